What follows belongs to an exercise in optimizing a design on an open flow for small area; a production flow would make more cautious choices. The RTL was checked by simulation tests, not by an equivalence proof against the original design. Order is by start time. A run may have started before the one above it ended, and the first run may already hold edits. The series may have gaps, and a smaller design here may also do less where the tests do not look.

==> design/flow/design.v <==
module change_heat(	input clk, 
							input rst,  
							input button1,  
							input button2,  
							input toggle_oven,  
							input toggle_time_temp,  
							input toggle_set,  
							output reg [6:0] hex3,  
							output reg [6:0] hex2, 
							output reg [6:0] hex1, 
							output reg [6:0] hex0, 
							output reg temp_reached,  
							output reg timer_reached);  
	parameter MAX_COUNT_HEAT = 500;  
	reg [30:0] count;
	reg new_clk;
	parameter BUTTON_LIM = 100;  
	reg [30:0] button_count;
	reg button_clk;
	reg heat_val;  
	reg [9:0] updated_temp;  
	reg [9:0] goal_temp;  
	reg [3:0] hex3_num;
	reg [3:0] hex2_num;
	reg [3:0] hex1_num;
	reg [3:0] hex0_num;
	parameter max_count_timer = 250;  
	reg [28:0] count_timer;
	reg timer_clk;
	reg[3:0] number;
	reg[2:0] number2;
	reg[3:0] number3;
	reg[2:0] number4;
	reg[3:0] num;
	reg[2:0] num2;
	reg[3:0] num3;
	reg[2:0] num4;
	reg [5:0] set_sec;
	reg [5:0] set_min;
	reg [3:0] number1_clock;
	reg [2:0] number2_clock;
	reg [3:0] number3_clock;
	reg [2:0] number4_clock;
	wire button_tick = (button_count > BUTTON_LIM) && !button_clk;
	wire heat_tick   = (count > MAX_COUNT_HEAT) && !new_clk;
	wire timer_tick  = (count_timer > max_count_timer) && !timer_clk;
	always @ (posedge clk) begin
		if (rst) begin
			button_count <= 0;
			button_clk <= 0;
			count <= 0;
			new_clk <= 0;
			count_timer <= 0;
			timer_clk <= 0;
		end else begin
			if (button_count <= BUTTON_LIM) begin
				 button_count <= button_count + 1;
			end else begin 
				 button_count <= 0;
				 button_clk <= ~button_clk;
			end
			if (count <= MAX_COUNT_HEAT) begin
				 count <= count + 1;
			end else begin 
				 count <= 0;
				 new_clk <= ~new_clk;
			end
			if (count_timer <= max_count_timer) begin
				count_timer <= count_timer + 1;
			end else begin 
				count_timer <= 0;
				timer_clk <= ~timer_clk;
			end
		end
	end
	wire [5:0] set_min_up = set_min + 1;
	wire [5:0] set_min_dn = set_min - 1;
	wire [5:0] set_sec_up = set_sec + 5;
	wire [5:0] set_sec_dn = set_sec - 5;
	always @(posedge clk) begin
		if (rst) begin
			set_sec <= 0;
			set_min <= 0;
			num <= 0;
			num2 <= 0;
			num3 <= 0;
			num4 <= 0;
			goal_temp <= 300;
		end else if (button_tick) begin
			if (toggle_oven == 1) begin  
				if (toggle_time_temp == 0) begin  
					if(toggle_set == 0) begin  
						if (button1 == 0) begin
							if (set_sec >= 55) begin
								set_sec <= 0;
								set_min <= set_min_up;
								num3 <= set_min_up % 10;
								num4 <= set_min_up / 10;
							end else begin
								set_sec <= set_sec_up;
								num <= set_sec_up % 10;
								num2 <= set_sec_up / 10;
							end
						end else if (button2 == 0) begin
							if (set_sec == 0) begin
								set_min <= set_min_dn;
								num3 <= set_min_dn % 10;
								num4 <= set_min_dn / 10;
								set_sec <= 60;
							end else begin
								set_sec <= set_sec_dn;
								num <= set_sec_dn % 10;
								num2 <= set_sec_dn / 10;
							end
						end
					end
				end else begin  
					if (toggle_set == 0) begin  
						if (button1 == 0) begin  
							goal_temp <= goal_temp + 5;
						end else if (button2 == 0) begin
							goal_temp <= goal_temp - 5;
						end
					end
				end
			end
		end
	end
	always @(*) begin
		temp_reached = 0;  
		if (toggle_oven == 1) begin  
			if (toggle_time_temp == 1) begin 
				if (toggle_set == 0) begin  
					hex3_num = 11;
					hex2_num = goal_temp / 100; 
					hex1_num = (goal_temp / 10) % 10;
					hex0_num = goal_temp % 10;
				end else begin
					hex3_num = 11;
					hex2_num = updated_temp / 100; 
					hex1_num = (updated_temp / 10) % 10;
					hex0_num = updated_temp % 10;
				end
			end else begin
				if (toggle_set == 0) begin
					hex0_num = num;
					hex1_num = num2;
					hex2_num = num3;
					hex3_num = num4;
				end else begin
					hex0_num = number;
					hex1_num = number2;
					hex2_num = number3;
					hex3_num = number4;
				end
			end
			if (updated_temp > goal_temp - 2 && updated_temp < goal_temp + 2) begin
				temp_reached = 1;  
			end else begin
				temp_reached = 0;  
			end
		end else begin  
			hex3_num = number4_clock;
			hex2_num = number3_clock;
			hex1_num = number2_clock;
			hex0_num = number1_clock; 
		end
	end
	always @(*) begin
		if (updated_temp < goal_temp) begin
			heat_val = 1;
		end else begin
			heat_val = 0;
		end
	end
	always @(posedge clk) begin
		if (rst) begin
			updated_temp <= 60;
		end else if (heat_tick) begin
			if (heat_val == 1) begin
				updated_temp <= updated_temp + 4;
			end else begin
				updated_temp <= updated_temp - 1;
			end
		end
	end
	always @ (posedge clk) begin
		if (rst) begin
			timer_reached <= 0;
			number <= 0;
			number2 <= 0;
			number3 <= 0;
			number4 <= 0;
			number1_clock <= 0;
			number2_clock <= 0;
			number3_clock <= 0;
			number4_clock <= 0;
		end else if (timer_tick) begin
			if (toggle_oven == 1) begin  
				if (toggle_set == 0) begin
					number <= num;
					number2 <= num2;
					number3 <= num3;
					number4 <= num4;
				end else if (toggle_set == 1) begin  
					if (number == 0 && number2 == 0 && number3 == 0 && number4 == 0) begin
							timer_reached <= 1;
							number <= 0;
							number2 <= 0;
							number3 <= 0;
							number4 <= 0;
					end else begin
						timer_reached <= 0;
						if (number == 0) begin
							number <= 9;
							number2 <= number2 - 1;
							if (number2 == 0) begin
								number2 <= 5;
								number3 <= number3 - 1;
								if (number3 == 0) begin
									number3 <= 9;
									number4 <= number4 - 1;
									if (number4 == 0) begin
										number4 <= 5;
									end
								end else begin
									number3 <= number3 - 1;
								end
							end else begin
								number2 <= number2 - 1;
							end
						end else begin
							number <= number - 1;
						end
					end
				end
			end else begin  
				if (number1_clock >= 9) begin
					number1_clock <= 0;
					number2_clock <= number2_clock + 1;
					if (number2_clock >= 5) begin
						number2_clock <= 0;
						number3_clock <= number3_clock +1;
						if (number3_clock >= 9) begin
							number3_clock <= 0;
							number4_clock <= number4_clock + 1;
							if (number4_clock >= 5) begin
								number4_clock <= 0;
							end
						end else begin
							number3_clock <= number3_clock + 1;
						end
					end else begin
						number2_clock <= number2_clock + 1;
					end
				end else begin
					number1_clock <= number1_clock + 1;
				end
			end
		end
	end
	always @ (*) begin
		case (hex3_num) 
			 0: begin
				  hex3 = 7'b1000000;
			 end
			 1: begin
				  hex3 = 7'b1111001;
			 end
			 2: begin
				  hex3 = 7'b0100100;
			 end
			 3: begin
				  hex3 = 7'b0110000;
			 end
			 4: begin
				  hex3 = 7'b0011001;
			 end
			 5: begin
				  hex3 = 7'b0010010;
			 end
			 6: begin
				  hex3 = 7'b0000010;
			 end
			 7: begin
				  hex3 = 7'b1111000;
			 end
			 8: begin
				  hex3 = 7'b0000000;
			 end
			 9: begin
				  hex3 = 7'b0010000;
			 end
			 default: hex3 = 7'b1111111;
		endcase
		case (hex2_num) 
			 0: begin
				  hex2 = 7'b1000000;
			 end
			 1: begin
				  hex2 = 7'b1111001;
			 end
			 2: begin
				  hex2 = 7'b0100100;
			 end
			 3: begin
				  hex2 = 7'b0110000;
			 end
			 4: begin
				  hex2 = 7'b0011001;
			 end
			 5: begin
				  hex2 = 7'b0010010;
			 end
			 6: begin
				  hex2 = 7'b0000010;
			 end
			 7: begin
				  hex2 = 7'b1111000;
			 end
			 8: begin
				  hex2 = 7'b0000000;
			 end
			 9: begin
				  hex2 = 7'b0010000;
			 end
			 default: hex2 = 7'b1111111;
		endcase
		case (hex1_num) 
			 0: begin
				  hex1 = 7'b1000000;
			 end
			 1: begin
				  hex1 = 7'b1111001;
			 end
			 2: begin
				  hex1 = 7'b0100100;
			 end
			 3: begin
				  hex1 = 7'b0110000;
			 end
			 4: begin
				  hex1 = 7'b0011001;
			 end
			 5: begin
				  hex1 = 7'b0010010;
			 end
			 6: begin
				  hex1 = 7'b0000010;
			 end
			 7: begin
				  hex1 = 7'b1111000;
			 end
			 8: begin
				  hex1 = 7'b0000000;
			 end
			 9: begin
				  hex1 = 7'b0010000;
			 end
			 default: hex1 = 7'b1111111;
		endcase
		case (hex0_num) 
			 0: begin
				  hex0 = 7'b1000000;
			 end
			 1: begin
				  hex0 = 7'b1111001;
			 end
			 2: begin
				  hex0 = 7'b0100100;
			 end
			 3: begin
				  hex0 = 7'b0110000;
			 end
			 4: begin
				  hex0 = 7'b0011001;
			 end
			 5: begin
				  hex0 = 7'b0010010;
			 end
			 6: begin
				  hex0 = 7'b0000010;
			 end
			 7: begin
				  hex0 = 7'b1111000;
			 end
			 8: begin
				  hex0 = 7'b0000000;
			 end
			 9: begin
				  hex0 = 7'b0010000;
			 end
			 default: hex0 = 7'b1111111;
		endcase
	end
endmodule
==> design/flow/run.sh <==
#!/bin/bash
# synth_recipe.tcl (not shown) runs the flow's synth.tcl, then flattens the netlist and writes it again
# the make line also repeats each setting of config.mk as NAME=value (left out here)
make -C /OpenROAD-flow-scripts/flow DESIGN_CONFIG=/design/flow/config.mk WORK_HOME=/design/flow/orfs CLKGATE_MAP_FILE= SYNTH_SCRIPT=/design/flow/synth_recipe.tcl finish
==> design/flow/config.mk <==
export PLATFORM = sky130hd
export DESIGN_NAME = change_heat
export DESIGN_NICKNAME = change_heat
export VERILOG_FILES = /design/flow/design.v
export SDC_FILE = /design/flow/constraint.sdc
export NUM_CORES = 4
export LEC_CHECK = 0
export CAP_MARGIN = 20
export CORE_MARGIN = 2
export CORE_UTILIZATION = 40
export SLEW_MARGIN = 20
==> design/flow/constraint.sdc <==
create_clock -name core_clock -period 16.0 [get_ports {clk}]
set_input_delay 3.2000 -clock core_clock [delete_from_list [all_inputs] [get_ports {clk}]]
set_output_delay 3.2000 -clock core_clock [all_outputs]
set_load 0.01 [all_outputs]
==> results of run 1 <==
routing by layer:
| layer | vias to the layer above | wire length, um |
|---|---|---|
| li1 | 5917 | - |
| met5 | - | 0 |
| met3 | 49 | 1220 |
| met2 | 290 | 14300 |
| met1 | 5366 | 14300 |
| met4 | 0 | 683 |
synthesized netlist by cell type (19+ instances only):
cell	number
nand4_1	20
xor2_1	19
o21ai_0	87
nor4_1	27
nor3_1	44
a21oi_1	113
nor2b_1	24
dfxtp_1	169
nor2_1	201
nand3_1	49
nand2b_1	32
nand2_1	140
xnor2_1	64
ha_1	101
inv_1	76
a211oi_1	27
a31oi_1	29
clkbuf_1	34
mux2i_1	44
final cells by class:
type | instances | area share [%]
Multi-Input combinational cell | 1358 | 62.5
Sequential cell | 169 | 23.7
Timing Repair Buffer | 61 | 3.75
Tap cell | 402 | 3.52
Clock buffer | 17 | 2.98
Inverter | 83 | 2.18
Clock inverter | 15 | 1.42
logic make-up after synthesis:
family / after synthesis / synth area share [%]
flops: 169 / 26.8
compound gates: 436 / 23.2
buf+inv: 146 / 4.99
other cells: 1 / 0.0297
simple gates: 598 / 22.4
mux: 66 / 6.04
fa+ha+maj: 108 / 10.7
xor+xnor: 83 / 5.76
sequential cells by signal (all words and copies together) (netlist names), 6 cells and up:
signal        cells
count_timer      29
button_count     31
set_min           6
set_sec           6
goal_temp        10
updated_temp     10
count            31
stage by stage:
stage | util [%] | setup slack [ns]
after floorplan | - | 1.87
after global placement | 43.4 | 0.588
after detailed placement | 43.4 | 0.420
after CTS | 45.4 | 0.389
after global routing | 45.6 | -0.0117
final | 45.6 | 0.650
worst paths after layout:
check                                  endpoint  depth (start not counted)  slack [ns]
worst max-delay path                    hex1[5]                         39        0.65
worst min-delay path            button_count[0]                          1        0.47
worst max register to register          num3[2]                         16       12.02
worst min register to register  button_count[0]                          1        0.47
repair_timing:
item	in CTS	in global routing
endpoints found under the setup margin	0	7
setup buffers	0	0
endpoints found under the hold margin	0	0
gates resized for setup	0	10
hold buffers	0	0
==> results.py, run 1 <==
metrics = {
    "outcome": {
        "status": "no timing/DRC/antenna violations",
    },
    "sta": {
        "final_hold_viol_count": 0,
        "finClkSkew_ns": 0.0149,
        "fmax_ghz": 0.0651,
        "setup_viol": 0,
        "report.final.slew_viol_count": 0,
        "min_period_over_period_pct": 95.9,
        "worst_hold_slack_ns": 0.470,
        "fin_setup_tns_ns": 0,
        "relSlewSlack_pct": 31.5,
        "min_period_ns": 15.35,
        "worst_pin_slew_ns": 1.02,
    },
    "route": {
        "post_drt_wl_per_cell_um": 14.5,
        "dr.pass1.iters": 5,
        "wl_mm": 30.5,
        "drt_iter0_markers": 698,
        "antenna_left": 0,
        "num_vias": 11622,
        "remaining_drc_errors": 0,
        "viasPerCell": 5.52,
    },
    "floorplan": {
        "fp.dieW_um": 182,
        "rows": 65,
        "start_util_pct": 40.3,
        "coreArea_sq_um": 31300,
        "die_h_um": 182,
        "dieArea_sq_um": 33000,
        "num_io_pins": 37,
    },
    "global_route": {
        "grt_overflow": 0,
        "grt_pass1_wl_mm": 51.8,
        "antenna_found_initial": 0,
        "grt_most_used_layer": "met2",
        "grt_pass1_vias": 10712,
        "track_usage_pct": 18.6,
        "use_met3_pct": 2.11,
        "met2_usage_pct": 31.2,
        "grt_max_degree": 81,
        "grt_use_met1_pct": 24.8,
    },
    "clock_tree": {
        "htreeDepth": 4,
        "cts_made_buffers": 17,
        "cts_tree": "yes",
        "clkLatencyLatePin_ns": 0.43,
        "cts.sinks": 169,
        "clock_path_buffers": 2,
        "clkTransAtPathRegs_ns": 0.07,
        "clockRootBuffer": "clkbuf_16",
    },
    "critical_path": {
        "critPathKind": "in -> out",
        "critPathArrivalTime_ns": 12.15,
        "start_kind": "input port",
        "path_buf_inv": 4,
        "end_kind": "output pin",
        "critPathMaxFanout": 10,
        "critPathMaxStageDelay_ns": 0.52,
        "reg2reg_from": "set_min[0]",
        "required_ns": 12.80,
        "cp_slowest_cell": "clkdlybuf4s50_1",
        "cp-startpoint": "toggle_set",
        "path_delay_family": "compound AO/OA/AOI/OAI gates",
    },
    "layout": {
        "regArea_sq_um": 3380,
        "num-nets-final": 1800,
        "multi_input_area_sq_um": 8920,
        "drive_above_1_share_pct": 7.22,
        "diodes": 0,
        "final_cell_mix": "nor2_1, dfxtp_1, nand2_1",
        "stdcell_area_sq_um": 14300,
        "syn2layout_area_growth_pct": 13.2,
        "fin_cells": 2105,
        "final_common_cell": "nor2_1",
        "n_fill_cell": 3087,
    },
    "min_path": {
        "hp-class": "reg -> reg",
        "hold_start": "button_count[0]",
    },
    "place": {
        "dp_hpwl_mm": 22.7,
        "io_buffers": 36,
        "placedCellCount": 2072,
        "gp_congestion": 0.890,
        "dpl-instance-area_sq_um": 13600,
    },
    "synthesis": {
        "yosysTopAreaCellShare_pct": 26.8,
        "syn_area_sq_um": 12600,
        "yosys_warnings": 1,
        "synth-edff-count": 0,
        "avgSynthCellArea_sq_um": 7.86,
        "synthCells": 1607,
        "ys_async_sr_fraction_pct": 0,
        "synth_flop_cell": "dfxtp_1",
        "ys_ff_latch": 169,
        "post-synth-top-area-cell": "dfxtp_1",
        "yosysUniqueCellTypes": 106,
        "ys_seq_area_share_pct": 26.8,
        "synth_area_leaders": "dfxtp_1, ha_1, nor2_1",
    },
    "job": {
        "drv_cap": 0,
    },
}
Power of run 1 is not shown: the default activity estimate is doubtful for this run.
==> run 2, diff against run 1 <==
==> design/flow/design.v (replaced) <==
module change_heat(
	input clk,
	input rst,  
	input button1,  
	input button2,  
	input toggle_oven,
	input toggle_time_temp,
	input toggle_set,
	output reg [6:0] hex3,
	output reg [6:0] hex2,
	output reg [6:0] hex1,
	output reg [6:0] hex0,
	output reg temp_reached,
	output reg timer_reached);
	reg [7:0] lb; reg [8:0] lt; reg [9:0] lh;
	wire button_tick = (lb == 8'd205);
	wire timer_tick  = (lt == 9'd398);
	wire heat_tick   = (lh == 10'd278);
	always @(posedge clk) begin
		if (rst) begin
			lb <= 8'd50; lt <= 9'd72; lh <= 10'd780;
		end else begin
			lb <= button_tick ? 8'd18 : {lb[6:0], ~(lb[7]^lb[5]^lb[4]^lb[3])};
			lt <= timer_tick ? 9'd74 : {lt[7:0], ~(lt[8]^lt[4])};
			lh <= heat_tick ? 10'd844 : {lh[8:0], ~(lh[9]^lh[6])};
		end
	end
	reg [3:0] s;
	reg [3:0] d;
	reg [2:0] mt;
	reg [3:0] mo;
	wire set_time = button_tick && toggle_oven && !toggle_time_temp && !toggle_set;
	wire set_temp = button_tick && toggle_oven && toggle_time_temp && !toggle_set;
	always @(posedge clk) begin
		if (rst) begin
			s <= 0; d <= 0; mt <= 0; mo <= 0;
		end else if (set_time) begin
			if (!button1) begin
				if (s >= 4'd11) begin
					s <= 0;
					if (mt == 3'd6 && mo == 4'd3) begin mt <= 0; mo <= 0; end
					else if (mo == 4'd9) begin mo <= 0; mt <= mt + 1'b1; end
					else mo <= mo + 1'b1;
				end else begin
					s <= s + 1'b1;
					d <= s + 1'b1;
				end
			end else if (!button2) begin
				if (s == 4'd0) begin
					s <= 4'd12;
					if (mt == 3'd0 && mo == 4'd0) begin mt <= 3'd6; mo <= 4'd3; end
					else if (mo == 4'd0) begin mo <= 4'd9; mt <= mt - 1'b1; end
					else mo <= mo - 1'b1;
				end else begin
					s <= s - 1'b1;
					d <= s - 1'b1;
				end
			end
		end
	end
	reg [3:0] gh, gt, go;  
	reg [3:0] uh, ut, uo;  
	always @(posedge clk) begin
		if (rst) begin
			gh <= 4'd3; gt <= 4'd0; go <= 4'd0;
		end else if (set_temp) begin
			if (!button1) begin  
				if (gh == 4'd10 && (gt == 4'd2 || (gt == 4'd1 && go == 4'd9))) begin
					gh <= 0; gt <= 0; go <= (go == 4'd9) ? 4'd0 : go + 1'b1;
				end else if (go >= 4'd5) begin
					go <= go - 4'd5;
					if (gt == 4'd9) begin gt <= 0; gh <= gh + 1'b1; end
					else gt <= gt + 1'b1;
				end else go <= go + 4'd5;
			end else if (!button2) begin  
				if (gh == 4'd0 && gt == 4'd0 && go < 4'd5) begin
					gh <= 4'd10;
					if (go == 4'd0) begin gt <= 4'd1; go <= 4'd9; end
					else begin gt <= 4'd2; go <= go - 1'b1; end
				end else if (go >= 4'd5) go <= go - 4'd5;
				else begin
					go <= go + 4'd5;
					if (gt == 4'd0) begin gt <= 4'd9; gh <= gh - 1'b1; end
					else gt <= gt - 1'b1;
				end
			end
		end
	end
	wire heat_val = {uh, ut, uo} < {gh, gt, go};
	always @(posedge clk) begin
		if (rst) begin
			uh <= 4'd0; ut <= 4'd6; uo <= 4'd0;
		end else if (heat_tick) begin
			if (heat_val) begin  
				if (uh == 4'd10 && ut == 4'd2) begin uh <= 0; ut <= 0; end
				else if (uo >= 4'd6) begin
					uo <= uo - 4'd6;
					if (ut == 4'd9) begin ut <= 0; uh <= uh + 1'b1; end
					else ut <= ut + 1'b1;
				end else uo <= uo + 4'd4;
			end else begin  
				if (uh == 4'd0 && ut == 4'd0 && uo == 4'd0) begin
					uh <= 4'd10; ut <= 4'd2; uo <= 4'd3;
				end else if (uo == 4'd0) begin
					uo <= 4'd9;
					if (ut == 4'd0) begin ut <= 4'd9; uh <= uh - 1'b1; end
					else ut <= ut - 1'b1;
				end else uo <= uo - 1'b1;
			end
		end
	end
	wire eh = uh == gh, et = ut == gt;
	wire near_o = (uo == go) || (uo == go + 4'd1) || (go == uo + 4'd1);
	wire near = (eh && et && near_o) ||
		(eh && ut == gt + 4'd1 && uo == 4'd0 && go == 4'd9) ||
		(eh && gt == ut + 4'd1 && go == 4'd0 && uo == 4'd9) ||
		(uh == gh + 4'd1 && ut == 4'd0 && uo == 4'd0 && gt == 4'd9 && go == 4'd9) ||
		(gh == uh + 4'd1 && gt == 4'd0 && go == 4'd0 && ut == 4'd9 && uo == 4'd9);
	wire goal_ge2 = (gh != 0) || (gt != 0) || (go >= 4'd2);
	reg [3:0] n0; reg [2:0] n1; reg [3:0] n2; reg [2:0] n3;
	reg [3:0] c0; reg [2:0] c1; reg [3:0] c2; reg [2:0] c3;
	wire [3:0] num0 = {1'b0, d[0], 1'b0, d[0]};
	wire [2:0] num1 = d[3:1];
	wire n_zero = (n0 == 0) && (n1 == 0) && (n2 == 0) && (n3 == 0);
	always @(posedge clk) begin
		if (rst) begin
			timer_reached <= 0;
			n0 <= 0; n1 <= 0; n2 <= 0; n3 <= 0;
			c0 <= 0; c1 <= 0; c2 <= 0; c3 <= 0;
		end else if (timer_tick) begin
			if (toggle_oven) begin
				if (!toggle_set) begin
					n0 <= num0; n1 <= num1; n2 <= mo; n3 <= mt;
				end else if (n_zero) begin
					timer_reached <= 1;
				end else begin
					timer_reached <= 0;
					if (n0 != 0) n0 <= n0 - 1'b1;
					else begin
						n0 <= 4'd9;
						if (n1 != 0) n1 <= n1 - 1'b1;
						else begin
							n1 <= 3'd5;
							if (n2 != 0) n2 <= n2 - 1'b1;
							else begin
								n2 <= 4'd9;
								n3 <= n3 - 1'b1;
							end
						end
					end
				end
			end else begin
				if (c0 >= 4'd9) begin
					c0 <= 0;
					if (c1 >= 3'd5) begin
						c1 <= 0;
						if (c2 >= 4'd9) begin
							c2 <= 0;
							c3 <= (c3 >= 3'd5) ? 3'd0 : c3 + 1'b1;
						end else c2 <= c2 + 1'b1;
					end else c1 <= c1 + 1'b1;
				end else c0 <= c0 + 1'b1;
			end
		end
	end
	reg [3:0] h3, h2, h1, h0;
	always @(*) begin
		if (!toggle_oven) begin
			h3 = {1'b0, c3}; h2 = c2; h1 = {1'b0, c1}; h0 = c0;
		end else if (toggle_time_temp) begin
			h3 = 4'd11;
			if (toggle_set) begin h2 = uh; h1 = ut; h0 = uo; end
			else begin h2 = gh; h1 = gt; h0 = go; end
		end else if (!toggle_set) begin
			h3 = {1'b0, mt}; h2 = mo; h1 = {1'b0, num1}; h0 = num0;
		end else begin
			h3 = {1'b0, n3}; h2 = n2; h1 = {1'b0, n1}; h0 = n0;
		end
		temp_reached = toggle_oven && goal_ge2 && near;
	end
	function [6:0] seg(input [3:0] v);
		case (v)
			4'd0: seg = 7'b1000000;
			4'd1: seg = 7'b1111001;
			4'd2: seg = 7'b0100100;
			4'd3: seg = 7'b0110000;
			4'd4: seg = 7'b0011001;
			4'd5: seg = 7'b0010010;
			4'd6: seg = 7'b0000010;
			4'd7: seg = 7'b1111000;
			4'd8: seg = 7'b0000000;
			4'd9: seg = 7'b0010000;
			default: seg = 7'b1111111;
		endcase
	endfunction
	always @(*) begin
		hex3 = seg(h3); hex2 = seg(h2); hex1 = seg(h1); hex0 = seg(h0);
	end
endmodule
==> results.py, run 2 <==
metrics = {
    "clock_tree": {
        "clkTransAtPathRegs_ns": 0.08,
        "cts_tree": "yes",
        "cts_made_buffers": 9,
        "ctsHoldBuffers": 0,
        "htreeDepth": 3,
        "cts.sinks": 95,
        "post_cts_resized": 0,
        "clkLatencyLatePin_ns": 0.36,
        "post_cts_buffers": 0,
        "clockRootBuffer": "clkbuf_16",
        "clock_path_buffers": 2,
    },
    "route": {
        "drt_iter0_markers": 729,
        "wl_mm": 20.6,
        "post_drt_wl_per_cell_um": 16.4,
        "antenna_left": 0,
        "dr.pass1.iters": 5,
        "num_vias": 7056,
        "remaining_drc_errors": 0,
        "viasPerCell": 5.62,
    },
    "critical_path": {
        "reg2reg_from": "go[2]",
        "end_kind": "output pin",
        "r2r_cells": 8,
        "reg2reg_slack_ns": 12.85,
        "cp-startpoint": "toggle_time_temp",
        "critPathKind": "in -> out",
        "start_kind": "input port",
        "critPathMaxFanout": 15,
        "critPathArrivalTime_ns": 6.36,
        "reg2reg_to": "uh[2]",
        "required_ns": 12.80,
    },
    "floorplan": {
        "coreArea_sq_um": 18900,
        "rows": 50,
        "start_util_pct": 41.1,
        "fp.dieW_um": 143,
        "dieArea_sq_um": 20600,
        "num_io_pins": 37,
        "die_h_um": 143,
    },
    "layout": {
        "drive_above_1_share_pct": 5.83,
        "fin_cells": 1255,
        "regMostFlops": "lh",
        "stdcell_area_sq_um": 8590,
        "diodes": 0,
        "syn2layout_area_growth_pct": 10.5,
        "final_cell_mix": "a21oi_1, dfxtp_1, ha_1",
        "largest_register_ffs": 10,
        "reg_top3": "lh (10), lt (9), lb (8)",
        "num-nets-final": 1085,
    },
    "min_path": {
        "hp-class": "reg -> reg",
        "min_to": "lh[2]",
        "hold_path_depth": 1,
        "hold_start": "lh[1]",
    },
    "synthesis": {
        "post-synth-top-area-cell": "dfxtp_1",
        "synth_flop_cell": "dfxtp_1",
        "ys_async_sr_fraction_pct": 0,
        "yosysTopAreaCellShare_pct": 24.5,
        "yosys_warnings": 1,
        "ys_ff_latch": 95,
        "synth-edff-count": 0,
        "yosysUniqueCellTypes": 81,
        "synth_area_leaders": "dfxtp_1, ha_1, a21oi_1",
        "synth_commonest_cells": "a21oi_1, dfxtp_1, ha_1",
        "ys_seq_area_share_pct": 24.5,
        "avgSynthCellArea_sq_um": 7.88,
        "synthCells": 986,
        "syn_area_sq_um": 7770,
    },
    "sta": {
        "report.final.slew_viol_count": 0,
        "finClkSkew_ns": 0.0138,
        "worst_pin_slew_ns": 0.859,
        "relSlewSlack_pct": 42.7,
        "final_hold_viol_count": 0,
        "min_period_over_period_pct": 59.7,
        "rsz0062_at_grt": "no",
        "setup_viol": 0,
        "fin_setup_tns_ns": 0,
        "min_period_ns": 9.56,
        "fmax_ghz": 0.105,
    },
    "global_route": {
        "antenna_found_initial": 0,
        "grt_max_degree": 75,
        "grt_pass1_vias": 6599,
        "grt_overflow": 0,
        "grt_pass1_wl_mm": 34.1,
        "track_usage_pct": 20.6,
    },
    "job": {
        "drv_cap": 0,
    },
    "place": {
        "placedCellCount": 1239,
        "dpl-instance-area_sq_um": 8280,
        "dp_hpwl_mm": 15.0,
        "gp_congestion": 0.859,
        "io_buffers": 36,
    },
    "outcome": {
        "status": "no timing/DRC/antenna violations",
    },
}
[run 2: changes by cell type after synthesis, sizes merged, moves of 18 or more]
cell    previous run  this run
a211oi            32        12
a21oi            115        97
nand2b            33        13
nand2            141        85
o21ai            101        62
mux2i             50        24
xnor2             64        25
dfxtp            169        95
nor2             202        71
[run 2: final cells by class]
| type | count | area, sq um |
|---|---|---|
| clock inverter | 7 | 80.1 |
| tap | 260 | 325 |
| clock buffer | 9 | 225 |
| sequential | 95 | 1900 |
| timing repair buffer | 40 | 380 |
| inverter | 67 | 251 |
| fill | 1925 | 10300 |
| multi-input combinational | 777 | 5430 |
[run 2: cells by family (layout without fill, tap and decap cells)]
family	count (synthesis)	in the layout	share of synthesized area, %
buffers and inverters	114	123	5.72
multiplexers	35	35	6.04
flip-flops	95	95	24.5
AND/OR/NAND/NOR	338	338	22.3
adder cells (fa/ha/maj)	88	88	14.2
AO/OA/AOI/OAI	274	274	22.6
XOR/XNOR	42	42	4.73
[run 2: worst max path at each step]
stage	endpoint	slack, ns	cells after the start
3_5_place_dp	hex0[3]	6.47	6
4_1_cts	hex0[3]	6.47	6
2_1_floorplan	hex3[1]	7.50	9
5_1_grt	hex0[5]	6.21	6
3_3_place_gp	hex0[6]	6.54	6
6_report	hex0[3]	6.44	6
[run 2: per-stage QoR]
step	worst slack (ns)	util [%]	hold WS, ns
finish	6.44	45.5	0.443
global route	6.21	45.5	0.465
CTS	6.47	45.5	0.438
detailed placement	6.47	43.8	0.426
global placement	6.54	43.8	0.422
floorplan	7.50	-	0.407
[run 2: per-layer routing]
metal | part of all wire (%) | vias to the layer above | track usage, %
met3 | 4.1 | 24 | 2.23
met4 | 1.5 | 0 | 6.14
met5 | 0 | - | 0
met1 | 50 | 3279 | 29.3
met2 | 45 | 154 | 32.9
li1 | - | 3599 | -
[run 2: critical path, stage by stage]
cell and delay [ns]:
clkdlybuf4s50_1 0.91, mux4_2 0.42, mux2i_1 0.66, nor3b_1 0.54, a21oi_1 0.09, clkdlybuf4s50_1 0.52
Power of run 2 is not shown: the default activity estimate is doubtful for this run.
==> run 3, diff against run 2 <==
==> design/flow/flow/run.sh (new file) <==
#!/bin/bash
# Own flow: the standard synthesis, then the combinational logic re-mapped
# for area (flip-flops untouched), then the standard layout steps.
set -euo pipefail
R=$PWD/orfs/results/$FLOW_PLATFORM/change_heat/base
LIB=$FLOW_HOME/platforms/$FLOW_PLATFORM/lib/sky130_fd_sc_hd__tt_025C_1v80.lib
bash standard.sh $R/1_2_yosys.v > synth.log 2>&1
cp $R/1_2_yosys.v $PWD/standard_synth.v
sed -e "s|LIBFILE|$LIB|g" -e "s|IN_NETLIST|$PWD/standard_synth.v|" \
    -e "s|OUT_NETLIST|$R/1_2_yosys.v|" -e "s|ABCSCRIPT|$PWD/flow/area.abc|" \
    flow/reopt.ys > reopt_run.ys
yosys -s reopt_run.ys > reopt.log 2>&1
bash standard.sh "BUFFER_PORTS_ARGS=-buffer_cell sky130_fd_sc_hd__buf_1" finish > layout.log 2>&1
==> design/flow/flow/area.abc (new file) <==
strash
dch -f
amap
topo
==> design/flow/flow/reopt.ys (new file) <==
# Re-map the combinational logic of the standard synthesis netlist for area.
# The flip-flops (and their instance names) are kept as they are.
read_liberty -ignore_miss_func LIBFILE
read_verilog IN_NETLIST
hierarchy -top change_heat
setattr -mod -set keep_hierarchy 1 sky130_fd_sc_hd__df* sky130_fd_sc_hd__edf* sky130_fd_sc_hd__sdf* sky130_fd_sc_hd__dl*
flatten
delete t:$scopeinfo
select change_heat
opt_clean
opt -fast
abc -liberty LIBFILE -dont_use *lpflow* -dont_use *probe* -script ABCSCRIPT
opt_clean -purge
hilomap -singleton -hicell sky130_fd_sc_hd__conb_1 HI -locell sky130_fd_sc_hd__conb_1 LO
insbuf -buf sky130_fd_sc_hd__buf_4 A X
splitnets
opt_clean -purge
select -clear
blackbox sky130_fd_sc_hd__*
write_verilog -noattr -nohex -nodec -selected OUT_NETLIST
==> design/flow/standard.sh (new file) <==
#!/bin/bash
# synth_recipe.tcl (not shown) runs the flow's synth.tcl, then flattens the netlist and writes it again
# the make line also repeats each setting of config.mk as NAME=value (left out here)
make -C /OpenROAD-flow-scripts/flow DESIGN_CONFIG=/design/flow/config.mk WORK_HOME=/design/flow/orfs CLKGATE_MAP_FILE= SYNTH_SCRIPT=/design/flow/synth_recipe.tcl "${@:-finish}"
removed: design/flow/run.sh
==> results.py, run 3 <==
metrics = {
    "floorplan": {
        "rows": 44,
        "dieArea_sq_um": 16100,
        "start_util_pct": 41.2,
        "die_h_um": 127,
        "fp.dieW_um": 127,
        "coreArea_sq_um": 14600,
        "num_io_pins": 37,
    },
    "job": {
        "drv_cap": 0,
    },
    "synthesis": {
        "avgSynthCellArea_sq_um": 6.60,
        "syn_area_sq_um": 6030,
        "synthCells": 913,
        "yosys_warnings": 1,
    },
    "clock_tree": {
        "clock_path_buffers": 2,
        "ctsHoldBuffers": 0,
        "post_cts_buffers": 0,
        "clockRootBuffer": "clkbuf_16",
        "clkLatencyLatePin_ns": 0.36,
        "htreeDepth": 3,
        "cts_made_buffers": 9,
        "clkTransAtPathRegs_ns": 0.06,
        "post_cts_resized": 0,
        "cts_tree": "yes",
        "cts.sinks": 95,
    },
    "critical_path": {
        "required_ns": 12.80,
        "critPathMaxFanout": 14,
        "start_kind": "input port",
        "end_kind": "output pin",
        "critPathKind": "in -> out",
        "critPathArrivalTime_ns": 6.68,
    },
    "route": {
        "post_drt_wl_per_cell_um": 15.4,
        "remaining_drc_errors": 0,
        "num_vias": 6729,
        "antenna_left": 0,
        "dr.pass1.iters": 5,
        "viasPerCell": 5.83,
        "wl_mm": 17.8,
        "drt_iter0_markers": 630,
    },
    "sta": {
        "relSlewSlack_pct": 40.1,
        "min_period_over_period_pct": 61.8,
        "fmax_ghz": 0.101,
        "final_hold_viol_count": 0,
        "setup_viol": 0,
        "min_period_ns": 9.88,
        "fin_setup_tns_ns": 0,
        "finClkSkew_ns": 0.00978,
        "worst_pin_slew_ns": 0.898,
        "rsz0062_at_grt": "no",
        "report.final.slew_viol_count": 0,
    },
    "place": {
        "gp_congestion": 0.918,
        "io_buffers": 36,
        "dp_hpwl_mm": 13.1,
        "dpl-instance-area_sq_um": 6440,
    },
    "layout": {
        "drive_above_1_share_pct": 2.27,
        "final_common_cell": "nor2_1",
        "diodes": 0,
        "largest_register_ffs": 10,
        "num-nets-final": 972,
        "stdcell_area_sq_um": 6740,
        "reg_top3": "lh (10), lt (9), lb (8)",
        "regMostFlops": "lh",
        "final_cell_mix": "nor2_1, clkinv_1, dfxtp_1",
        "syn2layout_area_growth_pct": 11.8,
    },
    "outcome": {
        "status": "no timing/DRC/antenna violations",
    },
    "global_route": {
        "grt_overflow": 0,
        "grt_pass1_vias": 6034,
        "antenna_found_initial": 0,
        "grt_pass1_wl_mm": 29.9,
        "grt_max_degree": 62,
        "track_usage_pct": 22.6,
    },
    "min_path": {
        "hp-class": "reg -> reg",
    },
}
run 3: layout make-up:
type | count | area [sq um]
Timing Repair Buffer | 41 | 174
Sequential cell | 95 | 1900
Clock buffer | 10 | 229
Fill cell | 1534 | 7910
Clock inverter | 6 | 70.1
Inverter | 125 | 469
Tap cell | 184 | 230
Multi-Input combinational cell | 693 | 3660
run 3: path summary, 6_finish.rpt:
kind | slack [ns] | to | depth (start not counted) | start
setup / recovery | 6.12 | hex2[1] | 10 | toggle_oven
hold / removal | 0.42 | lb[2] | 2 | lb[1]
setup reg to reg | 12.41 | uh[1] | 15 | uh[2]
hold reg to reg | 0.42 | lb[2] | 2 | lb[1]
run 3: per-stage QoR:
| stage | util, % | cells | hold WS, ns | setup slack (ns) |
|---|---|---|---|---|
| CTS | 46.0 | 1154 | 0.421 | 6.22 |
| finish | 46.0 | 1154 | 0.415 | 6.12 |
| floorplan | - | 913 | 0.398 | 7.54 |
| detailed placement | 44.0 | 1138 | 0.412 | 6.23 |
| global placement | 44.0 | 1138 | 0.404 | 6.41 |
| global route | 46.0 | 1154 | 0.451 | 5.80 |
run 3: worst max-delay path, cell delays in order:
cell and delay (ns):
buf_1 0.51, clkinv_1 0.56, nor2_1 0.58, clkinv_1 0.24, o311ai_0 0.64, clkinv_1 0.24
nor2_1 0.27, nor3_1 0.09, or2_0 0.22, buf_1 0.13
run 3: per-layer routing:
metal | share of wire [%] | global-route usage, % | vias up | wire, um
met3 | 6.3 | 4.51 | 24 | 1120
met1 | 49 | 32.6 | 3057 | 8780
met2 | 43 | 33.4 | 221 | 7570
met5 | 0 | 0 | - | 0
li1 | - | - | 3427 | -
met4 | 1.7 | 7.69 | 0 | 297
Power of run 3 is not shown: the default activity estimate is doubtful for this run.
==> run 4, diff against run 3 <==
==> design/flow/flow/run.sh (replaced) <==
#!/bin/bash
# Own flow: the standard synthesis, then the combinational logic re-mapped
# for area (flip-flops untouched), then the standard layout steps.
set -euo pipefail
R=$PWD/orfs/results/$FLOW_PLATFORM/change_heat/base
LIB=$FLOW_HOME/platforms/$FLOW_PLATFORM/lib/sky130_fd_sc_hd__tt_025C_1v80.lib
ABC=${ABC:-area.abc}
bash standard.sh $R/1_2_yosys.v > synth.log 2>&1
cp $R/1_2_yosys.v $PWD/standard_synth.v
sed -e "s|LIBFILE|$LIB|g" -e "s|IN_NETLIST|$PWD/standard_synth.v|" \
    -e "s|OUT_NETLIST|$R/1_2_yosys.v|" -e "s|ABCSCRIPT|$PWD/flow/$ABC|" \
    flow/reopt.ys > reopt_run.ys
yosys -s reopt_run.ys > reopt.log 2>&1
CTS="${CTS:--sink_clustering_enable -repair_clock_nets -dont_use_dummy_load -buf_list sky130_fd_sc_hd__clkbuf_8}"
bash standard.sh "BUFFER_PORTS_ARGS=-buffer_cell sky130_fd_sc_hd__buf_1" "CTS_ARGS=$CTS" finish > layout.log 2>&1
==> design/flow/flow/area.abc (replaced) <==
strash
&get -n
&deepsyn -T 60
&put
dch -f
amap
topo
==> results.py, run 4 <==
metrics = {
    "sta": {
        "setup_viol": 0,
        "finClkSkew_ns": 0.0288,
        "rsz0062_at_grt": "no",
        "final_hold_viol_count": 0,
        "fin_setup_tns_ns": 0,
        "min_period_ns": 10.75,
        "relSlewSlack_pct": 30.5,
        "worst_pin_slew_ns": 1.03,
        "min_period_over_period_pct": 67.2,
        "fmax_ghz": 0.0930,
        "report.final.slew_viol_count": 0,
    },
    "layout": {
        "regArea_sq_um": 1900,
        "final_common_cell": "nor2_1",
        "multi_input_area_sq_um": 2930,
        "final_cell_mix": "nor2_1, clkinv_1, dfxtp_1",
        "diodes": 0,
        "num-nets-final": 822,
        "regMostFlops": "lh",
        "stdcell_area_sq_um": 5740,
        "reg_top3": "lh (10), lt (9), lb (8)",
        "n_fill_cell": 1350,
        "largest_register_ffs": 10,
        "drive_above_1_share_pct": 1.48,
        "syn2layout_area_growth_pct": 9.34,
    },
    "route": {
        "num_vias": 5644,
        "drt_iter0_markers": 467,
        "viasPerCell": 5.73,
        "antenna_left": 0,
        "remaining_drc_errors": 0,
        "wl_mm": 15.8,
        "dr.pass1.iters": 8,
        "post_drt_wl_per_cell_um": 16.0,
    },
    "synthesis": {
        "avgSynthCellArea_sq_um": 6.85,
        "synthCells": 766,
        "yosys_warnings": 1,
        "syn_area_sq_um": 5250,
    },
    "floorplan": {
        "die_h_um": 119,
        "fp.dieW_um": 119,
        "num_io_pins": 37,
        "rows": 41,
        "start_util_pct": 41.3,
        "dieArea_sq_um": 14100,
        "coreArea_sq_um": 12700,
    },
    "global_route": {
        "grt_overflow": 0,
        "grt_max_degree": 46,
        "antenna_found_initial": 0,
        "grt_pass1_vias": 5212,
        "track_usage_pct": 22.5,
        "grt_pass1_wl_mm": 25.6,
    },
    "clock_tree": {
        "ctsHoldBuffers": 0,
        "post_cts_resized": 0,
        "cts_made_buffers": 9,
        "clockRootBuffer": "clkbuf_8",
        "clkLatencyLatePin_ns": 0.40,
        "clock_path_buffers": 2,
        "htreeDepth": 3,
        "cts.sinks": 95,
        "post_cts_buffers": 0,
        "clkTransAtPathRegs_ns": 0.09,
        "cts_tree": "yes",
    },
    "place": {
        "dp_hpwl_mm": 11.9,
        "dpl-instance-area_sq_um": 5620,
        "io_buffers": 36,
        "gp_congestion": 0.929,
    },
    "job": {
        "drv_cap": 0,
    },
    "critical_path": {
        "cp-startpoint": "toggle_oven",
        "critPathArrivalTime_ns": 7.55,
        "reg2reg_to": "gh[2]",
        "critPathKind": "in -> out",
        "required_ns": 12.80,
        "start_kind": "input port",
        "reg2reg_slack_ns": 11.76,
        "r2r_cells": 14,
        "critPathMaxFanout": 16,
        "end_kind": "output pin",
        "reg2reg_from": "go[3]",
    },
    "min_path": {
        "hold_path_depth": 2,
        "hold_start": "lb[5]",
        "hp-class": "reg -> reg",
        "min_to": "lb[6]",
    },
    "outcome": {
        "status": "no timing/DRC/antenna violations",
    },
}
==> run 4: changes by cell type in the layout (fill, tap and decap cells not counted), moves of 4 or more <==
cell and delta:
o32ai_1 -4, nand2_1 -15, clkinv_1 -13, nor2_1 -46, clkbuf_16 -9, or3_1 +5, a221oi_1 -10, a21oi_1 -19
o21ai_0 -11, o22ai_1 -8, o221a_1 -5, or4_1 -7, clkbuf_8 +9
==> run 4: cell type report <==
cell class	instances	area share, %
multi-input cells	559	51.0
repair buffers	38	2.64
well taps	172	3.75
inverters	112	7.32
flip-flops and latches	95	33.1
clock buffers	9	2.16
==> run 4: how the worst max path moves through the flow <==
stage / endpoint / slack [ns] / cells past startpoint
floorplan: hex2[1] / 6.97 / 12
global placement: hex2[5] / 5.78 / 15
detailed placement: hex2[5] / 5.46 / 15
CTS: hex2[5] / 5.44 / 15
global route: hex2[5] / 4.84 / 15
finish: hex2[5] / 5.25 / 15
==> run 4: routing by layer <==
metal | global-route usage (%) | up-vias | wire [um] | part of all wire (%)
met1 | 30.2 | 2612 | 7270 | 46
met4 | 8.48 | 0 | 381 | 2.4
li1 | - | 2833 | - | -
met5 | 0 | - | 0 | 0
met2 | 35.0 | 167 | 7100 | 45
met3 | 5.41 | 32 | 1010 | 6.4
==> run 4: metrics by stage <==
step,utilization (%),hold slack [ns],setup WS (ns),std cells
after floorplan,-,0.398,6.97,766
after global placement,44.1,0.404,5.78,976
after detailed placement,44.1,0.411,5.46,976
after CTS,45.1,0.414,5.44,985
after global routing,45.1,0.431,4.84,985
final,45.1,0.412,5.25,985
==> run 4: worst max-delay path, cell delays in order <==
cell,delay [ns]
buf_1,0.57
clkinv_1,0.60
nor3_1,0.69
clkinv_1,0.42
o221ai_1,0.44
clkinv_1,0.17
nor2b_1,0.28
nor2_1,0.12
a21oi_1,0.18
o31ai_1,0.12
o21ai_0,0.31
a21oi_1,0.12
nor2_1,0.14
nand2_1,0.06
buf_1,0.13
Power of run 4 is not shown: the default activity estimate is doubtful for this run.
==> run 5, diff against run 4 <==
--- a/design/flow/design.v
+++ b/design/flow/design.v
@@ -60,34 +60,38 @@
 	end
-	reg [3:0] gh, gt, go;  
-	reg [3:0] uh, ut, uo;  
-	always @(posedge clk) begin
-		if (rst) begin
-			gh <= 4'd3; gt <= 4'd0; go <= 4'd0;
+	reg [3:0] gh, gt; reg gb; reg [2:0] gr;  
+	reg [3:0] uh, ut; reg ub; reg [2:0] ur;  
+	always @(posedge clk) begin
+		if (rst) begin
+			gh <= 4'd3; gt <= 4'd0; gb <= 0; gr <= 0;
 		end else if (set_temp) begin
 			if (!button1) begin  
-				if (gh == 4'd10 && (gt == 4'd2 || (gt == 4'd1 && go == 4'd9))) begin
-					gh <= 0; gt <= 0; go <= (go == 4'd9) ? 4'd0 : go + 1'b1;
-				end else if (go >= 4'd5) begin
-					go <= go - 4'd5;
-					if (gt == 4'd9) begin gt <= 0; gh <= gh + 1'b1; end
-					else gt <= gt + 1'b1;
-				end else go <= go + 4'd5;
+				if (gh == 4'd10 && (gt == 4'd2 || (gt == 4'd1 && gb && gr == 3'd4))) begin
+					gh <= 0; gt <= 0; gb <= 0; gr <= gb ? 3'd0 : gr + 1'b1;
+				end else begin
+					gb <= !gb;
+					if (gb) begin
+						if (gt == 4'd9) begin gt <= 0; gh <= gh + 1'b1; end
+						else gt <= gt + 1'b1;
+					end
+				end
 			end else if (!button2) begin  
-				if (gh == 4'd0 && gt == 4'd0 && go < 4'd5) begin
+				if (gh == 4'd0 && gt == 4'd0 && !gb) begin
 					gh <= 4'd10;
-					if (go == 4'd0) begin gt <= 4'd1; go <= 4'd9; end
-					else begin gt <= 4'd2; go <= go - 1'b1; end
-				end else if (go >= 4'd5) go <= go - 4'd5;
-				else begin
-					go <= go + 4'd5;
-					if (gt == 4'd0) begin gt <= 4'd9; gh <= gh - 1'b1; end
-					else gt <= gt - 1'b1;
-				end
-			end
-		end
-	end
-	wire heat_val = {uh, ut, uo} < {gh, gt, go};
-	always @(posedge clk) begin
-		if (rst) begin
-			uh <= 4'd0; ut <= 4'd6; uo <= 4'd0;
+					if (gr == 3'd0) begin gt <= 4'd1; gb <= 1; gr <= 3'd4; end
+					else begin gt <= 4'd2; gr <= gr - 1'b1; end
+				end else begin
+					gb <= !gb;
+					if (!gb) begin
+						if (gt == 4'd0) begin gt <= 4'd9; gh <= gh - 1'b1; end
+						else gt <= gt - 1'b1;
+					end
+				end
+			end
+		end
+	end
+	wire heat_val = {uh, ut, ub, ur} < {gh, gt, gb, gr};
+	wire ur0 = ur == 3'd0;
+	always @(posedge clk) begin
+		if (rst) begin
+			uh <= 4'd0; ut <= 4'd6; ub <= 0; ur <= 0;
 		end else if (heat_tick) begin
@@ -95,26 +99,39 @@
 				if (uh == 4'd10 && ut == 4'd2) begin uh <= 0; ut <= 0; end
-				else if (uo >= 4'd6) begin
-					uo <= uo - 4'd6;
-					if (ut == 4'd9) begin ut <= 0; uh <= uh + 1'b1; end
-					else ut <= ut + 1'b1;
-				end else uo <= uo + 4'd4;
+				else begin
+					ur <= ur0 ? 3'd4 : ur - 1'b1;
+					ub <= ub ^ !ur0;
+					if (!ur0 && ub) begin
+						if (ut == 4'd9) begin ut <= 0; uh <= uh + 1'b1; end
+						else ut <= ut + 1'b1;
+					end
+				end
 			end else begin  
-				if (uh == 4'd0 && ut == 4'd0 && uo == 4'd0) begin
-					uh <= 4'd10; ut <= 4'd2; uo <= 4'd3;
-				end else if (uo == 4'd0) begin
-					uo <= 4'd9;
-					if (ut == 4'd0) begin ut <= 4'd9; uh <= uh - 1'b1; end
-					else ut <= ut - 1'b1;
-				end else uo <= uo - 1'b1;
-			end
-		end
-	end
+				if (uh == 4'd0 && ut == 4'd0 && !ub && ur0) begin
+					uh <= 4'd10; ut <= 4'd2; ub <= 0; ur <= 3'd3;
+				end else begin
+					ur <= ur0 ? 3'd4 : ur - 1'b1;
+					ub <= ub ^ ur0;
+					if (ur0 && !ub) begin
+						if (ut == 4'd0) begin ut <= 4'd9; uh <= uh - 1'b1; end
+						else ut <= ut - 1'b1;
+					end
+				end
+			end
+		end
+	end
+	wire uo0 = !ub && ur == 3'd0, uo9 = ub && ur == 3'd4;
+	wire go0 = !gb && gr == 3'd0, go9 = gb && gr == 3'd4;
+	wire o_eq = ub == gb && ur == gr;
+	wire o_up = (ub == gb && ur == gr + 3'd1) || (!gb && gr == 3'd4 && ub && ur == 3'd0);
+	wire o_gp = (ub == gb && gr == ur + 3'd1) || (!ub && ur == 3'd4 && gb && gr == 3'd0);
 	wire eh = uh == gh, et = ut == gt;
-	wire near_o = (uo == go) || (uo == go + 4'd1) || (go == uo + 4'd1);
-	wire near = (eh && et && near_o) ||
-		(eh && ut == gt + 4'd1 && uo == 4'd0 && go == 4'd9) ||
-		(eh && gt == ut + 4'd1 && go == 4'd0 && uo == 4'd9) ||
-		(uh == gh + 4'd1 && ut == 4'd0 && uo == 4'd0 && gt == 4'd9 && go == 4'd9) ||
-		(gh == uh + 4'd1 && gt == 4'd0 && go == 4'd0 && ut == 4'd9 && uo == 4'd9);
-	wire goal_ge2 = (gh != 0) || (gt != 0) || (go >= 4'd2);
+	wire near = (eh && et && (o_eq || o_up || o_gp)) ||
+		(eh && ut == gt + 4'd1 && uo0 && go9) ||
+		(eh && gt == ut + 4'd1 && go0 && uo9) ||
+		(uh == gh + 4'd1 && ut == 4'd0 && uo0 && gt == 4'd9 && go9) ||
+		(gh == uh + 4'd1 && gt == 4'd0 && go0 && ut == 4'd9 && uo9);
+	wire goal_ge2 = (gh != 0) || (gt != 0) || gb || (gr >= 3'd2);
+	wire sb = toggle_set ? ub : gb;
+	wire [2:0] sr = toggle_set ? ur : gr;
+	wire [3:0] so = sb ? {1'b0, sr} + 4'd5 : {1'b0, sr};
 	reg [3:0] n0; reg [2:0] n1; reg [3:0] n2; reg [2:0] n3;
@@ -171,4 +188,5 @@
 			h3 = 4'd11;
-			if (toggle_set) begin h2 = uh; h1 = ut; h0 = uo; end
-			else begin h2 = gh; h1 = gt; h0 = go; end
+			if (toggle_set) begin h2 = uh; h1 = ut; end
+			else begin h2 = gh; h1 = gt; end
+			h0 = so;
 		end else if (!toggle_set) begin
==> results.py, run 5 <==
metrics = {
    "sta": {
        "worst_pin_slew_ns": 0.962,
        "min_period_ns": 9.86,
        "fmax_ghz": 0.101,
        "final_hold_viol_count": 0,
        "rsz0062_at_grt": "no",
        "min_period_over_period_pct": 61.6,
        "relSlewSlack_pct": 35.7,
        "finClkSkew_ns": 0.0194,
        "setup_viol": 0,
        "report.final.slew_viol_count": 0,
        "fin_setup_tns_ns": 0,
    },
    "global_route": {
        "track_usage_pct": 22.3,
        "antenna_found_initial": 0,
        "grt_pass1_vias": 5075,
        "grt_overflow": 0,
        "grt_max_degree": 50,
        "grt_pass1_wl_mm": 25.2,
    },
    "layout": {
        "num-nets-final": 805,
        "fin_cells": 968,
        "syn2layout_area_growth_pct": 9.29,
        "final_common_cell": "nor2_1",
        "diodes": 0,
        "reg_top3": "lh (10), lt (9), lb (8)",
        "final_cell_mix": "nor2_1, clkinv_1, dfxtp_1",
        "largest_register_ffs": 10,
        "drive_above_1_share_pct": 1.38,
        "regMostFlops": "lh",
    },
    "route": {
        "post_drt_wl_per_cell_um": 16.0,
        "drt_iter0_markers": 492,
        "num_vias": 5574,
        "route.met2.wl_mm": 6.74,
        "remaining_drc_errors": 0,
        "met3_wirelength_mm": 1.12,
        "wl_mm": 15.5,
        "antenna_left": 0,
        "viasPerCell": 5.76,
        "dr.max_layer_used": "met4",
        "m1WireLength_mm": 7.11,
        "dr.pass1.iters": 5,
    },
    "critical_path": {
        "path_buf_inv": 5,
        "critPathMaxStageDelay_ns": 0.58,
        "critPathKind": "in -> out",
        "reg2reg_to": "n1[0]",
        "reg2reg_slack_ns": 11.38,
        "path_delay_family": "compound AO/OA/AOI/OAI gates",
        "r2r_cells": 21,
        "critPathArrivalTime_ns": 6.66,
        "cp-startpoint": "toggle_oven",
        "end_kind": "output pin",
        "required_ns": 12.80,
        "critPathMaxFanout": 16,
        "crit_chain": "buf_1 -> nand2_1 -> nor2_1 -> clkinv_1 -> o22ai_1 -> nor2_1 -> o21a_1 -> a21oi_1 -> o21ai_0 -> clkinv_1 -> o22ai_1 -> o21ai_0 -> clkinv_1 -> o21ai_0 -> buf_1",
        "critical_path_depth": 15,
        "start_kind": "input port",
        "cp_slowest_cell": "buf_1",
        "reg2reg_from": "lt[2]",
        "crit_path_end": "hex1[1]",
    },
    "floorplan": {
        "start_util_pct": 41.2,
        "die_h_um": 118,
        "rows": 41,
        "coreArea_sq_um": 12700,
        "fp.dieW_um": 118,
        "dieArea_sq_um": 14000,
        "num_io_pins": 37,
    },
    "synthesis": {
        "avgSynthCellArea_sq_um": 6.95,
        "yosys_warnings": 1,
        "synthCells": 750,
        "syn_area_sq_um": 5220,
    },
    "clock_tree": {
        "clock_path_buffers": 2,
        "post_cts_resized": 0,
        "htreeDepth": 3,
        "ctsHoldBuffers": 0,
        "cts_tree": "yes",
        "cts.sinks": 95,
        "cts_made_buffers": 9,
        "clockRootBuffer": "clkbuf_8",
        "post_cts_buffers": 0,
        "clkTransAtPathRegs_ns": 0.07,
        "clkLatencyLatePin_ns": 0.38,
    },
    "place": {
        "io_buffers": 36,
        "gp_congestion": 0.940,
        "placedCellCount": 959,
        "dp_hpwl_mm": 11.8,
    },
    "job": {
        "drv_cap": 0,
    },
    "outcome": {
        "status": "no timing/DRC/antenna violations",
    },
    "min_path": {
        "hp-class": "reg -> reg",
    },
}
run 5: area by class of cell:
cell class | count | area (sq um)
flip-flops and latches | 95 | 1900
fillers | 1347 | 6970
well taps | 172 | 215
inverters | 118 | 443
clock buffers | 9 | 124
multi-input cells | 537 | 2870
repair buffers | 37 | 144
run 5: worst min path at each step:
stage / cells past startpoint / slack, ns / endpoint / start
after detailed placement: 2 / 0.41 / lh[4] / lh[3]
after floorplan: 2 / 0.40 / lh[4] / lh[3]
after global placement: 1 / 0.41 / lh[8] / lh[7]
after global routing: 2 / 0.44 / lh[4] / lh[3]
after CTS: 2 / 0.42 / lh[4] / lh[3]
final: 2 / 0.41 / lh[4] / lh[3]
run 5: worst min-delay path: cells and delay by family (launching register included):
family        cells  cell delay, ns
flops             1            0.30
simple gates      1            0.03
buf+inv           1            0.04
run 5: routing by layer:
layer	track usage, %	vias to the layer above
met2	34.0	209
met5	0	-
met4	10.8	0
li1	-	2774
met1	30.4	2556
met3	4.10	35
run 5: through the flow:
step	setup slack (ns)	instance area, sq um	hold slack, ns	utilization [%]
after CTS	6.18	5700	0.418	45.0
after global placement	6.43	5570	0.407	44.0
after floorplan	7.21	5220	0.397	-
after detailed placement	6.19	5570	0.406	44.0
final	6.14	5700	0.415	45.0
after global routing	5.72	5700	0.439	45.0
Power of run 5 is not shown: the default activity estimate is doubtful for this run.
==> run 6, diff against run 5 <==
--- a/design/flow/design.v
+++ b/design/flow/design.v
@@ -14,17 +14,22 @@
 	output reg timer_reached);
-	reg [7:0] lb; reg [8:0] lt; reg [9:0] lh;
-	wire button_tick = (lb == 8'd205);
-	wire timer_tick  = (lt == 9'd398);
-	wire heat_tick   = (lh == 10'd278);
-	always @(posedge clk) begin
-		if (rst) begin
-			lb <= 8'd50; lt <= 9'd72; lh <= 10'd780;
+	reg [2:0] c8;
+	reg [5:0] c63, c51;
+	reg [7:0] c251;
+	wire p1 = c8[1:0] == 2'd1;
+	wire w51 = c51 == 6'd19;
+	wire w251 = c251 == 8'd216;
+	wire button_tick = p1 && w51;
+	wire heat_tick   = p1 && w251;
+	wire timer_tick  = c8 == 3'd3 && c63 == 6'd32;
+	always @(posedge clk) begin
+		if (rst) begin
+			c8 <= 0; c63 <= 0; c51 <= 0; c251 <= 0;
 		end else begin
-			lb <= button_tick ? 8'd18 : {lb[6:0], ~(lb[7]^lb[5]^lb[4]^lb[3])};
-			lt <= timer_tick ? 9'd74 : {lt[7:0], ~(lt[8]^lt[4])};
-			lh <= heat_tick ? 10'd844 : {lh[8:0], ~(lh[9]^lh[6])};
-		end
-	end
-	reg [3:0] s;
-	reg [3:0] d;
+			c8 <= c8 + 1'b1;
+			c63 <= {c63[4:0], ~(c63[5] ^ c63[4])};
+			c51 <= w51 ? 6'd0 : {c51[4:0], ~(c51[5] ^ c51[4])};
+			c251 <= w251 ? 8'd0 : {c251[6:0], ~(c251[7] ^ c251[5] ^ c251[4] ^ c251[3])};
+		end
+	end
+	reg [3:0] e;
 	reg [2:0] mt;
@@ -33,26 +38,41 @@
 	wire set_temp = button_tick && toggle_oven && toggle_time_temp && !toggle_set;
-	always @(posedge clk) begin
-		if (rst) begin
-			s <= 0; d <= 0; mt <= 0; mo <= 0;
-		end else if (set_time) begin
-			if (!button1) begin
-				if (s >= 4'd11) begin
-					s <= 0;
-					if (mt == 3'd6 && mo == 4'd3) begin mt <= 0; mo <= 0; end
-					else if (mo == 4'd9) begin mo <= 0; mt <= mt + 1'b1; end
-					else mo <= mo + 1'b1;
-				end else begin
-					s <= s + 1'b1;
-					d <= s + 1'b1;
-				end
-			end else if (!button2) begin
-				if (s == 4'd0) begin
-					s <= 4'd12;
-					if (mt == 3'd0 && mo == 4'd0) begin mt <= 3'd6; mo <= 4'd3; end
-					else if (mo == 4'd0) begin mo <= 4'd9; mt <= mt - 1'b1; end
-					else mo <= mo - 1'b1;
-				end else begin
-					s <= s - 1'b1;
-					d <= s - 1'b1;
-				end
+	wire s_up = set_time && !button1;
+	wire s_dn = set_time && button1 && !button2;
+	reg [3:0] e_up, e_dn;
+	reg m_up, m_dn;
+	always @(*) begin
+		m_up = 0; m_dn = 0;
+		case (e)
+			4'd11: begin e_up = 4'd13; m_up = 1; end
+			4'd12: begin e_up = 4'd0; m_up = 1; end
+			4'd13: e_up = 4'd1;
+			4'd14: begin e_up = 4'd0; m_up = 1; end
+			4'd15: begin e_up = 4'd13; m_up = 1; end
+			default: e_up = e + 1'b1;
+		endcase
+		case (e)
+			4'd0: begin e_dn = 4'd12; m_dn = 1; end
+			4'd12: e_dn = 4'd11;
+			4'd13: begin e_dn = 4'd15; m_dn = 1; end
+			4'd14: e_dn = 4'd11;
+			4'd15: e_dn = 4'd11;
+			default: e_dn = e - 1'b1;
+		endcase
+	end
+	wire sp = e[3] && e[2];
+	wire [3:0] d = sp ? {e[0], 1'b0, e[0], e[0]} : e;
+	always @(posedge clk) begin
+		if (rst) begin
+			e <= 0; mt <= 0; mo <= 0;
+		end else begin
+			if (s_up) e <= e_up;
+			else if (s_dn) e <= e_dn;
+			if (s_up && m_up) begin
+				if (mt == 3'd6 && mo == 4'd3) begin mt <= 0; mo <= 0; end
+				else if (mo == 4'd9) begin mo <= 0; mt <= mt + 1'b1; end
+				else mo <= mo + 1'b1;
+			end else if (s_dn && m_dn) begin
+				if (mt == 3'd0 && mo == 4'd0) begin mt <= 3'd6; mo <= 4'd3; end
+				else if (mo == 4'd0) begin mo <= 4'd9; mt <= mt - 1'b1; end
+				else mo <= mo - 1'b1;
 			end
@@ -133,10 +153,8 @@
 	wire goal_ge2 = (gh != 0) || (gt != 0) || gb || (gr >= 3'd2);
-	wire sb = toggle_set ? ub : gb;
-	wire [2:0] sr = toggle_set ? ur : gr;
-	wire [3:0] so = sb ? {1'b0, sr} + 4'd5 : {1'b0, sr};
-	reg [3:0] n0; reg [2:0] n1; reg [3:0] n2; reg [2:0] n3;
-	reg [3:0] c0; reg [2:0] c1; reg [3:0] c2; reg [2:0] c3;
-	wire [3:0] num0 = {1'b0, d[0], 1'b0, d[0]};
+	reg n0b; reg [2:0] n0r; reg [2:0] n1; reg [3:0] n2; reg [2:0] n3;
+	reg c0b; reg [2:0] c0r; reg [2:0] c1; reg [3:0] c2; reg [2:0] c3;
 	wire [2:0] num1 = d[3:1];
-	wire n_zero = (n0 == 0) && (n1 == 0) && (n2 == 0) && (n3 == 0);
+	wire n0z = !n0b && n0r == 3'd0;
+	wire n_zero = n0z && (n1 == 0) && (n2 == 0) && (n3 == 0);
+	wire c09 = c0b && c0r == 3'd4;
 	always @(posedge clk) begin
@@ -144,4 +162,4 @@
 			timer_reached <= 0;
-			n0 <= 0; n1 <= 0; n2 <= 0; n3 <= 0;
-			c0 <= 0; c1 <= 0; c2 <= 0; c3 <= 0;
+			n0b <= 0; n0r <= 0; n1 <= 0; n2 <= 0; n3 <= 0;
+			c0b <= 0; c0r <= 0; c1 <= 0; c2 <= 0; c3 <= 0;
 		end else if (timer_tick) begin
@@ -149,3 +167,3 @@
 				if (!toggle_set) begin
-					n0 <= num0; n1 <= num1; n2 <= mo; n3 <= mt;
+					n0b <= d[0]; n0r <= 0; n1 <= num1; n2 <= mo; n3 <= mt;
 				end else if (n_zero) begin
@@ -154,5 +172,5 @@
 					timer_reached <= 0;
-					if (n0 != 0) n0 <= n0 - 1'b1;
-					else begin
-						n0 <= 4'd9;
+					n0r <= (n0r == 3'd0) ? 3'd4 : n0r - 1'b1;
+					if (n0r == 3'd0) n0b <= !n0b;
+					if (n0z) begin
 						if (n1 != 0) n1 <= n1 - 1'b1;
@@ -169,4 +187,5 @@
 			end else begin
-				if (c0 >= 4'd9) begin
-					c0 <= 0;
+				c0r <= (c0r == 3'd4) ? 3'd0 : c0r + 1'b1;
+				if (c0r == 3'd4) c0b <= !c0b;
+				if (c09) begin
 					if (c1 >= 3'd5) begin
@@ -178,19 +197,19 @@
 					end else c1 <= c1 + 1'b1;
-				end else c0 <= c0 + 1'b1;
-			end
-		end
-	end
-	reg [3:0] h3, h2, h1, h0;
+				end
+			end
+		end
+	end
+	reg [3:0] h3, h2, h1;
+	reg h0b; reg [2:0] h0r;
 	always @(*) begin
 		if (!toggle_oven) begin
-			h3 = {1'b0, c3}; h2 = c2; h1 = {1'b0, c1}; h0 = c0;
+			h3 = {1'b0, c3}; h2 = c2; h1 = {1'b0, c1}; h0b = c0b; h0r = c0r;
 		end else if (toggle_time_temp) begin
 			h3 = 4'd11;
-			if (toggle_set) begin h2 = uh; h1 = ut; end
-			else begin h2 = gh; h1 = gt; end
-			h0 = so;
+			if (toggle_set) begin h2 = uh; h1 = ut; h0b = ub; h0r = ur; end
+			else begin h2 = gh; h1 = gt; h0b = gb; h0r = gr; end
 		end else if (!toggle_set) begin
-			h3 = {1'b0, mt}; h2 = mo; h1 = {1'b0, num1}; h0 = num0;
+			h3 = {1'b0, mt}; h2 = mo; h1 = {1'b0, num1}; h0b = d[0]; h0r = 3'd0;
 		end else begin
-			h3 = {1'b0, n3}; h2 = n2; h1 = {1'b0, n1}; h0 = n0;
+			h3 = {1'b0, n3}; h2 = n2; h1 = {1'b0, n1}; h0b = n0b; h0r = n0r;
 		end
@@ -213,4 +232,19 @@
 	endfunction
+	function [6:0] seg5(input b, input [2:0] r);
+		case ({b, r})
+			4'd0: seg5 = 7'b1000000;
+			4'd1: seg5 = 7'b1111001;
+			4'd2: seg5 = 7'b0100100;
+			4'd3: seg5 = 7'b0110000;
+			4'd4: seg5 = 7'b0011001;
+			4'd8: seg5 = 7'b0010010;
+			4'd9: seg5 = 7'b0000010;
+			4'd10: seg5 = 7'b1111000;
+			4'd11: seg5 = 7'b0000000;
+			4'd12: seg5 = 7'b0010000;
+			default: seg5 = 7'b1111111;
+		endcase
+	endfunction
 	always @(*) begin
-		hex3 = seg(h3); hex2 = seg(h2); hex1 = seg(h1); hex0 = seg(h0);
+		hex3 = seg(h3); hex2 = seg(h2); hex1 = seg(h1); hex0 = seg5(h0b, h0r);
 	end
==> design/flow/flow/run.sh (replaced) <==
#!/bin/bash
# Own flow: the standard synthesis, then the combinational logic re-mapped
# for area by ABC (flip-flops and their names untouched; several seeds, the
# smallest kept), then the standard layout steps with small port buffers
# and a clock tree of clkbuf_8 without dummy loads.
set -euo pipefail
R=$PWD/orfs/results/$FLOW_PLATFORM/change_heat/base
LIB=$FLOW_HOME/platforms/$FLOW_PLATFORM/lib/sky130_fd_sc_hd__tt_025C_1v80.lib
SEEDS=${SEEDS:-1 2 3 4}
DEEP_T=${DEEP_T:-90}
bash standard.sh $R/1_2_yosys.v > synth.log 2>&1
cp $R/1_2_yosys.v $PWD/standard_synth.v
for s in $SEEDS; do
  printf 'strash\n&get -n\n&deepsyn -T %s -S %s\n&put\namap\ntopo\n' $DEEP_T $s > area_$s.abc
  sed -e "s|LIBFILE|$LIB|g" -e "s|IN_NETLIST|$PWD/standard_synth.v|" \
      -e "s|OUT_NETLIST|$PWD/reopt_$s.v|" -e "s|ABCSCRIPT|$PWD/area_$s.abc|" \
      flow/reopt.ys > reopt_$s.ys
  ( yosys -s reopt_$s.ys > reopt_$s.log 2>&1
    yosys -p "read_liberty -lib $LIB; read_verilog $PWD/reopt_$s.v; hierarchy -top $FLOW_TOP; tee -o $PWD/stat_$s.txt stat -liberty $LIB" > stat_$s.log 2>&1 ) &
done
wait
best=""; besta=""
for s in $SEEDS; do
  a=$(grep "Chip area" stat_$s.txt | head -1 | awk '{print $NF}')
  echo "seed $s area $a" >> reopt_choice.txt
  if [[ -n "$a" ]] && { [[ -z "$besta" ]] || python3 -c "import sys; sys.exit(0 if $a < $besta else 1)"; }; then best=$s; besta=$a; fi
done
echo "chosen seed $best area $besta" >> reopt_choice.txt
cp reopt_$best.v $R/1_2_yosys.v
CTS="${CTS:--sink_clustering_enable -repair_clock_nets -dont_use_dummy_load -buf_list sky130_fd_sc_hd__clkbuf_8}"
bash standard.sh "BUFFER_PORTS_ARGS=-buffer_cell sky130_fd_sc_hd__buf_1" "CTS_ARGS=$CTS" finish > layout.log 2>&1
removed: design/flow/flow/area.abc
==> results.py, run 6 <==
metrics = {
    "critical_path": {
        "crit_chain": "buf_1 -> clkinv_1 -> or2_0 -> nor2_1 -> a222oi_1 -> o221ai_1 -> and2_0 -> or2_0 -> o21ai_0 -> nor2_1 -> a22oi_1 -> o21ai_0 -> clkinv_1 -> o21ai_0 -> buf_1",
        "start_kind": "input port",
        "critPathMaxStageDelay_ns": 0.57,
        "critPathMaxFanout": 14,
        "reg2reg_from": "ut[0]",
        "end_kind": "output pin",
        "cp-startpoint": "toggle_oven",
        "cp_slowest_cell": "nor2_1",
        "critPathKind": "in -> out",
        "path_delay_family": "simple AND/OR/NAND/NOR gates",
        "critPathArrivalTime_ns": 6.82,
        "critical_path_depth": 15,
        "reg2reg_slack_ns": 11.83,
        "cpMostUsedCell": "o21ai_0",
        "required_ns": 12.80,
        "r2r_cells": 19,
        "path_buf_inv": 4,
    },
    "layout": {
        "syn2layout_area_growth_pct": 9.70,
        "n_fill_cell": 1292,
        "reg_top3": "c251 (8), c51 (6), c63 (6)",
        "regMostFlops": "c251",
        "final_cell_mix": "nor2_1, clkinv_1, dfxtp_1",
        "stdcell_area_sq_um": 5430,
        "final_common_cell": "nor2_1",
        "drive_above_1_share_pct": 1.42,
        "num-nets-final": 781,
        "diodes": 0,
        "largest_register_ffs": 8,
        "final_util_pct": 45.0,
    },
    "route": {
        "dr.pass1.iters": 6,
        "wl_mm": 14.9,
        "num_vias": 5409,
        "drt_iter0_markers": 588,
        "remaining_drc_errors": 0,
        "viasPerCell": 5.75,
        "post_drt_wl_per_cell_um": 15.8,
        "antenna_left": 0,
    },
    "clock_tree": {
        "clockRootBuffer": "clkbuf_8",
        "cts_tree": "yes",
        "cts_made_buffers": 9,
        "ctsHoldBuffers": 0,
        "post_cts_buffers": 0,
        "clkTransAtPathRegs_ns": 0.08,
        "clock_path_buffers": 2,
        "clkLatencyLatePin_ns": 0.38,
        "htreeDepth": 3,
        "cts.sinks": 87,
        "post_cts_resized": 0,
    },
    "sta": {
        "fin_setup_tns_ns": 0,
        "setup_viol": 0,
        "finClkSkew_ns": 0.0282,
        "rsz0062_at_grt": "no",
        "report.final.slew_viol_count": 0,
        "final_hold_viol_count": 0,
        "min_period_ns": 10.02,
        "relSlewSlack_pct": 28.8,
        "fmax_ghz": 0.0998,
        "worst_pin_slew_ns": 1.05,
        "min_period_over_period_pct": 62.6,
    },
    "global_route": {
        "antenna_found_initial": 0,
        "grt_pass1_vias": 5064,
        "grt_overflow": 0,
        "grt_pass1_wl_mm": 24.6,
        "grt_max_degree": 45,
        "track_usage_pct": 23.6,
    },
    "place": {
        "gp_congestion": 0.933,
        "dpl-instance-area_sq_um": 5310,
        "dp_hpwl_mm": 11.5,
        "io_buffers": 36,
    },
    "outcome": {
        "status": "no timing/DRC/antenna violations",
    },
    "synthesis": {
        "avgSynthCellArea_sq_um": 6.82,
        "syn_area_sq_um": 4950,
        "yosys_warnings": 1,
        "synthCells": 726,
    },
    "floorplan": {
        "start_util_pct": 41.0,
        "coreArea_sq_um": 12100,
        "dieArea_sq_um": 13300,
        "fp.dieW_um": 115,
        "num_io_pins": 37,
        "rows": 40,
        "die_h_um": 115,
    },
    "job": {
        "drv_cap": 0,
    },
    "min_path": {
        "hold_path_depth": 2,
        "hold_start": "c63[2]",
        "hp-class": "reg -> reg",
    },
}
[run 6: layer usage]
| layer | vias to the layer above | GRT usage (%) | wire [um] | share of wire (%) |
|---|---|---|---|---|
| li1 | 2684 | - | - | - |
| met1 | 2491 | 29.2 | 6330 | 43 |
| met2 | 198 | 39.5 | 7130 | 48 |
| met3 | 36 | 5.06 | 1000 | 6.7 |
| met4 | 0 | 10.4 | 411 | 2.8 |
| met5 | - | 0 | 0 | 0 |
[run 6: path summary, 6_finish.rpt]
kind | endpoint
max | hex2[1]
min | c63[3]
max reg2reg | uh[2]
min reg2reg | c63[3]
[run 6: cell type report]
type                       instances  area, sq um  area share [%]
sequential                        87         1740            32.1
inverter                         123          462            8.50
multi-input combinational        516         2750            50.6
tap                              168          210            3.87
timing repair buffer              37          144            2.65
clock buffer                       9          124            2.28
[run 6: stage by stage]
step,hold WS (ns),instances,setup WS [ns]
global placement,0.406,931,6.44
finish,0.417,940,5.98
global route,0.432,940,5.53
floorplan,0.397,726,7.03
CTS,0.419,940,6.12
detailed placement,0.407,931,6.15
[run 6: worst reg2reg max path: stages, from the launching register on]
cell and delay [ns]:
dfxtp_1 0.61, clkinv_1 0.46, nor2_1 0.26, nor2_1 0.07, a21oi_1 0.18, nor4_1 0.08, o21ai_0 0.25, o21ai_0 0.19
nor2_1 0.21, a22oi_1 0.13, nor2_1 0.16, clkinv_1 0.12, nor4_1 0.32, nor2_1 0.08, nor2_1 0.23, clkinv_1 0.13
nor2_1 0.20, o221ai_1 0.17, o21ai_0 0.18, a21oi_1 0.06
Power of run 6 is not shown: the default activity estimate is doubtful for this run.
==> run 7, diff against run 6 <==
==> design/flow/design.v (replaced) <==
module change_heat(
	input clk,
	input rst,  
	input button1,  
	input button2,  
	input toggle_oven,
	input toggle_time_temp,
	input toggle_set,
	output reg [6:0] hex3,
	output reg [6:0] hex2,
	output reg [6:0] hex1,
	output reg [6:0] hex0,
	output reg temp_reached,
	output reg timer_reached);
	reg [2:0] c8;
	reg [5:0] c63, c51;
	reg [7:0] c251;
	wire p1 = c8[1:0] == 2'd1;
	wire w51 = c51 == 6'd19;
	wire w251 = c251 == 8'd216;
	wire button_tick = p1 && w51;
	wire heat_tick   = p1 && w251;
	wire timer_tick  = c8 == 3'd3 && c63 == 6'd32;
	always @(posedge clk) begin
		if (rst) begin
			c8 <= 0; c63 <= 0; c51 <= 0; c251 <= 0;
		end else begin
			c8 <= c8 + 1'b1;
			c63 <= {c63[4:0], ~(c63[5] ^ c63[4])};
			c51 <= w51 ? 6'd0 : {c51[4:0], ~(c51[5] ^ c51[4])};
			c251 <= w251 ? 8'd0 : {c251[6:0], ~(c251[7] ^ c251[5] ^ c251[4] ^ c251[3])};
		end
	end
	reg [3:0] e;
	reg [5:0] sm;
	wire set_time = button_tick && toggle_oven && !toggle_time_temp && !toggle_set;
	wire set_temp = button_tick && toggle_oven && toggle_time_temp && !toggle_set;
	wire s_up = set_time && !button1;
	wire s_dn = set_time && button1 && !button2;
	reg [3:0] e_up, e_dn;
	reg m_up, m_dn;
	always @(*) begin
		m_up = 0; m_dn = 0;
		case (e)
			4'd11: begin e_up = 4'd13; m_up = 1; end
			4'd12: begin e_up = 4'd0; m_up = 1; end
			4'd13: e_up = 4'd1;
			4'd14: begin e_up = 4'd0; m_up = 1; end
			4'd15: begin e_up = 4'd13; m_up = 1; end
			default: e_up = e + 1'b1;
		endcase
		case (e)
			4'd0: begin e_dn = 4'd12; m_dn = 1; end
			4'd12: e_dn = 4'd11;
			4'd13: begin e_dn = 4'd15; m_dn = 1; end
			4'd14: e_dn = 4'd11;
			4'd15: e_dn = 4'd11;
			default: e_dn = e - 1'b1;
		endcase
	end
	wire sp = e[3] && e[2];
	wire [3:0] d = sp ? {e[0], 1'b0, e[0], e[0]} : e;
	always @(posedge clk) begin
		if (rst) begin
			e <= 0; sm <= 0;
		end else begin
			if (s_up) e <= e_up;
			else if (s_dn) e <= e_dn;
			if (s_up && m_up) sm <= sm + 1'b1;
			else if (s_dn && m_dn) sm <= sm - 1'b1;
		end
	end
	reg [6:0] gq; reg gb; reg [2:0] gr;  
	reg [6:0] uq; reg ub; reg [2:0] ur;  
	always @(posedge clk) begin
		if (rst) begin
			gq <= 7'd30; gb <= 0; gr <= 0;
		end else if (set_temp) begin
			if (!button1) begin  
				if (gq == 7'd102 || (gq == 7'd101 && gb && gr == 3'd4)) begin
					gq <= 0; gb <= 0; gr <= gb ? 3'd0 : gr + 1'b1;
				end else begin
					gb <= !gb;
					if (gb) gq <= gq + 1'b1;
				end
			end else if (!button2) begin  
				if (gq == 7'd0 && !gb) begin
					if (gr == 3'd0) begin gq <= 7'd101; gb <= 1; gr <= 3'd4; end
					else begin gq <= 7'd102; gr <= gr - 1'b1; end
				end else begin
					gb <= !gb;
					if (!gb) gq <= gq - 1'b1;
				end
			end
		end
	end
	wire ur0 = ur == 3'd0;
	wire [7:0] dq = {1'b0, uq} - {1'b0, gq};
	wire q_eq = dq == 8'd0, q_up = dq == 8'd1, q_dn = dq == 8'hff;
	wire o_lt = {ub, ur} < {gb, gr};
	wire heat_val = dq[7] || (q_eq && o_lt);
	always @(posedge clk) begin
		if (rst) begin
			uq <= 7'd6; ub <= 0; ur <= 0;
		end else if (heat_tick) begin
			if (heat_val) begin  
				if (uq == 7'd102) uq <= 0;
				else begin
					ur <= ur0 ? 3'd4 : ur - 1'b1;
					ub <= ub ^ !ur0;
					if (!ur0 && ub) uq <= uq + 1'b1;
				end
			end else begin  
				if (uq == 7'd0 && !ub && ur0) begin
					uq <= 7'd102; ub <= 0; ur <= 3'd3;
				end else begin
					ur <= ur0 ? 3'd4 : ur - 1'b1;
					ub <= ub ^ ur0;
					if (ur0 && !ub) uq <= uq - 1'b1;
				end
			end
		end
	end
	wire uo0 = !ub && ur == 3'd0, uo9 = ub && ur == 3'd4;
	wire go0 = !gb && gr == 3'd0, go9 = gb && gr == 3'd4;
	wire o_eq = ub == gb && ur == gr;
	wire o_up = (ub == gb && ur == gr + 3'd1) || (!gb && gr == 3'd4 && ub && ur == 3'd0);
	wire o_gp = (ub == gb && gr == ur + 3'd1) || (!ub && ur == 3'd4 && gb && gr == 3'd0);
	wire near = (q_eq && (o_eq || o_up || o_gp)) || (q_up && uo0 && go9) || (q_dn && go0 && uo9);
	wire goal_ge2 = (gq != 0) || gb || (gr >= 3'd2);
	reg [5:0] nm; reg [2:0] n1; reg n0b; reg [2:0] n0r;
	reg [5:0] cm; reg [2:0] c1; reg c0b; reg [2:0] c0r;
	wire [2:0] num1 = d[3:1];
	wire n0z = !n0b && n0r == 3'd0;
	wire ns_zero = n0z && n1 == 3'd0;
	wire n_zero = ns_zero && nm == 6'd0;
	wire c09 = c0b && c0r == 3'd4;
	always @(posedge clk) begin
		if (rst) begin
			timer_reached <= 0;
			nm <= 0; n1 <= 0; n0b <= 0; n0r <= 0;
			cm <= 0; c1 <= 0; c0b <= 0; c0r <= 0;
		end else if (timer_tick) begin
			if (toggle_oven) begin
				if (!toggle_set) begin
					nm <= sm; n1 <= num1; n0b <= d[0]; n0r <= 0;
				end else if (n_zero) begin
					timer_reached <= 1;
				end else begin
					timer_reached <= 0;
					n0r <= (n0r == 3'd0) ? 3'd4 : n0r - 1'b1;
					if (n0r == 3'd0) n0b <= !n0b;
					if (n0z) n1 <= (n1 == 3'd0) ? 3'd5 : n1 - 1'b1;
					if (ns_zero) nm <= nm - 1'b1;
				end
			end else begin
				c0r <= (c0r == 3'd4) ? 3'd0 : c0r + 1'b1;
				if (c0r == 3'd4) c0b <= !c0b;
				if (c09) begin
					if (c1 >= 3'd5) begin
						c1 <= 0;
						cm <= (cm == 6'd59) ? 6'd0 : cm + 1'b1;
					end else c1 <= c1 + 1'b1;
				end
			end
		end
	end
	wire temp_mode = toggle_oven && toggle_time_temp;
	wire [5:0] mins = !toggle_oven ? cm : (!toggle_set ? sm : nm);
	wire [6:0] cv = !temp_mode ? {1'b0, mins} : (toggle_set ? uq : gq);
	wire [3:0] cv_hi = cv / 7'd10;
	wire [3:0] cv_lo = cv % 7'd10;
	reg [2:0] h1t; reg h0b; reg [2:0] h0r;
	always @(*) begin
		if (!toggle_oven) begin
			h1t = c1; h0b = c0b; h0r = c0r;
		end else if (toggle_time_temp) begin
			h1t = 3'd0;
			if (toggle_set) begin h0b = ub; h0r = ur; end
			else begin h0b = gb; h0r = gr; end
		end else if (!toggle_set) begin
			h1t = num1; h0b = d[0]; h0r = 3'd0;
		end else begin
			h1t = n1; h0b = n0b; h0r = n0r;
		end
		temp_reached = toggle_oven && goal_ge2 && near;
	end
	wire [2:0] h3 = temp_mode ? 3'd7 : cv_hi[2:0];
	wire [3:0] h2 = temp_mode ? cv_hi : cv_lo;
	wire [3:0] h1 = temp_mode ? cv_lo : {1'b0, h1t};
	function [6:0] seg3(input [2:0] v);
		case (v)
			3'd0: seg3 = 7'b1000000;
			3'd1: seg3 = 7'b1111001;
			3'd2: seg3 = 7'b0100100;
			3'd3: seg3 = 7'b0110000;
			3'd4: seg3 = 7'b0011001;
			3'd5: seg3 = 7'b0010010;
			3'd6: seg3 = 7'b0000010;
			default: seg3 = 7'b1111111;
		endcase
	endfunction
	function [6:0] seg(input [3:0] v);
		case (v)
			4'd0: seg = 7'b1000000;
			4'd1: seg = 7'b1111001;
			4'd2: seg = 7'b0100100;
			4'd3: seg = 7'b0110000;
			4'd4: seg = 7'b0011001;
			4'd5: seg = 7'b0010010;
			4'd6: seg = 7'b0000010;
			4'd7: seg = 7'b1111000;
			4'd8: seg = 7'b0000000;
			4'd9: seg = 7'b0010000;
			default: seg = 7'b1111111;
		endcase
	endfunction
	function [6:0] seg5(input b, input [2:0] r);
		case ({b, r})
			4'd0: seg5 = 7'b1000000;
			4'd1: seg5 = 7'b1111001;
			4'd2: seg5 = 7'b0100100;
			4'd3: seg5 = 7'b0110000;
			4'd4: seg5 = 7'b0011001;
			4'd8: seg5 = 7'b0010010;
			4'd9: seg5 = 7'b0000010;
			4'd10: seg5 = 7'b1111000;
			4'd11: seg5 = 7'b0000000;
			4'd12: seg5 = 7'b0010000;
			default: seg5 = 7'b1111111;
		endcase
	endfunction
	always @(*) begin
		hex3 = seg3(h3); hex2 = seg(h2); hex1 = seg(h1); hex0 = seg5(h0b, h0r);
	end
endmodule
==> results.py, run 7 <==
metrics = {
    "layout": {
        "final_common_cell": "nor2_1",
        "diodes": 0,
        "regMostFlops": "c251",
        "largest_register_ffs": 8,
        "num-nets-final": 736,
        "final_cell_mix": "nor2_1, clkinv_1, dfxtp_1",
        "syn2layout_area_growth_pct": 9.52,
        "drive_above_1_share_pct": 1.65,
        "reg_top3": "c251 (8), gq (7), uq (7)",
    },
    "critical_path": {
        "critPathMaxFanout": 13,
        "critPathMaxStageDelay_ns": 0.50,
        "path_delay_family": "simple AND/OR/NAND/NOR gates",
        "critPathArrivalTime_ns": 8.98,
        "critPathKind": "in -> out",
        "path_buf_inv": 6,
        "cpMostUsedCell": "nor2_1",
        "end_kind": "output pin",
        "required_ns": 12.80,
        "cp_slowest_cell": "nor2_1",
        "start_kind": "input port",
    },
    "global_route": {
        "grt_pass1_wl_mm": 22.8,
        "antenna_found_initial": 0,
        "grt_pass1_vias": 4791,
        "track_usage_pct": 22.4,
        "grt_max_degree": 51,
        "grt_overflow": 0,
    },
    "synthesis": {
        "synthCells": 681,
        "yosys_warnings": 1,
        "avgSynthCellArea_sq_um": 6.92,
        "syn_area_sq_um": 4720,
    },
    "sta": {
        "finClkSkew_ns": 0.0193,
        "final_hold_viol_count": 0,
        "setup_viol": 0,
        "fmax_ghz": 0.0821,
        "report.final.slew_viol_count": 0,
        "setup_slack_ns": 3.82,
        "min_period_ns": 12.18,
        "worst_pin_slew_ns": 0.892,
        "fin_setup_tns_ns": 0,
        "rsz0062_at_grt": "no",
        "worst_hold_slack_ns": 0.417,
        "relSlewSlack_pct": 40.4,
        "min_period_over_period_pct": 76.1,
    },
    "clock_tree": {
        "cts.sinks": 82,
        "htreeDepth": 3,
        "clockRootBuffer": "clkbuf_8",
        "cts_tree": "yes",
        "post_cts_buffers": 0,
        "clkLatencyLatePin_ns": 0.37,
        "post_cts_resized": 0,
        "clock_path_buffers": 2,
        "clkTransAtPathRegs_ns": 0.07,
        "cts_made_buffers": 9,
        "ctsHoldBuffers": 0,
    },
    "place": {
        "post-place-ws_ns": 3.98,
        "io_buffers": 36,
        "dp_hpwl_mm": 10.5,
        "gp_congestion": 0.970,
    },
    "min_path": {
        "hp-class": "reg -> reg",
    },
    "floorplan": {
        "start_util_pct": 41.1,
        "fp.dieW_um": 113,
        "rows": 39,
        "coreArea_sq_um": 11500,
        "num_io_pins": 37,
        "die_h_um": 113,
        "dieArea_sq_um": 12700,
    },
    "route": {
        "num_vias": 5140,
        "dr.pass1.iters": 6,
        "wl_mm": 13.8,
        "remaining_drc_errors": 0,
        "viasPerCell": 5.91,
        "drt_iter0_markers": 449,
        "post_drt_wl_per_cell_um": 15.8,
        "antenna_left": 0,
    },
    "job": {
        "drv_cap": 0,
    },
    "outcome": {
        "status": "no timing/DRC/antenna violations",
    },
}
[run 7: metal layers]
layer	global-route usage [%]	vias to the layer above	wire length (um)
li1	-	2553	-
met1	28.5	2352	6000
met2	35.5	189	6300
met3	4.21	46	915
met4	12.7	0	575
met5	0	-	0
[run 7: worst paths after layout]
path | from | end | slack (ns) | cells after the start
worst max-delay path | toggle_oven | hex2[1] | 3.82 | 28
worst min-delay path | c51[3] | c51[4] | 0.42 | 2
worst max register to register | uq[2] | ur[1] | 11.94 | 20
worst min register to register | c51[3] | c51[4] | 0.42 | 2
[run 7: worst min-delay path, stage by stage (launching register included)]
cell and delay, ns:
dfxtp_1 0.30, clkinv_1 0.05, nor2_1 0.03
[run 7: layout make-up]
| cell class | count | area [sq um] |
|---|---|---|
| Clock buffer | 9 | 124 |
| Fill cell | 1182 | 6300 |
| Inverter | 109 | 409 |
| Multi-Input combinational cell | 489 | 2660 |
| Sequential cell | 82 | 1640 |
| Tap cell | 143 | 179 |
| Timing Repair Buffer | 38 | 151 |
[run 7: metrics by stage]
| stage | utilization [%] | std cells | cell area (sq um) |
|---|---|---|---|
| CTS | 45.0 | 870 | 5160 |
| finish | 45.0 | 870 | 5160 |
| detailed placement | 43.9 | 861 | 5040 |
| floorplan | - | 681 | 4720 |
| global placement | 43.9 | 861 | 5040 |
| global route | 45.0 | 870 | 5160 |
Power of run 7 is not shown: the default activity estimate is doubtful for this run.
==> run 8, diff against run 7 <==
--- a/design/flow/design.v
+++ b/design/flow/design.v
@@ -97,6 +97,5 @@
 	wire ur0 = ur == 3'd0;
-	wire [7:0] dq = {1'b0, uq} - {1'b0, gq};
-	wire q_eq = dq == 8'd0, q_up = dq == 8'd1, q_dn = dq == 8'hff;
-	wire o_lt = {ub, ur} < {gb, gr};
-	wire heat_val = dq[7] || (q_eq && o_lt);
+	wire [8:0] dk = {1'b0, uq, ub} - {1'b0, gq, gb};
+	wire k_eq = dk == 9'd0, k_up = dk == 9'd1, k_dn = dk == 9'h1ff;
+	wire heat_val = dk[8] || (k_eq && ur < gr);
 	always @(posedge clk) begin
@@ -123,8 +122,4 @@
 	end
-	wire uo0 = !ub && ur == 3'd0, uo9 = ub && ur == 3'd4;
-	wire go0 = !gb && gr == 3'd0, go9 = gb && gr == 3'd4;
-	wire o_eq = ub == gb && ur == gr;
-	wire o_up = (ub == gb && ur == gr + 3'd1) || (!gb && gr == 3'd4 && ub && ur == 3'd0);
-	wire o_gp = (ub == gb && gr == ur + 3'd1) || (!ub && ur == 3'd4 && gb && gr == 3'd0);
-	wire near = (q_eq && (o_eq || o_up || o_gp)) || (q_up && uo0 && go9) || (q_dn && go0 && uo9);
+	wire near = (k_eq && (ur == gr || ur == gr + 3'd1 || gr == ur + 3'd1)) ||
+		(k_up && ur == 3'd0 && gr == 3'd4) || (k_dn && ur == 3'd4 && gr == 3'd0);
 	wire goal_ge2 = (gq != 0) || gb || (gr >= 3'd2);
@@ -217,2 +212,22 @@
 	endfunction
+	function [6:0] seg9(input [3:0] v);
+		case (v)
+			4'd0: seg9 = 7'b1000000;
+			4'd1: seg9 = 7'b1111001;
+			4'd2: seg9 = 7'b0100100;
+			4'd3: seg9 = 7'b0110000;
+			4'd4: seg9 = 7'b0011001;
+			4'd5: seg9 = 7'b0010010;
+			4'd6: seg9 = 7'b0000010;
+			4'd7: seg9 = 7'b1111000;
+			4'd8: seg9 = 7'b0000000;
+			4'd9: seg9 = 7'b0010000;
+			4'd10: seg9 = 7'b1101111;
+			4'd11: seg9 = 7'b1111011;
+			4'd12: seg9 = 7'b1001111;
+			4'd13: seg9 = 7'b1111011;
+			4'd14: seg9 = 7'b1101111;
+			default: seg9 = 7'b1111011;
+		endcase
+	endfunction
 	function [6:0] seg5(input b, input [2:0] r);
@@ -233,3 +248,3 @@
 	always @(*) begin
-		hex3 = seg3(h3); hex2 = seg(h2); hex1 = seg(h1); hex0 = seg5(h0b, h0r);
+		hex3 = seg3(h3); hex2 = seg(h2); hex1 = seg9(h1); hex0 = seg5(h0b, h0r);
 	end
==> results.py, run 8 <==
metrics = {
    "sta": {
        "fmax_ghz": 0.0780,
        "min_period_ns": 12.82,
        "relSlewSlack_pct": 36.1,
        "worst_pin_slew_ns": 0.951,
        "final_hold_viol_count": 0,
        "worst_hold_slack_ns": 0.407,
        "setup_viol": 0,
        "finClkSkew_ns": 0.0202,
        "min_period_over_period_pct": 80.1,
        "fin_setup_tns_ns": 0,
        "report.final.slew_viol_count": 0,
        "rsz0062_at_grt": "no",
    },
    "job": {
        "drv_cap": 0,
    },
    "layout": {
        "final_common_cell": "nor2_1",
        "regMostFlops": "c251",
        "n_fill_cell": 1243,
        "final_util_pct": 45.0,
        "syn2layout_area_growth_pct": 9.26,
        "drive_above_1_share_pct": 1.47,
        "largest_register_ffs": 8,
        "num-nets-final": 759,
        "final_cell_mix": "nor2_1, clkinv_1, dfxtp_1",
        "reg_top3": "c251 (8), gq (7), uq (7)",
        "stdcell_area_sq_um": 5180,
        "diodes": 0,
    },
    "global_route": {
        "grt_pass1_wl_mm": 23.3,
        "antenna_found_initial": 0,
        "grt_max_degree": 50,
        "track_usage_pct": 22.8,
        "grt_overflow": 0,
        "grt_pass1_vias": 4748,
    },
    "clock_tree": {
        "htreeDepth": 3,
        "cts.sinks": 82,
        "post_cts_resized": 0,
        "ctsHoldBuffers": 0,
        "clkLatencyLatePin_ns": 0.37,
        "post_cts_buffers": 0,
        "clockRootBuffer": "clkbuf_8",
        "cts_made_buffers": 9,
        "cts_tree": "yes",
        "clock_path_buffers": 2,
        "clkTransAtPathRegs_ns": 0.08,
    },
    "outcome": {
        "status": "no timing/DRC/antenna violations",
    },
    "place": {
        "gp_congestion": 0.937,
        "io_buffers": 36,
        "dp_hpwl_mm": 10.8,
        "dpl-instance-area_sq_um": 5060,
    },
    "critical_path": {
        "critPathKind": "in -> out",
        "required_ns": 12.80,
        "start_kind": "input port",
        "critPathMaxFanout": 15,
        "end_kind": "output pin",
        "critPathArrivalTime_ns": 9.62,
    },
    "route": {
        "drt_iter0_markers": 449,
        "wl_mm": 14.0,
        "post_drt_wl_per_cell_um": 15.7,
        "num_vias": 5127,
        "antenna_left": 0,
        "dr.pass1.iters": 18,
        "dr.max_layer_used": "met4",
        "viasPerCell": 5.74,
        "m1WireLength_mm": 6.53,
        "route.met2.wl_mm": 6.13,
        "met3_wirelength_um": 949,
        "remaining_drc_errors": 0,
    },
    "floorplan": {
        "fp.dieW_um": 113,
        "rows": 39,
        "dieArea_sq_um": 12700,
        "die_h_um": 113,
        "num_io_pins": 37,
        "start_util_pct": 41.2,
        "coreArea_sq_um": 11500,
    },
    "synthesis": {
        "avgSynthCellArea_sq_um": 6.73,
        "yosys_warnings": 1,
        "synthCells": 705,
        "syn_area_sq_um": 4740,
    },
    "min_path": {
        "hp-class": "reg -> reg",
    },
}
## run 8: final cells by class
| type | instances | area (sq um) | share of cell area (%) |
|---|---|---|---|
| multi-input cells | 496 | 2620 | 50.6 |
| inverters | 126 | 473 | 9.13 |
| clock buffers | 9 | 124 | 2.39 |
| repair buffers | 37 | 144 | 2.78 |
| well taps | 143 | 179 | 3.45 |
| flip-flops and latches | 82 | 1640 | 31.7 |
## run 8: worst paths after layout
check	startpoint	end	slack, ns	cells after the start
hold reg to reg	c63[1]	c63[2]	0.41	2
hold / removal	c63[1]	c63[2]	0.41	2
setup / recovery	toggle_oven	hex2[3]	3.18	28
setup reg to reg	gb	uq[4]	11.87	22
## run 8: per-layer routing
metal,up-vias,global-route usage [%]
met4,0,10.3
met2,198,36.5
met3,35,4.66
met5,-,0
li1,2599,-
met1,2295,29.9
## run 8: worst max-delay path: stages
cell	delay, ns
buf_1	0.52
clkinv_1	0.40
nor2_1	0.50
clkinv_1	0.37
nor2_1	0.41
clkinv_1	0.28
o22ai_1	0.22
a211oi_1	0.09
nor2_1	0.31
nand2_1	0.15
o21ai_0	0.17
nor2_1	0.07
a31oi_1	0.14
nor2_1	0.08
or3_1	0.32
o221ai_1	0.21
a21oi_1	0.09
o22ai_1	0.28
o21ai_0	0.21
or2_0	0.28
o21a_1	0.13
or3_1	0.32
nand2_1	0.10
clkinv_1	0.09
or3_1	0.32
o21ai_0	0.13
clkinv_1	0.10
buf_1	0.13
## run 8: metrics by stage
step	worst slack, ns	cells
6_report	3.18	893
5_1_grt	2.56	893
4_1_cts	3.36	893
3_5_place_dp	3.37	884
3_3_place_gp	3.83	884
2_1_floorplan	5.06	705
Power of run 8 is not shown: the default activity estimate is doubtful for this run.
==> run 9, diff against run 8 <==
--- a/design/flow/design.v
+++ b/design/flow/design.v
@@ -17,16 +17,19 @@
 	reg [7:0] c251;
+	wire [5:0] s63 = c63 ^ 6'b101010;
+	wire [5:0] s51 = c51 ^ 6'b101010;
+	wire [7:0] s251 = c251 ^ 8'b10101010;
 	wire p1 = c8[1:0] == 2'd1;
-	wire w51 = c51 == 6'd19;
-	wire w251 = c251 == 8'd216;
+	wire w51 = s51 == 6'd19;
+	wire w251 = s251 == 8'd216;
 	wire button_tick = p1 && w51;
 	wire heat_tick   = p1 && w251;
-	wire timer_tick  = c8 == 3'd3 && c63 == 6'd32;
-	always @(posedge clk) begin
-		if (rst) begin
-			c8 <= 0; c63 <= 0; c51 <= 0; c251 <= 0;
+	wire timer_tick  = c8 == 3'd3 && s63 == 6'd32;
+	always @(posedge clk) begin
+		if (rst) begin
+			c8 <= 0; c63 <= 6'b101010; c51 <= 6'b101010; c251 <= 8'b10101010;
 		end else begin
 			c8 <= c8 + 1'b1;
-			c63 <= {c63[4:0], ~(c63[5] ^ c63[4])};
-			c51 <= w51 ? 6'd0 : {c51[4:0], ~(c51[5] ^ c51[4])};
-			c251 <= w251 ? 8'd0 : {c251[6:0], ~(c251[7] ^ c251[5] ^ c251[4] ^ c251[3])};
+			c63 <= {s63[4:0], ~(s63[5] ^ s63[4])} ^ 6'b101010;
+			c51 <= (w51 ? 6'd0 : {s51[4:0], ~(s51[5] ^ s51[4])}) ^ 6'b101010;
+			c251 <= (w251 ? 8'd0 : {s251[6:0], ~(s251[7] ^ s251[5] ^ s251[4] ^ s251[3])}) ^ 8'b10101010;
 		end
--- a/design/flow/flow/run.sh
+++ b/design/flow/flow/run.sh
@@ -8,3 +8,3 @@
 LIB=$FLOW_HOME/platforms/$FLOW_PLATFORM/lib/sky130_fd_sc_hd__tt_025C_1v80.lib
-SEEDS=${SEEDS:-1 2 3 4}
+SEEDS=${SEEDS:-1 2 3 4 5 6 7 8}
 DEEP_T=${DEEP_T:-90}
@@ -12,2 +12,3 @@
 cp $R/1_2_yosys.v $PWD/standard_synth.v
+n=0
 for s in $SEEDS; do
@@ -19,2 +20,4 @@
     yosys -p "read_liberty -lib $LIB; read_verilog $PWD/reopt_$s.v; hierarchy -top $FLOW_TOP; tee -o $PWD/stat_$s.txt stat -liberty $LIB" > stat_$s.log 2>&1 ) &
+  n=$((n + 1))
+  if (( n % ${NUM_CORES:-4} == 0 )); then wait; fi
 done
--- a/design/flow/flow/reopt.ys
+++ b/design/flow/flow/reopt.ys
@@ -14,3 +14,3 @@
 hilomap -singleton -hicell sky130_fd_sc_hd__conb_1 HI -locell sky130_fd_sc_hd__conb_1 LO
-insbuf -buf sky130_fd_sc_hd__buf_4 A X
+insbuf -buf sky130_fd_sc_hd__buf_1 A X
 splitnets
==> results.py, run 9 <==
metrics = {
    "critical_path": {
        "cp-startpoint": "toggle_oven",
        "r2r_cells": 27,
        "critPathMaxStageDelay_ns": 0.55,
        "end_kind": "output pin",
        "critPathKind": "in -> out",
        "critPathArrivalTime_ns": 9.56,
        "required_ns": 12.80,
        "reg2reg_from": "uq[0]",
        "cp_slowest_cell": "nor2_1",
        "critPathMaxFanout": 11,
        "cpMostUsedCell": "nor2_1",
        "start_kind": "input port",
    },
    "synthesis": {
        "avgSynthCellArea_sq_um": 6.81,
        "yosys_warnings": 1,
        "syn_area_sq_um": 4630,
        "synthCells": 680,
    },
    "place": {
        "io_buffers": 36,
        "dp_hpwl_mm": 10.2,
        "gp_congestion": 0.956,
    },
    "clock_tree": {
        "post_cts_buffers": 0,
        "cts_made_buffers": 9,
        "cts.sinks": 82,
        "clockRootBuffer": "clkbuf_8",
        "ctsHoldBuffers": 0,
        "clkTransAtPathRegs_ns": 0.08,
        "clock_path_buffers": 2,
        "cts_tree": "yes",
        "clkLatencyLatePin_ns": 0.37,
        "htreeDepth": 3,
        "post_cts_resized": 0,
    },
    "route": {
        "post_drt_wl_per_cell_um": 15.5,
        "antenna_left": 0,
        "num_vias": 5087,
        "viasPerCell": 5.85,
        "dr.pass1.iters": 5,
        "remaining_drc_errors": 0,
        "drt_iter0_markers": 327,
        "wl_mm": 13.4,
    },
    "sta": {
        "fmax_ghz": 0.0784,
        "worst_pin_slew_ns": 0.663,
        "finClkSkew_ns": 0.0322,
        "min_period_over_period_pct": 79.8,
        "relSlewSlack_pct": 55.8,
        "rsz0062_at_grt": "no",
        "fin_setup_tns_ns": 0,
        "worst_hold_slack_ns": 0.391,
        "setup_viol": 0,
        "final_hold_viol_count": 0,
        "report.final.slew_viol_count": 0,
        "min_period_ns": 12.76,
    },
    "floorplan": {
        "fp.dieW_um": 112,
        "dieArea_sq_um": 12500,
        "coreArea_sq_um": 11400,
        "rows": 39,
        "num_io_pins": 37,
        "start_util_pct": 40.7,
        "die_h_um": 112,
    },
    "layout": {
        "reg_top3": "c251 (8), gq (7), uq (7)",
        "final_common_cell": "nor2_1",
        "syn2layout_area_growth_pct": 9.72,
        "n_fill_cell": 1172,
        "multi_input_area_sq_um": 2580,
        "drive_above_1_share_pct": 1.65,
        "final_util_pct": 44.7,
        "largest_register_ffs": 8,
        "diodes": 0,
        "num-nets-final": 735,
        "regArea_sq_um": 1640,
        "regMostFlops": "c251",
        "final_cell_mix": "nor2_1, clkinv_1, dfxtp_1",
    },
    "global_route": {
        "antenna_found_initial": 0,
        "track_usage_pct": 21.7,
        "grt_overflow": 0,
        "grt_pass1_vias": 4511,
        "grt_max_degree": 37,
        "grt_pass1_wl_mm": 22.0,
    },
    "min_path": {
        "hold_start": "c63[2]",
        "hp-class": "reg -> reg",
        "hold_path_depth": 1,
    },
    "job": {
        "drv_cap": 0,
    },
    "outcome": {
        "status": "no timing/DRC/antenna violations",
    },
}
[run 9: area by class of cell]
type	count	area share, %
Tap cell	143	3.52
Clock buffer	9	2.44
Multi-Input combinational cell	488	50.7
Inverter	109	8.05
Timing Repair Buffer	38	2.98
Sequential cell	82	32.3
[run 9: critical path, delay by kind of cell]
kind	cells	cell delay, ns
simple gates	10	2.07
compound gates	11	2.40
buf+inv	7	1.88
[run 9: worst paths after layout]
kind,endpoint,slack [ns]
setup reg to reg,uq[6],11.02
hold reg to reg,c63[3],0.39
hold / removal,c63[3],0.39
setup / recovery,hex1[6],3.24
[run 9: metrics by stage]
| stage | cells | instance area, sq um | worst slack (ns) |
|---|---|---|---|
| final | 869 | 5080 | 3.24 |
| after detailed placement | 860 | 4960 | 3.52 |
| after global placement | 860 | 4960 | 4.06 |
| after CTS | 869 | 5080 | 3.49 |
| after floorplan | 680 | 4630 | 4.98 |
| after global routing | 869 | 5080 | 2.46 |
[run 9: metal layers]
metal	vias to the layer above	track usage (%)	wire, um
met1	2353	29.7	6300
met4	0	8.23	220
met3	20	3.86	878
li1	2540	-	-
met5	-	0	0
met2	174	34.3	6040
Power of run 9 is not shown: the default activity estimate is doubtful for this run.

==> port drivers added, routing unchanged <==
No port has a modelled driver above. Below, the same layouts with a new extraction and two added sets of constraints.
Step 1 assumes that a clkbuf_16 drives the clock port and a buf_2 every other input.
Step 2, shift: input delay + t, output delay - t, t = (earliest + latest rising clock arrival at the registers) / 2. This alone moves slack from input paths to output paths.
a / b / c = ideal / step 1 / step 2; a / b = the first two.
run	shift t [ns]	setup slack, ns	worst hold slack (ns)	worst setup path after step 2	worst slew at a driven data input, ns
run 1	0.470	0.650 / 0.599 / 0.599	0.470 / 0.470 / 0.470	input to output	0.06
run 2	0.403	6.444 / 6.393 / 6.393	0.443 / 0.443 / 0.443	input to output	0.05
run 3	0.400	6.115 / 6.086 / 6.086	0.415 / 0.415 / 0.415	input to output	0.04
run 4	0.415	5.249 / 5.214 / 5.214	0.412 / 0.412 / 0.412	input to output	0.04
run 5	0.408	6.144 / 6.116 / 6.116	0.415 / 0.415 / 0.415	input to output	0.03
run 6	0.406	5.982 / 5.947 / 5.947	0.417 / 0.417 / 0.417	input to output	0.04
run 7	0.397	3.818 / 3.796 / 3.796	0.417 / 0.417 / 0.417	input to output	0.04
run 8	0.396	3.183 / 3.137 / 3.137	0.407 / 0.407 / 0.407	input to output	0.04
run 9	0.388	3.238 / 3.193 / 3.193	0.391 / 0.391 / 0.391	input to output	0.04
After both steps every run listed still meets setup and hold.
